This design comes from an exercise in tuning for small area, a short achievable clock period and few clock cycles on the open sky130 flow, not from production work.
Where RTL was checked, it was by simulation tests only, not by an equivalence proof against the original.
The runs stand in the order in which they began. Some may have run side by side, so a run need not build on the results above it, and the first need not be the original design.
Not every run is shown, and edits may drop behaviour that the tests do not exercise.
Only the layout flow was run in runs 5 to 10 and 13 to 16; the RTL was not checked for function there.
Power figures rest on the tool's default switching activity, not on a simulated workload.

## run.sh

```bash
#!/bin/bash
# synth_recipe.tcl (not shown) runs the flow's synth.tcl, then flattens the netlist and writes it again
# the make line also repeats each setting of config.mk as NAME=value (left out here)
make -C /OpenROAD-flow-scripts/flow DESIGN_CONFIG=/design/flow/config.mk WORK_HOME=/design/flow/orfs CLKGATE_MAP_FILE= SYNTH_SCRIPT=/design/flow/synth_recipe.tcl finish
```

## config.mk

```make
export PLATFORM = sky130hd
export DESIGN_NAME = MIPS_Stack
export DESIGN_NICKNAME = MIPS_Stack
export VERILOG_FILES = /design/flow/design.v
export SDC_FILE = /design/flow/constraint.sdc
export NUM_CORES = 4
export LEC_CHECK = 0
export CAP_MARGIN = 20
export CORE_MARGIN = 2
export CORE_UTILIZATION = 40
export SLEW_MARGIN = 20
```

## constraint.sdc

```tcl
create_clock -name core_clock -period 6.0 [get_ports {clk}]
set_input_delay 1.2000 -clock core_clock [delete_from_list [all_inputs] [get_ports {clk}]]
set_output_delay 1.2000 -clock core_clock [all_outputs]
set_load 0.01 [all_outputs]
```

## design.v

```verilog
`timescale 1ns/1ns
module ALU (lop, rop, op, result);
    input [1:0] op;
    input [7:0] lop, rop;
    output [7:0] result;
    parameter Add = 2'b00, Sub = 2'b01, And = 2'b10, Not = 2'b11;
    assign result = op == Add ? lop + rop :
                    op == Sub ? rop - lop : 
                    op == And ? lop & rop :
		    ~lop;
endmodule
`timescale 1ns/1ns
module DecideMuxPC(tos_Stack, next, jump, decide);
	input next, jump;
	input[7:0] tos_Stack;
	output decide;
	assign decide = next || (~jump && |tos_Stack);
endmodule
module EnRegister (clk, pi, po, en);
parameter size = 8;
input clk, en;
input [size-1:0] pi;
output reg [size-1:0] po;
always @(posedge clk) begin
    if (en)
        po <= pi;
end
endmodule
`timescale 1ns/1ns
module Mux#(parameter n = 8)(s, a, b, c );
	input s;
	input[n-1:0] a,b;
	output[n-1:0] c;	
	assign c = s ? b : a;
endmodule
`timescale 1ns/1ns
module programCounter(clk, rst, nextAddr, currAddr, PCL);
input [4:0] nextAddr;
input clk, rst, PCL;
output reg [4:0] currAddr;
	always@(posedge clk, posedge rst)begin
		if (rst)
			currAddr <= 0;
		else if (PCL)
			currAddr <= nextAddr;
	end
endmodule
`timescale 1ns/1ns
module Stack (clk, rst, din, dout, tos, push, pop);
    input push, pop, tos, clk, rst;
    input [7:0] din;
    output reg [7:0] dout;
    reg [7:0] file[31:0];
    reg [4:0] top;
    always @(posedge clk, posedge rst) begin
        if(rst)
            top <= 0;
        else begin
            if(push)
                top <= top + 1;
            if(pop)
                top <= top - 1;
        end
    end
    always @(posedge clk) begin
        if(push)
            file[top] <= din;
    end
    assign dout = file[top - 1];
endmodule
`timescale 1ns/1ns
module Controller(opcode,clk, rst, next, jump, PCL, LorD, MR, MW, LR, StackSrc,RegDst,
		ToS, Push, Pop, LA, LB, Ain, Bin, ALUop);
	input[2:0] opcode;
	input rst, clk;
	output reg next, jump, PCL, LorD, MR, MW, LR, StackSrc, 
		ToS, Push, Pop, LA, LB, Ain, Bin, RegDst;
	output reg[1:0] ALUop;
	reg[3:0] ps, ns;
parameter [3:0]
	IF = 0, ID = 1, RTYPE = 2, PUSH = 3, POP = 4, JZ = 5, JUMP = 6, SP = 7,
	ALU = 8, Save = 9, NOTP = 10;
	always@(ps,opcode)begin
		case(ps)
			IF    : ns = ID;
			ID    : ns = 	opcode == 3'b011 ? NOTP : 
					opcode == 3'b100 ? PUSH :
					opcode == 3'b101 ? POP  :
					opcode == 3'b110 ? JUMP :
					opcode == 3'b111 ? JZ   : RTYPE;
			RTYPE : ns = SP  ;
			PUSH  : ns = 0   ;
			POP   : ns = 0   ;
			JZ    : ns = 0   ;
			JUMP  : ns = 0   ;
			SP    : ns = ALU ;
			ALU   : ns = Save;
			Save  : ns = 0   ;
			NOTP  : ns = ALU ;
			default: ns = 0;
		endcase
	end
	always@(posedge clk,posedge rst)begin
		if(rst)
			ps <= IF;
		else
			ps <= ns;
	end
	always@(ps)begin
	{next, jump, PCL, LorD, MR, MW, LR, RegDst,
		StackSrc, ToS, Push, Pop, LA, LB, Ain, Bin,
		ALUop} = 0;
		case(ps)
			IF    : begin next = 1; PCL = 1; LorD = 1; MR = 1; LR = 1; Ain = 1; Bin = 0; ALUop=0;	end
			ID    : begin ToS = 1; RegDst=0; LA = 1;  						end
			RTYPE : begin Pop = 1; ALUop = 3; 							end
			PUSH  : begin MR = 1; LorD = 0; Push = 1; StackSrc = 0;  				end
			POP   : begin MW = 1; LorD = 0; Pop = 1;  						end
			JZ    : begin jump = 0; next = 0; PCL = 1;  						end
			JUMP  : begin jump = 1; next = 0; PCL = 1;  						end
			SP    : begin Pop = 1; ToS = 1; RegDst = 1; LB = 1;  					end
			ALU   : begin Ain = 0; Bin = 1; ALUop = opcode[1:0];  					end
			Save  : begin StackSrc = 1; Push = 1;  							end
			NOTP  : begin Pop = 1;  								end
		endcase
	end
endmodule
`timescale 1ns/1ns
module Datapath(clk, rst, mem_addr, mem_wdata, mem_write, mem_rdata, LorD, read, write, StackSrc, tos, push, pop, RegDst,LA , LB, Ain, Bin, ALUop, next, jump, opcode, PCL, LR);
	input clk, LorD, read, write, StackSrc, tos, push, pop, RegDst, LA, LB, Ain, Bin, next, jump, PCL, LR;
	input rst;
	input [7:0] mem_rdata;
	output [4:0] mem_addr;
	output [7:0] mem_wdata;
	output mem_write;
	input [1:0] ALUop;
	output[2:0] opcode;
	wire[7:0] regA;
	wire decide;
	DecideMuxPC instDecide(regA, next, jump, decide);
	wire[7:0] outALU;
	wire[7:0] IR;
	wire[4:0] nextAddr;
	Mux#(5) mux0(decide, IR[4:0], outALU[4:0], nextAddr );
	wire[4:0] currAddr;
	wire PCen = PCL & (next | jump | ~decide);
	programCounter PC(clk, rst, nextAddr, currAddr, PCen);
	wire[4:0] selectLorD;
	Mux#(5) mux1(LorD, IR[4:0], currAddr, selectLorD );
	wire[7:0] readData;
	assign mem_addr = selectLorD;
	assign mem_wdata = regA;
	assign mem_write = write;
	assign readData = mem_rdata;
	EnRegister IRreg(clk, readData, IR, LR);
	assign opcode = IR[7:5];
	wire[7:0] regALU;
	wire[7:0] selectStackSrc;
	Mux#(8) mux2(StackSrc, readData, regALU, selectStackSrc );
	wire[7:0] outStack;
	Stack stack(clk, rst, selectStackSrc, outStack, tos, push, pop);
	wire[7:0] regB;
	EnRegister Areg(clk, outStack, regA, LA);
	EnRegister Breg(clk, outStack, regB, LB);
	wire[7:0] selectAin;
	Mux#(8) mux3(Ain, regA, {{3{currAddr[4]}}, currAddr} , selectAin );
	wire[7:0] selectBin;
	Mux#(8) mux4(Bin, 8'b00000001, regB, selectBin );
	ALU instALU(selectAin, selectBin, ALUop, outALU);
	EnRegister ALUreg(clk, outALU, regALU, 1'b1);
endmodule
module MIPS_Stack(input clk, rst,
	output [4:0] mem_addr,
	output [7:0] mem_wdata,
	output mem_write,
	input [7:0] mem_rdata);
	wire[2:0] opcode;
	wire[1:0] ALUop;
	wire next, jump, PCL, LorD, MR, MW, LR, StackSrc, ToS, Push, Pop, LA, LB, Ain, Bin, RegDst;
	Datapath datapath(clk, rst, mem_addr, mem_wdata, mem_write, mem_rdata, LorD, MR, MW, StackSrc, ToS, Push, Pop, RegDst, LA , LB, Ain, Bin, ALUop, next, jump, opcode, PCL, LR);
	Controller controller(opcode,clk, rst, next, jump, PCL, LorD, MR, MW, LR, StackSrc, RegDst, ToS, Push, Pop, LA, LB, Ain, Bin, ALUop);
endmodule
```

==> summary.txt, run 1 <==
status timing/DRC/antenna clean; die area around 34000 µm²; share of flip-flops with an asynchronous set or reset 0.0464; max-slew violation count 0; Seq/Total Area, Yosys 0.689; gr usage total 0.187; Clock Tree Root clkbuf_16; number of synthesized flops with an enable pin between 200 and 300; top cell type's share of synthesized area 0.650; synth warn 5; Worst setup EP type flip-flop; count of cell types in the netlist 71; vias in the first global route 7005; Rows 65; I/O pins 24; Setup crit start kind flip-flop; # DRC 0; worst-skew pair later-pin latency ~0.52 ns; Critical Path Fanout Max 19; Crit path required time 6.41 ns; final setup vio count 0; Seq pwr share 0.367; area grow syn2layout 12.5%; worst vdd rail ir drop 0.275 mV; clk buf depth 3; Ant. Diodes 0; core area about 32000 µm²; layout cells sized above 1 0.215; die width roughly 180 µm; Power Density 552 nW/µm²; Comb power frac 0.398; leading area contributor after synthesis edfxtp_1; Clock Pin Slew Worst Setup and Hold Paths ~0.060 ns; Num CTS Buffers 34; DRT iter0 DRCs 668; Final min period 4.25 ns; post-CTS resize count 0; H-Tree Depth 2; routed length per instance approximately 26 µm; switching pwr 2820 µW; final total power 8040 µW; Placer Congestion about 0.85; RSZ-0062 raised after global routing false; global-route wire length before repair 46.4 mm; Placed Area 13600 µm²; CTS Hold Bufs 0; top cells by area, synth edfxtp_1, mux4_2, dfrtp_1; Max Freq 235 MHz; Synth Net Count 754; Port Buffers 23; Worst slew margin 0.239; dominant synthesized flop cell edfxtp_1; largest net degree at the start of global routing 43; leakage 0.00480 µW; Synth Area per Inst 17.8 µm²; # clock sinks roughly 300; GR Overflow Total 0; hpwl dp 19.9 mm; Switching Fraction 0.350; internal power 5220 µW; Worst Path Arrival 4.66 ns; design area 14600 µm²; Tcrit/Tclk final 0.709; Setup TNS 0 ns; Max-Cap Viols 0; Clk pwr share 0.235; Least-Margin Pin Slew 1.13 ns; CP Class reg -> reg; initial antenna violation count 0; Gate Count Post-Synth 726; Post-Syn Area ~13000 µm²; TritonCTS clock tree done; First-pass DRT Iterations 5; Hold Vio Cnt, Final 0; Clock Skew 0.0154 ns; nets 783; die height 184 µm; Initial Util 0.408; DR vias/cell 5.79; Post-Route WL 30.7 mm; vias post-DR 6837; Hold Path Class reg -> reg; Detail Route Antenna Nets 0; post-CTS setup buffer count 0; Seq cells post-synth between 300 and 400
layer usage:
layer / GRT usage / part of all wire
met2: 0.281 / 0.45
met3: 0.0351 / 0.072
met5: 0 / 0
met1: 0.271 / 0.44
met4: 0.0736 / 0.039
power by group through the flow:
stage / combinational [µW] / sequential (µW) / clock, µW
global route: 3450 / 2980 / 2010
global placement: 3130 / 2980 / 0
detailed placement: 3210 / 2990 / 0
CTS: 3220 / 2950 / 1930
floorplan: 2430 / 2770 / 0
finish: 3200 / 2950 / 1890
path summary, 6_finish.rpt:
kind / start / end / slack, ns / cells after the start
min in group asynchronous: rst / datapath.stack.top[2] / 1.07 / 2
max in group asynchronous: rst / datapath.stack.top[0] / 4.47 / 2
min: datapath.PC.currAddr[1] / datapath.PC.currAddr[1] / 0.49 / 2
max reg2reg: controller.ps[0] / datapath.ALUreg.po[7] / 1.75 / 13
max: controller.ps[0] / datapath.ALUreg.po[7] / 1.75 / 13
min reg2reg: datapath.PC.currAddr[1] / datapath.PC.currAddr[1] / 0.49 / 2
Yosys cell counts (2+ instances only):
cell type,instances
a21boi_0,2
dfxtp_1,8
a21o_1,8
xor2_1,5
mux2i_1,6
nand3_1,6
ha_1,16
nor4_1,2
buf_1,8
a221oi_1,3
inv_1,15
nor4b_1,2
dfrtp_1,14
edfxtp_1,280
or3_1,3
or4_1,2
o22ai_1,3
nand2_1,40
nand4_1,2
o21ai_0,6
buf_2,2
xnor2_1,8
nand2b_1,8
a211o_1,4
a21oi_2,2
nor2_1,55
or2_2,2
clkbuf_1,20
a21oi_1,20
a22o_1,2
fa_1,2
nor2b_1,4
o31ai_1,3
nor3_1,5
and2_1,9
nand3b_1,4
a221o_1,2
buf_6,4
a211oi_1,7
nor3b_1,3
mux4_2,80
a311oi_1,2
mux2_2,16
and3_1,4
through the flow:
step                      hold WS (ns)  std cells   util  setup slack, ns
after floorplan                  0.450        726      -             2.48
after global placement           0.465       1121  0.427             1.88
after detailed placement         0.477       1121  0.427             1.77
after CTS                        0.489       1180  0.459             1.76
after global routing             0.521       1180  0.459             1.26
final                            0.489       1180  0.459             1.75
critical path: stages (launching register included):
cell      delay (ns)
dfrtp_1         0.72
or4_4           0.37
clkinv_2        0.29
nand2_1         0.19
a21boi_0        0.36
inv_1           0.16
ha_1            0.32
and3_1          0.19
a211oi_1        0.45
a31oi_1         0.23
nand4_1         0.14
nor4b_1         0.34
a211oi_1        0.08
a211o_1         0.29
placed cells by master (no fill, tap or decap), drive strengths merged, types with 4 or more instances in the layout:
| master | synthesis | layout |
|---|---|---|
| clkinv | 1 | 14 |
| xnor2 | 8 | 8 |
| and3 | 4 | 4 |
| a221oi | 4 | 4 |
| nand3 | 6 | 6 |
| and2 | 10 | 10 |
| clkdlybuf4s50 | 0 | 23 |
| nor3 | 5 | 5 |
| o22ai | 4 | 4 |
| a211oi | 8 | 8 |
| ha | 16 | 16 |
| dfxtp | 8 | 8 |
| nand3b | 4 | 4 |
| clkbuf | 21 | 44 |
| buf | 15 | 6 |
| inv | 15 | 16 |
| nor2 | 56 | 56 |
| o21ai | 8 | 8 |
| nand2 | 40 | 40 |
| edfxtp | 280 | 280 |
| mux2 | 17 | 17 |
| a21oi | 22 | 22 |
| xor2 | 5 | 5 |
| mux4 | 80 | 80 |
| nand2b | 8 | 8 |
| a21o | 8 | 8 |
| nor2b | 4 | 4 |
| dfrtp | 14 | 14 |
| a211o | 4 | 4 |
| mux2i | 6 | 6 |
cell families (layout without fill, tap and decap cells):
logic type	Yosys count	count (layout)	share of synthesized area
buf+inv	52	104	0.0188
fa+ha+maj	20	20	0.0202
compound gates	80	80	0.0449
flops	302	302	0.689
simple gates	156	156	0.0593
mux	103	103	0.159
xor+xnor	13	13	0.00880
cell type report:
type	count	area, µm²
fillers	2674	17100
flip-flops and latches	302	8920
multi-input cells	372	3800
clock buffers	44	898
well taps	402	503
repair buffers	29	275
clock inverters	15	111
inverters	16	61.3
registers in the layout, indices dropped and copies added (netlist names):
name	count
datapath.stack.top	5
datapath.PC.currAddr	5
datapath.ALUreg.po	8
datapath.IRreg.po	8
datapath.Breg.po	8
datapath.stack.file	256
controller.ps	4
datapath.Areg.po	8
Testbench counts, summed over its fixed seeds: cycles 90,163.
==> run 2: changes to the inputs <==
==> design.v (replaced) <==
module Stack (clk, hold, up, dn, top_in, top, second);
    input clk;
    input hold, up, dn;           
    input [7:0] top_in;           
    output [7:0] top, second;
    reg [7:0] s [0:31];
    always @(posedge clk)
        s[0] <= top_in;
    genvar i;
    generate
        for (i = 1; i < 32; i = i + 1) begin : g
            always @(posedge clk)
                s[i] <= ~(({8{hold}} & ~s[i]) | ({8{up}} & ~s[i-1]) | ({8{dn}} & ~s[(i+1) % 32]));
        end
    endgenerate
    assign top = s[0];
    assign second = s[1];
endmodule
module MIPS_Stack(input clk, rst,
	output [4:0] mem_addr,
	output [7:0] mem_wdata,
	output mem_write,
	input [7:0] mem_rdata);
	reg [4:0] addr;      
	reg [4:0] ret;       
	reg       pushc;     
	reg       popc;      
	wire fetch = ~pushc & ~popc;
	wire [2:0] op = mem_rdata[7:5];
	wire [4:0] x  = mem_rdata[4:0];
	wire [7:0] T, N;
	wire tz = ~|T;
	wire is_bin  = fetch & ~op[2] & ~(op[1] & op[0]);
	wire is_not  = fetch & (op == 3'b011);
	wire is_mem  = fetch & op[2] & ~op[1];               
	wire to_x    = op[2] & (~op[1] | ~op[0] | tz);       
	wire [4:0] addr_inc = addr + 5'd1;
	wire [4:0] addr_n = ~fetch ? ret : (to_x ? x : addr_inc);
	always @(posedge clk, posedge rst) begin
		if (rst) begin
			addr  <= 5'd0;
			pushc <= 1'b0;
			popc  <= 1'b0;
		end else begin
			addr  <= addr_n;
			pushc <= is_mem & ~op[0];
			popc  <= is_mem & op[0];
		end
	end
	always @(posedge clk)
		if (fetch)
			ret <= addr_inc;
	wire [7:0] sum  = N + T;
	wire [7:0] diff = N - T;
	wire [7:0] alu  = op[1] ? (op[0] ? ~T : (N & T)) : (op[0] ? diff : sum);
	wire up   = pushc;
	wire dn   = popc | is_bin;
	wire hold = ~up & ~dn;
	wire [7:0] top_in = pushc ? mem_rdata :
	                    popc ? N :
	                    (is_bin | is_not) ? alu : T;
	Stack stack(clk, hold, up, dn, top_in, T, N);
	assign mem_addr  = addr;
	assign mem_write = popc;
	assign mem_wdata = T;
endmodule
==> run 2 against run 1 <==
Net effect: non-clock buffer count grew 1; power is 24% lower; fmax rose by 15%; synthesized cell count up 72%; critical path depth fell by 6; sequential share of layout area fell by 14 points; clock power is 8% lower; area after synthesis decreased by 20%; setup slack improved by 0.56 ns; routed wire length fell by 35%; die area fell by 19%.
==> summary.txt, run 2 <==
status timing/DRC/antenna clean; Layout fillers 2507; Seq/Total Area, Yosys 0.532; worst-skew pair later-pin latency 0.53 ns; top cells by area, synth dfxtp_1, nor2_1, o22ai_1; worst vdd rail ir drop around 0.27 mV; Least-Margin Pin Slew 0.948 ns; Crit path required time 6.46 ns; top cell type's share of synthesized area 0.477; Placer Congestion 0.770; die height roughly 170 µm; nets between 1k and 1.5k; leading area contributor after synthesis dfxtp_1; Post-Route WL approximately 20 mm; final total power 6130 µW; dominant synthesized flop cell dfxtp_1; largest registers stack.s (256), addr (5), ret (5); die width around 170 µm; # DRC 0; clk buf depth 3; Num CTS Buffers 28; Clock Pin Slew Worst Setup and Hold Paths 0.06 ns; Max Freq 271 MHz; max-slew violation count 0; Final min period about 3.7 ns; synth warn 3; Post-Syn Area 10400 µm²; Gate Count Post-Synth 1249; Hold Vio Cnt, Final 0; hpwl dp roughly 11 mm; die area 27300 µm²; DRT iter0 DRCs around 680; Critical Path Fanout Max 137; number of synthesized flops with an enable pin 13; Max-Cap Viols 0; Synth Net Count ~1.3k; top-count cell post-synth nor2_1; Top reg by flops stack.s; Worst Path Arrival about 4.2 ns; vias post-DR 8323; Ant. Diodes 0; Worst slew margin 0.368; Commonest cells post-synth nor2_1, o22ai_1, dfxtp_1; Setup TNS 0 ns; Rows 59; RSZ-0062 raised after global routing false; Synth Area per Inst between 8 and 9 µm²; Detail Route Antenna Nets 0; share of flip-flops with an asynchronous set or reset 0.0261; # clock sinks between 200 and 300; area of the multi-input gates 4360 µm²; Setup crit start kind input port; Fin Hold WS 0.466 ns; First-pass DRT Iterations 5; Seq cells post-synth between 200 and 300; layout cells sized above 1 0.0549; Initial Util 0.404; TritonCTS clock tree done; Power Density 528 nW/µm²; post-CTS resize count 0; routed length per instance 12.7 µm; most common cell after layout, fill and taps aside nor2_1; global-route wire length before repair 34.1 mm; Tcrit/Tclk final 0.616; area grow syn2layout 11.6%; commonest non-fill, non-tap cells in the layout nor2_1, o22ai_1, dfxtp_1, clkbuf_16, clkdlybuf4s50_1; GR Overflow Total 0; count of cell types in the netlist 48; sequential cell area about 5500 µm²; post-CTS setup buffer count 0; initial antenna violation count 0; Clock Tree Root clkbuf_16; largest net degree at the start of global routing 143; core area between 20000 and 30000 µm²; gr usage total 0.145; H-Tree Depth 1; max FFs per register approximately 260; final setup vio count 0; CP Class in -> reg; leakage 0.00429 µW; Hold Path Class reg -> reg; DR vias/cell 5.29; Port Buffers 23; CTS Hold Bufs 0; Worst setup EP type flip-flop; Clock Skew roughly 0.0088 ns; I/O pins 24; vias in the first global route between 7k and 8k
==> run 2: logic make-up after synthesis <==
group | after synthesis | synth area share
fa+ha+maj | 11 | 0.0140
buf+inv | 105 | 0.0518
simple gates | 545 | 0.203
xor+xnor | 15 | 0.0126
flops | 268 | 0.532
compound gates | 298 | 0.180
mux | 7 | 0.00698
==> run 2: where the power goes <==
part,switching [µW],internal [µW]
clock,680,1060
sequential,577,2500
combinational,647,664
total,1900,4230
==> run 2: worst paths after layout <==
check                                     end  slack, ns          from  cells after the start
worst max-delay path            stack.s[1][6]       2.31  mem_rdata[5]                      7
worst min-delay path                  addr[2]       0.47        ret[2]                      2
worst max register to register  stack.s[1][6]       2.82         pushc                      7
worst min register to register        addr[2]       0.47        ret[2]                      2
max in group asynchronous             addr[4]       4.86           rst                      2
min in group asynchronous                popc       0.91           rst                      2
==> run 2: worst max-delay path, stage by stage <==
cell             delay [ns]
clkdlybuf4s50_1        0.78
nand2_1                0.27
nand2b_1               0.19
nand2_8                0.63
buf_4                  0.74
o22ai_1                0.18
nor2_1                 0.11
==> run 2: layout make-up <==
class / count / share of cell area
multi-input cells: 876 / 0.375
clock inverters: 11 / 0.00937
repair buffers: 30 / 0.0254
flip-flops and latches: 268 / 0.476
inverters: 13 / 0.00463
clock buffers: 41 / 0.0733
well taps: 335 / 0.0361
==> run 2: stage by stage <==
step	std cells	area, µm²	utilization	setup slack [ns]
detailed placement	1522	10700	0.414	1.80
CTS	1574	11600	0.451	2.36
global placement	1522	10700	0.414	1.80
finish	1574	11600	0.451	2.31
floorplan	1249	10400	-	2.89
global route	1574	11600	0.451	1.99
==> run 2: metal layers <==
layer	vias to the layer above	wire, µm	global-route usage
met4	0	447	0.0431
met3	29	807	0.0212
met5	-	0	0
met2	139	8770	0.236
li1	4277	-	-
met1	3878	9950	0.199
Testbench counts for the RTL of run 2, summed over its fixed seeds: cycles 41,413.
==> run 3: changes to the inputs <==
--- a/config.mk
+++ b/config.mk
@@ -6,6 +6,8 @@
 export NUM_CORES = 4
 export LEC_CHECK = 0
+export ABC_CLOCK_PERIOD_IN_PS = 2500
 export CAP_MARGIN = 20
 export CORE_MARGIN = 2
 export CORE_UTILIZATION = 40
+export SETUP_SLACK_MARGIN = 3.5
 export SLEW_MARGIN = 20
==> run 3 against run 2 <==
Net effect: still clean; sequential power down 2%; power grew 2.5%; global-route usage rose by 1.5 points; routed wire length up 13%; hold slack worse by 0.0086 ns; register-to-register slack better by 0.60 ns; first-iteration DRC count fell by 2.4%; setup slack better by 1.1 ns; combinational power rose by 14%; synthesized cell count unchanged; clock power is 2% higher; sequential cell count did not move; largest cell class unchanged.
==> summary.txt, run 3 <==
Tcrit/Tclk final 0.429; Num CTS Buffers 28; Port Buffers 23; final setup vio count 0; Crit path required time 6.25 ns; First-pass DRT Iterations 5; Seq/Total Area, Yosys 0.532; vias in the first global route 7495; Reg2Reg Setup Slack 3.42 ns; largest registers stack.s (256), addr (5), ret (5); leakage 0.00449 µW; Power Density between 500 and 600 nW/µm²; slowest CP cell edfxtp_1; gr usage total 0.160; Worst slew margin 0.567; sequential cell area 5530 µm²; vias post-DR 8534; Max Freq roughly 390 MHz; Detail Route Antenna Nets 0; Crit path max-delay family compound AO/OA/AOI/OAI gates; core area 25800 µm²; hpwl dp 11.0 mm; TritonCTS clock tree done; Post-Syn Area 10400 µm²; initial antenna violation count 0; DR vias/cell 5.34; top-count cell post-synth nor2_1; Gate Count Post-Synth 1249; number of synthesized flops with an enable pin 13; count of cell types in the netlist between 40 and 50; leading area contributor after synthesis dfxtp_1; commonest non-fill, non-tap cells in the layout nor2_1, o22ai_1, dfxtp_1, clkbuf_16, nand2_1; DRT iter0 DRCs 659; status timing/DRC/antenna clean; # DRC 0; Clock Tree Root clkbuf_16; synth warn 3; Setup TNS 0 ns; GR Overflow Total 0; area of the multi-input gates 4490 µm²; Worst setup EP type flip-flop; Setup WS post-layout roughly 3.4 ns; Hold Vio Cnt, Final 0; Buf+Inv Stages, Crit Path 1; Layout fillers 2506; routed length per instance roughly 14 µm; die width between 150 and 200 µm; Ant. Diodes 0; critical-path cell list inv_1 -> ha_2 -> nor2b_4 -> a21oi_2 -> xnor2_1 -> ha_1 -> a21o_1 -> a31o_2 -> a21oi_2 -> xnor2_1 -> o221ai_1; share of flip-flops with an asynchronous set or reset 0.0261; Setup crit start kind flip-flop; CP Class reg -> reg; CP peak stage delay between 0.4 and 0.5 ns; Rows 59; I/O pins 24; area grow syn2layout 15.0%; die height ~170 µm; Worst Path Arrival 2.83 ns; Clock Pin Slew Worst Setup and Hold Paths 0.06 ns; largest net degree at the start of global routing 113; max-slew violation count 0; # clock sinks 268; nets ~1.3k; Commonest cells post-synth nor2_1, o22ai_1, dfxtp_1; die area roughly 27000 µm²; Placer Congestion 0.825; Least-Margin Pin Slew 0.649 ns; layout cells sized above 1 0.0902; Final min period roughly 2.6 ns; pre-CTS WS 1.86 ns; worst-skew pair later-pin latency 0.53 ns; top cell type's share of synthesized area 0.477; dominant synthesized flop cell dfxtp_1; Max-Cap Viols 0; Fin Hold WS about 0.46 ns; top cells by area, synth dfxtp_1, nor2_1, o22ai_1; RSZ-0062 raised after global routing true; Seq cells post-synth 268; Synth Net Count 1270; global-route wire length before repair around 37 mm; worst vdd rail ir drop approximately 0.25 mV; Critical Path Fanout Max 4; max FFs per register between 200 and 300; Post-Route WL 22.6 mm; Hold Path Class reg -> reg; most common cell after layout, fill and taps aside nor2_1; Synth Area per Inst 8.33 µm²; Top reg by flops stack.s; H-Tree Depth 1; clk buf depth 3; Initial Util 0.404; Clock Skew 0.0145 ns
## run 3: changes by cell type in the layout (fill, tap and decap cells not counted), moves of 2 or more
cell	before	now
clkdlybuf4s50_1	23	7
buf_4	6	18
dlygate4sd2_1	0	11
buf_6	0	5
a21oi_1	12	8
a21oi_2	0	4
clkbuf_1	4	0
nand2_4	0	3
dfrtp_1	7	5
dfrtp_2	0	2
inv_6	1	3
o21a_2	0	2
## run 3: what timing repair did
action,in CTS,in global routing
pin swaps,3,1
gates cloned,7,1
buffers inserted,17,2
resized for setup,46,11
hold buffers,0,0
endpoints found under the setup margin,282,65
## run 3: path summary, 6_finish.rpt
kind	from	endpoint	depth (start not counted)
worst max-delay path	stack.s[0][1]	stack.s[0][7]	11
worst min-delay path	ret[2]	addr[2]	2
worst max register to register	stack.s[0][1]	stack.s[0][7]	11
worst min register to register	ret[2]	addr[2]	2
max in group asynchronous	rst	popc	2
min in group asynchronous	rst	addr[2]	2
## run 3: cell type report
| class | instances | share of cell area |
|---|---|---|
| clock buffers | 37 | 0.0708 |
| clock inverters | 14 | 0.0107 |
| inverters | 13 | 0.00669 |
| multi-input cells | 883 | 0.375 |
| flip-flops and latches | 268 | 0.462 |
| well taps | 335 | 0.0350 |
| repair buffers | 48 | 0.0390 |
| repair inverters | 1 | 0.000732 |
## run 3: power by group
part | total (µW) | internal (µW) | switching (µW)
Combinational | 1490 | 722 | 770
Sequential | 3010 | 2500 | 513
Clock | 1780 | 1080 | 704
## run 3: logic make-up (layout without fill, tap and decap cells)
kind of cell    Yosys count  in the layout  synth area share
buf+inv                 105            113            0.0518
flops                   268            268             0.532
xor+xnor                 15             15            0.0126
mux                       7              7           0.00698
compound gates          298            301             0.180
fa+ha+maj                11             11            0.0140
simple gates            545            549             0.203
## run 3: worst min-delay path: cells and delay by family, from the launching register on
| family | cells | cell delay (ns) |
|---|---|---|
| DFF | 1 | 0.32 |
| AOI/OAI and AO/OA | 1 | 0.06 |
| and+or+nand+nor | 1 | 0.04 |
## run 3: metrics by stage
stage | instances | utilization | cell area, µm² | total power [µW]
after global placement | 1521 | 0.415 | 10700 | 4390
after detailed placement | 1521 | 0.415 | 10700 | 4430
final | 1599 | 0.465 | 12000 | 6290
after CTS | 1596 | 0.463 | 11900 | 6310
after floorplan | 1249 | - | 10400 | 4060
after global routing | 1599 | 0.465 | 12000 | 6690
## run 3: routing by layer
layer,part of all wire,track usage,wire length [µm]
met5,0,0,0
met4,0.018,0.0407,397
met3,0.041,0.0225,935
met2,0.44,0.262,9970
met1,0.50,0.222,11300
==> run 4: changes to the inputs <==
--- a/config.mk
+++ b/config.mk
@@ -6,8 +6,8 @@
 export NUM_CORES = 4
 export LEC_CHECK = 0
-export ABC_CLOCK_PERIOD_IN_PS = 2500
+export ABC_CLOCK_PERIOD_IN_PS = 1800
 export CAP_MARGIN = 20
 export CORE_MARGIN = 2
 export CORE_UTILIZATION = 40
-export SETUP_SLACK_MARGIN = 3.5
+export SETUP_SLACK_MARGIN = 4.2
 export SLEW_MARGIN = 20
==> run 4 against run 3 <==
Net effect: still clean; area after synthesis did not move; clock power barely moved; hold slack improved by 0.019 ns; critical path type unchanged; critical endpoint unchanged.
==> summary.txt, run 4 <==
Detail Route Antenna Nets 0; Worst setup EP type flip-flop; worst-skew pair later-pin latency 0.54 ns; DRT iter0 DRCs 1068; Top reg by flops stack.s; Placed Area 10700 µm²; H-Tree Depth 1; # DRC 0; Setup crit start kind flip-flop; Commonest cells post-synth nor2_1, o22ai_1, dfxtp_1; Crit path required time around 6.3 ns; met1 WL 15.6 mm; status timing/DRC/antenna clean; Worst Path Arrival 2.81 ns; xor-xnor portion of the synthesized cell area 0.0126; Setup TNS 0 ns; Seq/Total Area, Yosys 0.532; Rows 59; design area 16700 µm²; synth warn 3; Clock Skew 0.0110 ns; Synth Area in Adders 0.0140; Max Freq around 390 MHz; largest net degree at the start of global routing 52; die width roughly 170 µm; complex-gate fraction of the synthesized area 0.180; top cells by area, synth dfxtp_1, nor2_1, o22ai_1; critical-path cell list inv_1 -> ha_2 -> nor2b_4 -> a21oi_2 -> xnor2_1 -> ha_1 -> a21o_1 -> a31o_2 -> a21oi_2 -> xnor2_1 -> o221ai_1; vias in the first global route a little under 10k; Clock Pin Slew Worst Setup and Hold Paths 0.06 ns; share of flip-flops with an asynchronous set or reset 0.0261; core area 25800 µm²; layout cells sized above 1 0.391; Hold Path Class reg -> reg; final setup vio count 0; DR vias/cell between 6 and 7; top layer in use met4; leading area contributor after synthesis dfxtp_1; routed length per instance 23.0 µm; hpwl dp approximately 11 mm; Synth Area per Inst 8.33 µm²; Synth Net Count 1270; most common cell after layout, fill and taps aside nor2_1; Hold Vio Cnt, Final 0; combinational family with the most area after synthesis simple AND/OR/NAND/NOR gates; die area 27300 µm²; Post-Route WL 39.8 mm; Tcrit/Tclk final 0.424; gr usage total 0.244; First-pass DRT Iterations 5; dominant synthesized flop cell dfxtp_1; CTS Hold Bufs 0; I/O pins 24; Clock Tree Root clkbuf_16; Max-Cap Viols 0; global-route wire length before repair 52.7 mm; clk buf depth 3; simple-gate portion of the synthesized area 0.203; max FFs per register between 200 and 300; Port Buffers 23; Placer Congestion between 0.8 and 0.9; Layout fillers around 1.7k; initial antenna violation count 0; Initial Util 0.404; number of synthesized flops with an enable pin 13; top-count cell post-synth nor2_1; count of cell types in the netlist 48; DR WL met2 ~19 mm; Ant. Diodes 0; Fin Hold WS 0.477 ns; post-synthesis mux area share 0.00698; CP peak stage delay 0.44 ns; commonest non-fill, non-tap cells in the layout nor2_1, dfxtp_1, o22ai_1, nor2_4, buf_16; worst vdd rail ir drop 0.273 mV; nets 1400; Seq cells post-synth between 200 and 300; TritonCTS clock tree done; max-slew violation count 0; die height 165 µm; Least-Margin Pin Slew approximately 0.37 ns; CP Class reg -> reg; Num CTS Buffers 27; Gate Count Post-Synth roughly 1.2k; RSZ-0062 raised after global routing true; Post-Syn Area 10400 µm²; top cell type's share of synthesized area 0.477; leakage 0.00586 µW; GR Overflow Total 0; vias post-DR 10.7k; met3 WL ~3.1 mm; slowest CP cell edfxtp_1; Worst slew margin 0.753; # clock sinks between 200 and 300; largest registers stack.s (256), addr (5), ret (5); area grow syn2layout 60.7%; Final min period between 2 and 3 ns; Critical Path Fanout Max 5; Power Density around 450 nW/µm²
-- run 4: critical path, delay by kind of cell (launching register included) --
| kind | cells | cell delay (ns) |
|---|---|---|
| AOI/OAI and AO/OA | 5 | 0.74 |
| adders and majority gates | 2 | 0.52 |
| DFF | 1 | 0.44 |
| xor gates and xnor gates | 2 | 0.28 |
| and+or+nand+nor | 1 | 0.20 |
| buffers and inverters | 1 | 0.10 |
-- run 4: kinds of logic (layout without fill, tap and decap cells) --
| family | after synthesis | count (layout) |
|---|---|---|
| AO/OA/AOI/OAI | 298 | 304 |
| buffers and inverters | 105 | 221 |
| adder cells (fa/ha/maj) | 11 | 11 |
| AND/OR/NAND/NOR | 545 | 573 |
| XOR/XNOR | 15 | 15 |
| flip-flops | 268 | 268 |
| multiplexers | 7 | 7 |
-- run 4: cell type report --
cell class / count / area [µm²] / share of cell area
clock buffers: 41 / 840 / 0.0502
clock inverters: 8 / 93.8 / 0.00561
inverters: 13 / 93.8 / 0.00561
multi-input cells: 910 / 7020 / 0.420
flip-flops and latches: 268 / 5540 / 0.331
well taps: 335 / 419 / 0.0251
repair buffers: 158 / 2710 / 0.162
repair inverters: 1 / 8.76 / 0.000524
-- run 4: power breakdown --
part / switching (µW) / internal (µW)
sequential: 896 / 2500
clock: 737 / 1050
combinational: 1150 / 1230
total: 2790 / 4780
-- run 4: routing by layer --
metal,up-vias,global-route usage
li1,4686,-
met1,5253,0.323
met2,576,0.406
met3,142,0.0327
met4,0,0.0945
met5,-,0
-- run 4: final timing paths --
kind                               startpoint            end  slack, ns  cells after the start
worst max-delay path            stack.s[0][1]  stack.s[0][7]       3.45                     11
worst min-delay path                   ret[1]        addr[1]       0.48                      2
worst max register to register  stack.s[0][1]  stack.s[0][7]       3.45                     11
worst min register to register         ret[1]        addr[1]       0.48                      2
max in group asynchronous                 rst          pushc       4.82                      2
min in group asynchronous                 rst        addr[1]       0.91                      2
-- run 4: timing repair --
item,4_1_cts,5_1_grt
setup endpoints to repair,290,283
setup buffers,62,20
cloned,58,24
gates resized for setup,572,167
pin swaps,93,45
-- run 4: per-stage QoR --
stage / std cells / util / setup WS (ns) / power [µW]
CTS: 1690 / 0.596 / 3.56 / 7020
global placement: 1521 / 0.415 / 1.91 / 4380
finish: 1734 / 0.649 / 3.45 / 7560
floorplan: 1249 / - / 3.04 / 4080
global route: 1734 / 0.649 / 3.35 / 7880
detailed placement: 1521 / 0.415 / 1.89 / 4420
==> run 5: changes to the inputs <==
--- a/design.v
+++ b/design.v
@@ -26,4 +26,5 @@
 	reg       pushc;     
 	reg       popc;      
+	reg [7:0] wdata;     
 	wire fetch = ~pushc & ~popc;
 	wire [2:0] op = mem_rdata[7:5];
@@ -31,8 +32,12 @@
 	wire [7:0] T, N;
 	wire tz = ~|T;
-	wire is_bin  = fetch & ~op[2] & ~(op[1] & op[0]);
-	wire is_not  = fetch & (op == 3'b011);
-	wire is_mem  = fetch & op[2] & ~op[1];               
-	wire to_x    = op[2] & (~op[1] | ~op[0] | tz);       
+	wire s_add  = fetch & (op == 3'b000);
+	wire s_sub  = fetch & (op == 3'b001);
+	wire s_and  = fetch & (op == 3'b010);
+	wire s_not  = fetch & (op == 3'b011);
+	wire s_hold = fetch & op[2];
+	wire is_bin = fetch & ~op[2] & ~(op[1] & op[0]);
+	wire is_mem = fetch & op[2] & ~op[1];               
+	wire to_x   = op[2] & (~op[1] | ~op[0] | tz);       
 	wire [4:0] addr_inc = addr + 5'd1;
 	wire [4:0] addr_n = ~fetch ? ret : (to_x ? x : addr_inc);
@@ -48,19 +53,24 @@
 		end
 	end
-	always @(posedge clk)
+	always @(posedge clk) begin
 		if (fetch)
 			ret <= addr_inc;
+		wdata <= T;
+	end
 	wire [7:0] sum  = N + T;
 	wire [7:0] diff = N - T;
-	wire [7:0] alu  = op[1] ? (op[0] ? ~T : (N & T)) : (op[0] ? diff : sum);
 	wire up   = pushc;
 	wire dn   = popc | is_bin;
 	wire hold = ~up & ~dn;
-	wire [7:0] top_in = pushc ? mem_rdata :
-	                    popc ? N :
-	                    (is_bin | is_not) ? alu : T;
+	wire [7:0] top_in = ({8{pushc}}  & mem_rdata) |
+	                    ({8{popc}}   & N) |
+	                    ({8{s_add}}  & sum) |
+	                    ({8{s_sub}}  & diff) |
+	                    ({8{s_and}}  & (N & T)) |
+	                    ({8{s_not}}  & ~T) |
+	                    ({8{s_hold}} & T);
 	Stack stack(clk, hold, up, dn, top_in, T, N);
 	assign mem_addr  = addr;
 	assign mem_write = popc;
-	assign mem_wdata = T;
+	assign mem_wdata = wdata;
 endmodule
--- a/config.mk
+++ b/config.mk
@@ -6,8 +6,8 @@
 export NUM_CORES = 4
 export LEC_CHECK = 0
-export ABC_CLOCK_PERIOD_IN_PS = 1800
+export ABC_CLOCK_PERIOD_IN_PS = 2000
 export CAP_MARGIN = 20
 export CORE_MARGIN = 2
 export CORE_UTILIZATION = 40
-export SETUP_SLACK_MARGIN = 4.2
+export SETUP_SLACK_MARGIN = 4.0
 export SLEW_MARGIN = 20
==> run 5 against run 4 <==
Net effect: still clean; global-route usage fell by 6.4 points; area after synthesis up 5.5%; via count shrank 12%; clock-buffer cell count up 5; sequential power fell by 6%; critical path depth down 10; clock skew fell by 0.0015 ns; critical path type is now reg -> out.
==> summary.txt, run 5 <==
count of cell types in the netlist 53; slowest CP cell dfrtp_4; Worst Hold End wdata[3]; GR Overflow Total 0; worst reg2reg path depth 8; worst-skew pair later-pin latency 0.54 ns; Clock Skew 0.00947 ns; clk buf depth 3; DR vias/cell 5.68; Clock Tree Root clkbuf_16; Gate Count Post-Synth about 1.3k; Clock Pin Slew Worst Setup and Hold Paths ~0.060 ns; # DRC 0; largest registers stack.s (256), wdata (8); Rows 60; Hold Path Class reg -> reg; top-count cell post-synth dfxtp_1; dominant synthesized flop cell dfxtp_1; Crit path required time 4.80 ns; Reg2Reg Setup Slack 3.98 ns; Initial Util 0.407; final setup vio count 0; Layout fillers 2463; Detail Route Antenna Nets 0; top cells by area, synth dfxtp_1, o22ai_1, a21oi_1; Placer Congestion 0.830; Placed Cells 1558; Setup TNS 0 ns; area of the multi-input gates approximately 4400 µm²; largest net degree at the start of global routing 111; Commonest cells post-synth dfxtp_1, a21oi_1, inv_1; Placed Area 11500 µm²; vias post-DR 9390; Ant. Diodes 0; core area 27000 µm²; Power Density 511 nW/µm²; Crit Reg-Reg Startpoint popc; Worst setup EP type output port; gr usage total 0.181; Seq pwr share 0.470; synth warn 3; Max-Cap Viols 0; TritonCTS clock tree done; Tcrit/Tclk final 0.390; status timing/DRC/antenna clean; commonest non-fill, non-tap cells in the layout inv_1, a21oi_1, dfxtp_1, o22ai_1, o22ai_2; RSZ-0062 raised after global routing true; Top reg by flops stack.s; CP Class reg -> out; Setup crit start kind flip-flop; area grow syn2layout 21.8%; CP peak stage delay between 0.4 and 0.5 ns; Critical Path Fanout Max 2; Seq cells post-synth 276; First-pass DRT Iterations 5; Synth Net Count 1314; leakage 0.00660 µW; Buf+Inv Stages, Crit Path 1; Synth Area per Inst 8.53 µm²; critical-path cell list buf_6; design area ~13000 µm²; Port Buffers 23; max-slew violation count 0; vias in the first global route 8705; top cell type's share of synthesized area 0.482; Comb power frac 0.285; Hold Vio Cnt, Final 0; Post-Route WL 31.3 mm; Final Non-Filler Cells 1654; final total power between 6000 and 7000 µW; initial antenna violation count 0; Clk pwr share 0.246; Final min period 2.34 ns; Worst slew margin 0.379; DRT iter0 DRCs 792; Worst Path Arrival 1.14 ns; share of flip-flops with an asynchronous set or reset 0.0254; die width 170 µm; CTS Hold Bufs 0; leading area contributor after synthesis dfxtp_1; # clock sinks around 280; die height 170 µm; switching pwr 2330 µW; worst vdd rail ir drop 0.211 mV; internal power between 4000 and 5000 µW; layout cells sized above 1 0.140; number of synthesized flops with an enable pin 5; nets about 1.3k; max FFs per register 256; hold path startpoint stack.s[0][3]; Max Freq 428 MHz; H-Tree Depth 1; Switching Fraction 0.341; Crit path max-delay family flip-flops; die area 28800 µm²; Fin Hold WS roughly 0.43 ns; hold path depth 0; hpwl dp 11.8 mm; routed length per instance 18.9 µm; Least-Margin Pin Slew 0.932 ns; sequential cell area between 5000 and 6000 µm²; Num CTS Buffers 28; reg-to-reg endpoint stack.s[25][1]; I/O pins 24; Seq/Total Area, Yosys 0.511; global-route wire length before repair 43.3 mm; Post-Syn Area between 10000 and 15000 µm²
run 5: timing repair:
action | CTS | global route
endpoints found under the setup margin | 277 | 223
gates cloned | 9 | 19
pin swaps | 3 | 3
gates resized for setup | 108 | 46
hold endpoints to repair | 0 | 0
setup buffers | 17 | 4
run 5: per-stage QoR:
stage	worst slack, ns	util
floorplan	3.77	-
global placement	2.09	0.425
detailed placement	2.07	0.425
CTS	3.64	0.473
global route	3.63	0.496
finish	3.66	0.496
run 5: final cells by class:
cell class / instances / area share
clock inverters: 1 / 0.00225
repair buffers: 76 / 0.0814
well taps: 341 / 0.0319
inverters: 260 / 0.0736
clock buffers: 46 / 0.0628
multi-input cells: 654 / 0.326
flip-flops and latches: 276 / 0.422
run 5: how the worst max path moves through the flow:
stage	endpoint	depth (start not counted)	startpoint	slack, ns
floorplan	stack.s[0][6]	6	mem_rdata[7]	3.77
global placement	stack.s[25][4]	7	mem_rdata[5]	2.09
detailed placement	stack.s[7][6]	6	mem_rdata[5]	2.07
CTS	mem_write	1	popc	3.64
global route	mem_write	1	popc	3.63
finish	mem_write	1	popc	3.66
run 5: cell families (layout without fill, tap and decap cells):
group / Yosys count / count (layout) / share of synthesized area
AND/OR/NAND/NOR: 60 / 60 / 0.0273
buffers and inverters: 356 / 383 / 0.130
AO/OA/AOI/OAI: 563 / 563 / 0.298
XOR/XNOR: 6 / 6 / 0.00479
flip-flops: 276 / 276 / 0.511
multiplexers: 7 / 7 / 0.00639
adder cells (fa/ha/maj): 18 / 18 / 0.0219
run 5: metal layers:
metal / track usage / share of wire / vias up
met2: 0.313 / 0.46 / 266
met1: 0.234 / 0.46 / 4521
met5: 0 / 0 / -
met3: 0.0294 / 0.054 / 62
met4: 0.0476 / 0.026 / 0
li1: - / - / 4541
run 5: power groups by stage:
stage / sequential (µW) / clock [µW] / combinational (µW)
2_1_floorplan: 3050 / 0 / 1370
3_3_place_gp: 3190 / 0 / 1620
3_5_place_dp: 3200 / 0 / 1660
4_1_cts: 3160 / 1710 / 1760
5_1_grt: 3300 / 1790 / 2180
6_report: 3210 / 1680 / 1940
run 5: worst reg2reg max path: stages (launching register included):
cell	delay, ns
dfrtp_4	0.49
buf_4	0.21
or2_4	0.29
inv_6	0.11
o21ai_4	0.07
buf_12	0.18
buf_16	0.21
o22ai_1	0.23
a21oi_1	0.08
==> run 6: changes to the inputs <==
--- a/config.mk
+++ b/config.mk
@@ -6,8 +6,8 @@
 export NUM_CORES = 4
 export LEC_CHECK = 0
-export ABC_CLOCK_PERIOD_IN_PS = 2000
+export ABC_CLOCK_PERIOD_IN_PS = 2400
 export CAP_MARGIN = 20
 export CORE_MARGIN = 2
 export CORE_UTILIZATION = 40
-export SETUP_SLACK_MARGIN = 4.0
+export SETUP_SLACK_MARGIN = 3.6
 export SLEW_MARGIN = 20
==> run 6 against run 5 <==
Net effect: hold slack improved by 0.022 ns; die area is the same; setup slack worse by 0.031 ns; still clean on timing, DRC and antenna; sequential power is 2% lower; register-to-register slack got worse by 0.21 ns; area after synthesis unchanged; power decreased by 3.2%; combinational power shrank 13%.
==> summary.txt, run 6 <==
TritonCTS clock tree done; nets about 1.3k; Crit path max-delay family flip-flops; synth warn 3; worst vdd rail ir drop around 0.22 mV; number of synthesized flops with an enable pin 5; pre-CTS WS 1.85 ns; Port Buffers 23; Hold Path Class reg -> reg; Post-Route WL roughly 24 mm; Rows 60; top cells by area, synth dfxtp_1, o22ai_1, a21oi_1; clk buf depth 3; Placer Congestion 0.849; Setup TNS 0 ns; Comb power frac 0.257; Max-Cap Viols 0; CP peak stage delay around 0.4 ns; Core Util, Final 0.467; Seq/Total Area, Yosys 0.511; Gate Count Post-Synth 1286; global-route wire length before repair 39.9 mm; slowest CP cell dfrtp_1; Worst Path Arrival 1.17 ns; Setup crit start kind flip-flop; largest registers stack.s (256), wdata (8); Clock Tree Root clkbuf_16; layout cells sized above 1 0.0746; CP Class reg -> out; routed length per instance 14.6 µm; Ant. Diodes 0; Placed Cells 1560; die width 170 µm; die area between 20000 and 30000 µm²; top cell type's share of synthesized area 0.482; top-count cell post-synth dfxtp_1; Reg2Reg Setup Slack 3.77 ns; Top reg by flops stack.s; Crit path required time 4.80 ns; DRT iter0 DRCs 605; worst-skew pair later-pin latency 0.53 ns; Hold Vio Cnt, Final 0; Setup WS post-layout around 3.6 ns; Clock Skew 0.0115 ns; Tcrit/Tclk final 0.395; dominant synthesized flop cell dfxtp_1; area grow syn2layout 14.6%; CTS Hold Bufs 0; Least-Margin Pin Slew 0.771 ns; switching pwr approximately 2200 µW; internal power 4460 µW; GR Overflow Total 0; die height about 170 µm; Commonest cells post-synth dfxtp_1, a21oi_1, inv_1; vias in the first global route 8261; Buf+Inv Stages, Crit Path 1; H-Tree Depth 1; Placed Area 11300 µm²; Final min period 2.37 ns; Worst setup EP type output port; Layout fillers 2526; core area approximately 27000 µm²; I/O pins 24; Power Density 525 nW/µm²; gr usage total 0.163; # clock sinks 276; Num CTS Buffers 29; Switching Fraction 0.325; most common cell after layout, fill and taps aside dfxtp_1; largest net degree at the start of global routing roughly 110; status timing/DRC/antenna clean; leakage roughly 0.0063 µW; design area around 13000 µm²; RSZ-0062 raised after global routing true; commonest non-fill, non-tap cells in the layout dfxtp_1, a21oi_1, inv_1, o22ai_1, clkbuf_16; Clock Pin Slew Worst Setup and Hold Paths 0.06 ns; vias post-DR 8728; Max Freq 422 MHz; Seq cells post-synth approximately 280; count of cell types in the netlist 53; leading area contributor after synthesis dfxtp_1; DR vias/cell 5.36; Final Non-Filler Cells 1628; Synth Net Count 1314; max FFs per register 256; Initial Util 0.407; Seq pwr share 0.475; final setup vio count 0; Post-Syn Area between 10000 and 15000 µm²; Critical Path Fanout Max 2; hpwl dp about 12 mm; critical-path cell list clkdlybuf4s15_2; First-pass DRT Iterations 5; Worst slew margin 0.481; Synth Area per Inst 8.53 µm²; initial antenna violation count 0; max-slew violation count 0; Clk pwr share 0.268; Detail Route Antenna Nets 0; # DRC 0; share of flip-flops with an asynchronous set or reset 0.0254
==> run 6: layer usage <==
layer,wire [µm],vias to the layer above,global-route usage
met3,992,35,0.0268
met2,10600,169,0.269
met4,551,0,0.0461
li1,-,4474,-
met1,11600,4050,0.220
met5,0,-,0
==> run 6: what timing repair did <==
item | in CTS | in global routing
buffers inserted | 12 | 2
resized for setup | 51 | 6
gates cloned | 5 | 0
endpoints found under the setup margin | 275 | 10
pin swaps | 2 | 0
==> run 6: logic make-up after synthesis <==
logic type	share of synthesized area
DFF	0.511
buffers and inverters	0.130
xor gates and xnor gates	0.00479
AOI/OAI and AO/OA	0.298
adders and majority gates	0.0219
muxes	0.00639
and+or+nand+nor	0.0273
==> run 6: cell type report <==
type,count,area (µm²),share of cell area
Sequential cell,276,5620,0.447
Multi-Input combinational cell,655,3990,0.317
Inverter,260,976,0.0776
Clock buffer,38,821,0.0653
Timing Repair Buffer,48,622,0.0494
Tap cell,341,427,0.0339
Clock inverter,10,125,0.00995
==> run 6: power by group through the flow <==
stage	logic, µW	clock network [µW]	registers [µW]
4_1_cts	1680	1820	3140
3_3_place_gp	1580	0	3170
3_5_place_dp	1610	0	3180
5_1_grt	1950	1900	3230
6_report	1690	1770	3140
2_1_floorplan	1300	0	3030
==> run 6: through the flow <==
stage / total power (µW) / hold slack [ns]
after global placement: 4750 / 0.429
final: 6610 / 0.457
after CTS: 6640 / 0.454
after global routing: 7080 / 0.464
after floorplan: 4330 / 0.393
after detailed placement: 4790 / 0.447
==> run 6: worst paths after layout <==
kind | cells after the start | startpoint | to
min in group asynchronous | 2 | rst | addr[1]
setup reg to reg | 8 | popc | stack.s[29][6]
max in group asynchronous | 2 | rst | pushc
hold / removal | 0 | stack.s[0][1] | wdata[1]
setup / recovery | 1 | addr[0] | mem_addr[0]
hold reg to reg | 0 | stack.s[0][1] | wdata[1]
==> run 7: changes to the inputs <==
--- a/design.v
+++ b/design.v
@@ -27,4 +27,6 @@
 	reg       popc;      
 	reg [7:0] wdata;     
+	reg [4:0] waddr;     
+	reg       wvalid;    
 	wire fetch = ~pushc & ~popc;
 	wire [2:0] op = mem_rdata[7:5];
@@ -32,23 +34,29 @@
 	wire [7:0] T, N;
 	wire tz = ~|T;
+	wire hit = wvalid & (x == waddr);
 	wire s_add  = fetch & (op == 3'b000);
 	wire s_sub  = fetch & (op == 3'b001);
 	wire s_and  = fetch & (op == 3'b010);
 	wire s_not  = fetch & (op == 3'b011);
-	wire s_hold = fetch & op[2];
+	wire s_fwd  = fetch & (op == 3'b100) & hit;         
+	wire s_hold = fetch & op[2] & ~(~op[1] & ~op[0] & hit);
 	wire is_bin = fetch & ~op[2] & ~(op[1] & op[0]);
-	wire is_mem = fetch & op[2] & ~op[1];               
-	wire to_x   = op[2] & (~op[1] | ~op[0] | tz);       
+	wire is_pop = fetch & (op == 3'b101);
+	wire is_push = fetch & (op == 3'b100) & ~hit;
+	wire to_x   = op[2] & (op[1] | op[0] | ~hit) & (~op[1] | ~op[0] | tz);
 	wire [4:0] addr_inc = addr + 5'd1;
 	wire [4:0] addr_n = ~fetch ? ret : (to_x ? x : addr_inc);
 	always @(posedge clk, posedge rst) begin
 		if (rst) begin
-			addr  <= 5'd0;
-			pushc <= 1'b0;
-			popc  <= 1'b0;
+			addr   <= 5'd0;
+			pushc  <= 1'b0;
+			popc   <= 1'b0;
+			wvalid <= 1'b0;
 		end else begin
-			addr  <= addr_n;
-			pushc <= is_mem & ~op[0];
-			popc  <= is_mem & op[0];
+			addr   <= addr_n;
+			pushc  <= is_push;
+			popc   <= is_pop;
+			if (is_pop)
+				wvalid <= 1'b1;
 		end
 	end
@@ -56,12 +64,16 @@
 		if (fetch)
 			ret <= addr_inc;
-		wdata <= T;
+		if (is_pop) begin
+			wdata <= T;
+			waddr <= x;
+		end
 	end
 	wire [7:0] sum  = N + T;
 	wire [7:0] diff = N - T;
-	wire up   = pushc;
+	wire up   = pushc | s_fwd;
 	wire dn   = popc | is_bin;
 	wire hold = ~up & ~dn;
 	wire [7:0] top_in = ({8{pushc}}  & mem_rdata) |
+	                    ({8{s_fwd}}  & wdata) |
 	                    ({8{popc}}   & N) |
 	                    ({8{s_add}}  & sum) |
--- a/config.mk
+++ b/config.mk
@@ -10,4 +10,6 @@
 export CORE_MARGIN = 2
 export CORE_UTILIZATION = 40
+export CTS_CLUSTER_DIAMETER = 100
+export CTS_CLUSTER_SIZE = 30
 export SETUP_SLACK_MARGIN = 3.6
 export SLEW_MARGIN = 20
==> run 7 against run 6 <==
Net effect: clock skew increased by 0.0050 ns; synthesized cell count is 1.6% higher; sequential power up 12%; setup slack worse by 0.11 ns; cell area rose by 2.9%.
==> summary.txt, run 7 <==
CP peak stage delay 0.33 ns; routed length per instance 17.9 µm; Num CTS Buffers 13; switching pwr 2290 µW; H-Tree Depth 1; hpwl dp between 10 and 15 mm; Worst Path Arrival 2.86 ns; Worst slew margin 0.386; Crit path required time between 6 and 7 ns; commonest non-fill, non-tap cells in the layout nor2_1, dfxtp_1, o22ai_1, buf_4, nand2_1; Max-Cap Viols 0; reg-to-reg endpoint stack.s[25][1]; Synth Area per Inst 8.51 µm²; worst reg2reg path depth 10; final setup vio count 0; largest net degree at the start of global routing 64; Least-Margin Pin Slew 0.920 ns; GR Overflow Total 0; top-count cell post-synth nor2_1; count of cell types in the netlist 52; max FFs per register 256; TritonCTS clock tree done; CP Class in -> reg; hold path depth 2; Hold Path Class reg -> reg; internal power just over 4000 µW; Setup crit start kind input port; top cells by area, synth dfxtp_1, nor2_1, o22ai_1; First-pass DRT Iterations 6; Max Freq 404 MHz; nets between 1k and 1.5k; Seq cells post-synth 282; Commonest cells post-synth nor2_1, dfxtp_1, o22ai_1; die height ~170 µm; top cell type's share of synthesized area 0.461; Power Density 496 nW/µm²; Clk pwr share 0.155; dominant synthesized flop cell dfxtp_1; Reg2Reg Setup Slack about 3.6 ns; Clock Skew 0.0165 ns; Layout fillers 2595; Setup TNS 0 ns; critical-path cell list buf_6 -> xnor2_4 -> nand4_1 -> buf_4 -> nor4_4 -> nor2_4 -> a221o_1 -> a211o_1; clk buf depth 3; slowest CP cell a221o_1; Worst setup EP type flip-flop; most common cell after layout, fill and taps aside nor2_1; core area 27600 µm²; vias post-DR around 9.5k; Rows 61; Comb power frac 0.297; # clock sinks 282; Port Buffers 23; Hold Vio Cnt, Final 0; Clock Pin Slew Worst Setup and Hold Paths 0.11 ns; DRT iter0 DRCs 966; worst-skew pair later-pin latency 0.49 ns; area of the multi-input gates 5100 µm²; Post-Syn Area 11100 µm²; share of flip-flops with an asynchronous set or reset 0.0284; hold path startpoint ret[0]; gr usage total 0.197; Seq/Total Area, Yosys 0.528; Setup WS post-layout 3.52 ns; leading area contributor after synthesis dfxtp_1; initial antenna violation count 0; synth warn 3; sequential cell area 5870 µm²; die width 171 µm; RSZ-0062 raised after global routing true; Top reg by flops stack.s; die area 29100 µm²; # DRC 0; number of synthesized flops with an enable pin 18; vias in the first global route about 8.6k; area grow syn2layout 16.4%; Tcrit/Tclk final 0.413; Post-Route WL between 30 and 40 mm; Switching Fraction 0.356; Synth Net Count 1334; I/O pins 24; Detail Route Antenna Nets 0; global-route wire length before repair 46.3 mm; worst vdd rail ir drop 0.263 mV; Crit Reg-Reg Startpoint popc; largest registers stack.s (256), wdata (8); status timing/DRC/antenna clean; DR vias/cell 5.59; Final min period roughly 2.5 ns; Initial Util 0.403; Gate Count Post-Synth 1306; Clock Tree Root clkbuf_16; layout cells sized above 1 0.103; Critical Path Fanout Max 4; final total power around 6400 µW; Seq pwr share 0.549; Ant. Diodes 0; CTS Hold Bufs 0; leakage 0.00486 µW; max-slew violation count 0; Placer Congestion 0.832; Worst Hold End addr[0]; pre-CTS WS between 1.5 and 2 ns
==> run 7: timing repair <==
item / in CTS / in global routing
gates cloned: 19 / 9
gates resized for setup: 97 / 41
setup buffers: 25 / 11
endpoints found under the setup margin: 290 / 276
pin swaps: 10 / 16
==> run 7: cells by family (layout without fill, tap and decap cells) <==
| group | count (synthesis) | in the layout | synth area share |
|---|---|---|---|
| compound gates | 306 | 306 | 0.176 |
| xor+xnor | 15 | 15 | 0.0118 |
| fa+ha+maj | 18 | 18 | 0.0216 |
| buf+inv | 108 | 113 | 0.0540 |
| flops | 282 | 282 | 0.528 |
| mux | 10 | 10 | 0.0104 |
| simple gates | 567 | 577 | 0.199 |
==> run 7: power by group through the flow <==
stage | combinational [µW] | sequential (µW) | clock, µW
global placement | 1640 | 3530 | 0
CTS | 1850 | 3490 | 1030
global route | 2150 | 3640 | 1100
floorplan | 1480 | 3330 | 0
detailed placement | 1700 | 3530 | 0
finish | 1910 | 3520 | 993
==> run 7: cell type report <==
class	count	area share
Sequential cell	282	0.453
Multi-Input combinational cell	926	0.394
Clock inverter	2	0.00155
Inverter	16	0.00503
Timing Repair Buffer	80	0.0840
Tap cell	378	0.0365
Clock buffer	15	0.0257
==> run 7: per-layer routing <==
layer | GRT usage | share of wire
met1 | 0.275 | 0.47
met2 | 0.330 | 0.47
met3 | 0.0250 | 0.048
met4 | 0.0386 | 0.015
met5 | 0 | 0
==> run 7: worst max-delay path: cells and delay by family <==
kind | cells | cell delay [ns]
AND/OR/NAND/NOR | 3 | 0.57
buffers and inverters | 2 | 0.33
AO/OA/AOI/OAI | 2 | 0.59
XOR/XNOR | 1 | 0.16
==> run 7: worst max path at each step <==
| stage | startpoint | endpoint | depth (start not counted) |
|---|---|---|---|
| 2_1_floorplan | mem_rdata[0] | stack.s[0][7] | 6 |
| 3_3_place_gp | mem_rdata[5] | stack.s[23][6] | 8 |
| 3_5_place_dp | mem_rdata[5] | stack.s[5][6] | 8 |
| 4_1_cts | wdata[5] | mem_wdata[5] | 1 |
| 5_1_grt | mem_rdata[1] | stack.s[0][7] | 8 |
| 6_report | mem_rdata[1] | stack.s[0][7] | 8 |
==> run 7: metrics by stage <==
stage / cell area [µm²] / hold WS (ns) / util / std cells
finish: 12900 / 0.471 / 0.470 / 1699
global route: 12900 / 0.483 / 0.470 / 1699
CTS: 12600 / 0.474 / 0.457 / 1679
detailed placement: 11500 / 0.455 / 0.416 / 1618
global placement: 11500 / 0.437 / 0.416 / 1618
floorplan: 11500 / 0.432 / - / 1306
==> run 8: changes to the inputs <==
--- a/config.mk
+++ b/config.mk
@@ -10,6 +10,4 @@
 export CORE_MARGIN = 2
 export CORE_UTILIZATION = 40
-export CTS_CLUSTER_DIAMETER = 100
-export CTS_CLUSTER_SIZE = 30
 export SETUP_SLACK_MARGIN = 3.6
 export SLEW_MARGIN = 20
==> run 8 against run 7 <==
Net effect: critical path type unchanged; hold slack worse by 0.0079 ns; area after synthesis stayed put; sequential power is 3% higher; first-iteration DRC count is 2.3% lower; clock skew is 0.018 ns higher; sequential share of layout area is 4.3 points lower; setup slack worse by 0.027 ns; critical path depth is 1 higher.
==> summary.txt, run 8 <==
# clock sinks about 280; Final min period 2.50 ns; dominant synthesized flop cell dfxtp_1; GR Overflow Total 0; hold path startpoint ret[0]; Buf+Inv Stages, Crit Path 4; vias in the first global route 8586; Ant. Diodes 0; top cell type's share of synthesized area 0.461; # DRC 0; Rows 61; max FFs per register 256; Placer Congestion 0.832; Port Buffers 23; final setup vio count 0; top cells by area, synth dfxtp_1, nor2_1, o22ai_1; Gate Count Post-Synth between 1k and 1.5k; I/O pins 24; gr usage total 0.193; CP Class in -> reg; largest registers stack.s (256), wdata (8); Placed Cells about 1.6k; Hold Vio Cnt, Final 0; Tcrit/Tclk final 0.417; die area 29100 µm²; CP peak stage delay 0.46 ns; core area 27600 µm²; vias post-DR 9919; slowest CP cell o31a_4; max-slew violation count 0; Max Freq 399 MHz; largest net degree at the start of global routing 126; reg-to-reg endpoint stack.s[6][3]; top-count cell post-synth nor2_1; Least-Margin Pin Slew ~0.57 ns; Post-Route WL 33.4 mm; Crit path max-delay family buffers and inverters; Power Density 530 nW/µm²; number of synthesized flops with an enable pin 18; Crit path required time 6.42 ns; pre-CTS WS 1.84 ns; Clock Skew 0.0349 ns; Worst setup EP type flip-flop; CTS Hold Bufs 0; worst vdd rail ir drop 0.336 mV; initial antenna violation count 0; Max-Cap Viols 0; count of cell types in the netlist 52; Clock Pin Slew Worst Setup and Hold Paths 0.06 ns; critical-path cell list buf_12 -> xnor2_4 -> nand4_1 -> buf_4 -> o31a_4 -> buf_6 -> clkbuf_16 -> o22ai_1 -> nor2_1; Worst Path Arrival 2.93 ns; design area 14300 µm²; Seq cells post-synth approximately 280; hold path depth 2; die width 171 µm; nets 1375; Crit Reg-Reg Startpoint popc; leakage 0.00538 µW; Detail Route Antenna Nets 0; synth warn 3; Setup WS post-layout 3.50 ns; die height 171 µm; RSZ-0062 raised after global routing true; status timing/DRC/antenna clean; H-Tree Depth 1; Reg2Reg Setup Slack 3.63 ns; Synth Net Count roughly 1.3k; layout cells sized above 1 0.176; clk buf depth 3; global-route wire length before repair around 46 mm; leading area contributor after synthesis dfxtp_1; Setup TNS 0 ns; cell depth of the worst setup path 9; Placed Area 11500 µm²; worst-skew pair later-pin latency 0.56 ns; TritonCTS clock tree done; area grow syn2layout 28.5%; routed length per instance 19.1 µm; Setup crit start kind input port; First-pass DRT Iterations 6; Commonest cells post-synth nor2_1, dfxtp_1, o22ai_1; Initial Util 0.403; Final Non-Filler Cells 1746; Top reg by flops stack.s; DR vias/cell 5.68; commonest non-fill, non-tap cells in the layout nor2_1, dfxtp_1, o22ai_1, o22ai_2, clkbuf_16; Worst slew margin 0.621; most common cell after layout, fill and taps aside nor2_1; Critical Path Fanout Max 8; hpwl dp around 12 mm; worst reg2reg path depth 9; DRT iter0 DRCs 944; Post-Syn Area around 11000 µm²; share of flip-flops with an asynchronous set or reset 0.0284; Clock Tree Root clkbuf_16; Hold Path Class reg -> reg; Seq/Total Area, Yosys 0.528; Num CTS Buffers 30; Worst Hold End addr[0]; Synth Area per Inst roughly 8.5 µm²
[run 8: cell types whose count changed in the layout (fill, tap and decap cells not counted), moves of 4 or more]
cell / delta
buf_2: +11
buf_4: -5
buf_6: +4
clkbuf_16: +28
clkdlybuf4s15_1: -7
clkinv_2: +6
o22ai_1: -53
o22ai_2: +40
o22ai_4: +13
[run 8: metrics by stage]
step	utilization	hold slack, ns	total power [µW]
detailed placement	0.416	0.455	5230
floorplan	-	0.432	4810
finish	0.519	0.463	7580
global route	0.519	0.488	8050
CTS	0.475	0.469	7230
global placement	0.416	0.437	5180
[run 8: final cells by class]
cell class / instances / area (µm²)
tap: 378 / 473
multi-input combinational: 926 / 5550
timing repair buffer: 91 / 1330
clock buffer: 40 / 861
sequential: 282 / 5870
inverter: 16 / 62.6
clock inverter: 13 / 151
fill: 2441 / 13300
[run 8: layer usage]
metal  part of all wire  track usage  vias up
li1                   -            -     4678
met1               0.45        0.266     4852
met2               0.46        0.315      318
met3              0.067       0.0289       71
met4              0.030       0.0520        0
met5                  0            0        -
[run 8: power by group]
group	internal (µW)	switching (µW)	total, µW
clock network	1130	763	1900
registers	2780	847	3630
logic	1050	1000	2050
total	4960	2610	7580
[run 8: logic make-up after synthesis]
| logic type | count (synthesis) | share of synthesized area |
|---|---|---|
| AO/OA/AOI/OAI | 306 | 0.176 |
| XOR/XNOR | 15 | 0.0118 |
| adder cells (fa/ha/maj) | 18 | 0.0216 |
| buffers and inverters | 108 | 0.0540 |
| flip-flops | 282 | 0.528 |
| multiplexers | 10 | 0.0104 |
| AND/OR/NAND/NOR | 567 | 0.199 |
[run 8: how the worst max path moves through the flow]
| stage | from | endpoint | slack [ns] |
|---|---|---|---|
| 3_5_place_dp | mem_rdata[5] | stack.s[5][6] | 1.84 |
| 2_1_floorplan | mem_rdata[0] | stack.s[0][7] | 3.49 |
| 4_1_cts | mem_rdata[3] | stack.s[2][1] | 3.54 |
| 5_1_grt | mem_rdata[0] | stack.s[6][2] | 3.49 |
| 6_report | mem_rdata[0] | stack.s[6][2] | 3.50 |
| 3_3_place_gp | mem_rdata[5] | stack.s[23][6] | 1.83 |
[run 8: timing repair]
item	CTS	global route
gates cloned	18	23
buffers inserted	23	11
endpoints found under the setup margin	290	257
pin swaps	7	46
gates resized for setup	118	115
[run 8: tightest hold or removal path, stage by stage (launching register included)]
cell and delay [ns]:
edfxtp_1 0.32, nand2_1 0.04, o21ai_1 0.06
==> run 9: changes to the inputs <==
==> design.v (replaced) <==
module Stack (clk, hold, up, dn, top_in, top, second);
    input clk;
    input hold, up, dn;           
    input [7:0] top_in;           
    output [7:0] top, second;
    reg [7:0] s [0:31];
    always @(posedge clk)
        s[0] <= top_in;
    genvar i;
    generate
        for (i = 1; i < 32; i = i + 1) begin : g
            always @(posedge clk)
                s[i] <= ~(({8{hold}} & ~s[i]) | ({8{up}} & ~s[i-1]) | ({8{dn}} & ~s[(i+1) % 32]));
        end
    endgenerate
    assign top = s[0];
    assign second = s[1];
endmodule
module MIPS_Stack(input clk, rst,
	output [4:0] mem_addr,
	output [7:0] mem_wdata,
	output mem_write,
	input [7:0] mem_rdata);
	reg [4:0] addr;      
	reg [4:0] ret;       
	reg r_add, r_sub, r_and, r_not;
	reg r_pushm;         
	reg r_pushf;         
	reg r_pop;           
	reg z;               
	reg [7:0] wdata;     
	reg [4:0] waddr;     
	reg       wvalid;    
	wire [7:0] T, N;
	wire fa = ~r_pushm & ~r_pop;
	wire [2:0] op = mem_rdata[7:5];
	wire [4:0] x  = mem_rdata[4:0];
	wire hit = wvalid & (x == waddr);
	wire hold = ~(r_add | r_sub | r_and | r_not | r_pushm | r_pushf | r_pop);
	wire [7:0] sum  = N + T;
	wire [7:0] diff = N - T;
	wire [7:0] top_in = ({8{r_pushm}} & mem_rdata) |
	                    ({8{r_pushf}} & wdata) |
	                    ({8{r_pop}}   & N) |
	                    ({8{r_add}}   & sum) |
	                    ({8{r_sub}}   & diff) |
	                    ({8{r_and}}   & (N & T)) |
	                    ({8{r_not}}   & ~T) |
	                    ({8{hold}}    & T);
	wire [7:0] nt_or = N | T;
	wire z_sum = ~|(N ^ T ^ {nt_or[6:0], 1'b0});
	wire z_next = (r_pushm & ~|mem_rdata) |
	              (r_pushf & ~|wdata) |
	              (r_pop   & ~|N) |
	              (r_add   & z_sum) |
	              (r_sub   & (N == T)) |
	              (r_and   & ~|(N & T)) |
	              (r_not   & (&T)) |
	              (hold    & z);
	wire j_add   = fa & (op == 3'b000);
	wire j_sub   = fa & (op == 3'b001);
	wire j_and   = fa & (op == 3'b010);
	wire j_not   = fa & (op == 3'b011);
	wire j_pushf = fa & (op == 3'b100) & hit;
	wire j_pushm = fa & (op == 3'b100) & ~hit;
	wire j_pop   = fa & (op == 3'b101);
	wire to_x    = (op == 3'b101) | ((op == 3'b100) & ~hit) | (op == 3'b110) |
	               ((op == 3'b111) & z_next);
	wire [4:0] addr_inc = addr + 5'd1;
	wire [4:0] addr_n = ~fa ? ret : (to_x ? x : addr_inc);
	always @(posedge clk, posedge rst) begin
		if (rst) begin
			addr    <= 5'd0;
			r_add   <= 1'b0;
			r_sub   <= 1'b0;
			r_and   <= 1'b0;
			r_not   <= 1'b0;
			r_pushm <= 1'b0;
			r_pushf <= 1'b0;
			r_pop   <= 1'b0;
			wvalid  <= 1'b0;
		end else begin
			addr    <= addr_n;
			r_add   <= j_add;
			r_sub   <= j_sub;
			r_and   <= j_and;
			r_not   <= j_not;
			r_pushm <= j_pushm;
			r_pushf <= j_pushf;
			r_pop   <= j_pop;
			if (j_pop)
				wvalid <= 1'b1;
		end
	end
	always @(posedge clk) begin
		z <= z_next;
		if (fa)
			ret <= addr_inc;
		if (j_pop) begin
			wdata <= top_in;
			waddr <= x;
		end
	end
	wire up = r_pushm | r_pushf;
	wire dn = r_pop | r_add | r_sub | r_and;
	Stack stack(clk, ~up & ~dn, up, dn, top_in, T, N);
	assign mem_addr  = addr;
	assign mem_write = r_pop;
	assign mem_wdata = wdata;
endmodule
--- a/config.mk
+++ b/config.mk
@@ -6,8 +6,10 @@
 export NUM_CORES = 4
 export LEC_CHECK = 0
-export ABC_CLOCK_PERIOD_IN_PS = 2400
+export ABC_CLOCK_PERIOD_IN_PS = 2100
 export CAP_MARGIN = 20
 export CORE_MARGIN = 2
 export CORE_UTILIZATION = 40
-export SETUP_SLACK_MARGIN = 3.6
+export CTS_CLUSTER_DIAMETER = 100
+export CTS_CLUSTER_SIZE = 30
+export SETUP_SLACK_MARGIN = 3.9
 export SLEW_MARGIN = 20
==> run 9 against run 8 <==
Net effect: clock power down 46%; clock skew down 0.021 ns; setup slack better by 0.18 ns; final cell count up 1.2%; register-to-register slack better by 0.06 ns; global-route usage down 3.0 points; critical endpoint is now mem_wdata[1]; largest power group unchanged.
==> summary.txt, run 9 <==
status timing/DRC/antenna clean; design area 13500 µm²; worst vdd rail ir drop 0.229 mV; global-route wire length before repair around 42 mm; Max-Cap Viols 0; core area 28000 µm²; most common cell after layout, fill and taps aside nor2_1; Top reg by flops stack.s; Setup TNS 0 ns; Hold Vio Cnt, Final 0; hold path depth 2; Placed Area approximately 12000 µm²; switching pwr 2610 µW; Power Density 534 nW/µm²; top cells by area, synth dfxtp_1, nor2_1, o22ai_1; # clock sinks 288; largest net degree at the start of global routing 129; clk buf depth 3; CTS Hold Bufs 0; Gate Count Post-Synth 1358; vias in the first global route 8333; vias post-DR about 9.7k; First-pass DRT Iterations 5; Clock Skew 0.0136 ns; Commonest cells post-synth nor2_1, dfxtp_1, o22ai_1; Setup crit start kind flip-flop; dominant synthesized flop cell dfxtp_1; top cell type's share of synthesized area 0.449; Seq cells post-synth between 200 and 300; Port Buffers 23; TritonCTS clock tree done; Crit Reg-Reg Startpoint r_pop; GR Overflow Total 0; Worst Path Arrival 1.12 ns; Reg2Reg Setup Slack 3.69 ns; initial antenna violation count 0; Clock Pin Slew Worst Setup and Hold Paths 0.12 ns; slowest CP cell edfxtp_1; CP Class reg -> out; Tcrit/Tclk final 0.387; leakage between 0.005 and 0.006 µW; Detail Route Antenna Nets 0; Switching Fraction 0.363; Rows 61; Clk pwr share 0.144; hpwl dp 13.5 mm; Least-Margin Pin Slew 0.980 ns; Clock Tree Root clkbuf_16; Num CTS Buffers 13; internal power 4580 µW; RSZ-0062 raised after global routing true; nets 1421; share of flip-flops with an asynchronous set or reset 0.0451; Synth Area per Inst 8.44 µm²; Fin Hold WS 0.483 ns; Max Freq 430 MHz; worst reg2reg path depth 8; Comb power frac 0.356; critical-path cell list buf_2; Seq/Total Area, Yosys 0.525; Buf+Inv Stages, Crit Path 1; DR vias/cell about 5.5; final setup vio count 0; Worst setup EP type output port; max FFs per register between 200 and 300; Layout fillers 2595; Worst slew margin 0.346; synth warn 3; Hold Path Class reg -> reg; Post-Route WL 27.7 mm; die area 30000 µm²; Critical Path Fanout Max 2; routed length per instance between 15 and 20 µm; Synth Net Count 1393; I/O pins 24; leading area contributor after synthesis dfxtp_1; area grow syn2layout 17.5%; gr usage total 0.163; H-Tree Depth 1; number of synthesized flops with an enable pin 18; top-count cell post-synth nor2_1; count of cell types in the netlist between 50 and 60; # DRC 0; Post-Syn Area about 11000 µm²; layout cells sized above 1 0.150; largest registers stack.s (256), wdata (8); die width 173 µm; CP peak stage delay 0.46 ns; reg-to-reg endpoint addr[4]; Worst Hold End stack.s[31][6]; Crit path required time between 4 and 5 ns; Seq pwr share 0.500; Initial Util 0.409; worst-skew pair later-pin latency 0.49 ns; hold path startpoint stack.s[31][6]; Final min period 2.32 ns; Placer Congestion ~0.84; max-slew violation count 0; Ant. Diodes 0; Crit path max-delay family flip-flops; die height 173 µm; commonest non-fill, non-tap cells in the layout nor2_1, o22ai_1, dfxtp_1, buf_4, edfxtp_1; DRT iter0 DRCs 831
## run 9: repair_timing
action,CTS,global route
endpoints found under the hold margin,0,0
gates resized for setup,165,67
setup endpoints to repair,300,210
buffers inserted,30,44
gates cloned,6,3
pin swaps,23,42
## run 9: area by class of cell
class | count | area, µm² | share of cell area
flip-flops and latches | 288 | 6070 | 0.451
multi-input cells | 949 | 5400 | 0.401
repair buffers | 107 | 1020 | 0.0756
well taps | 378 | 473 | 0.0351
clock buffers | 15 | 333 | 0.0247
inverters | 27 | 126 | 0.00939
clock inverters | 3 | 41.3 | 0.00307
## run 9: worst max path at each step
stage	start	end	slack (ns)	cells past startpoint
4_1_cts	wdata[3]	mem_wdata[3]	3.66	1
5_1_grt	stack.s[0][3]	addr[3]	3.59	9
3_5_place_dp	mem_rdata[1]	addr[1]	2.61	7
3_3_place_gp	mem_rdata[1]	addr[1]	2.66	7
2_1_floorplan	mem_rdata[1]	addr[1]	3.38	6
6_report	wdata[1]	mem_wdata[1]	3.68	1
## run 9: metal layers
metal / vias to the layer above / global-route usage / part of all wire
li1: 4818 / - / -
met1: 4578 / 0.233 / 0.47
met2: 247 / 0.262 / 0.46
met3: 36 / 0.0226 / 0.053
met4: 0 / 0.0357 / 0.020
met5: - / 0 / 0
## run 9: logic make-up (layout without fill, tap and decap cells)
| group | Yosys count | after routing | share of synthesized area |
|---|---|---|---|
| AOI/OAI and AO/OA | 318 | 318 | 0.180 |
| and+or+nand+nor | 578 | 581 | 0.206 |
| xor gates and xnor gates | 23 | 23 | 0.0176 |
| buffers and inverters | 124 | 152 | 0.0418 |
| DFF | 288 | 288 | 0.525 |
| adders and majority gates | 25 | 25 | 0.0286 |
| muxes | 2 | 2 | 0.00175 |
## run 9: through the flow
stage | setup WS (ns) | power, µW | std cells | util
after floorplan | 3.38 | 4980 | 1358 | -
after global placement | 2.66 | 5480 | 1666 | 0.425
after detailed placement | 2.61 | 5520 | 1666 | 0.425
after CTS | 3.66 | 6810 | 1720 | 0.457
after global routing | 3.59 | 7670 | 1767 | 0.481
final | 3.68 | 7180 | 1767 | 0.481
## run 9: power groups by stage
stage               logic [µW]  registers (µW)  clock network, µW
finish                    2560            3590               1030
global route              2830            3710               1130
CTS                       2160            3570               1070
detailed placement        1920            3610                  0
global placement          1880            3600                  0
floorplan                 1580            3390                  0
==> run 10: changes to the inputs <==
--- a/config.mk
+++ b/config.mk
@@ -6,5 +6,5 @@
 export NUM_CORES = 4
 export LEC_CHECK = 0
-export ABC_CLOCK_PERIOD_IN_PS = 2100
+export ABC_CLOCK_PERIOD_IN_PS = 2300
 export CAP_MARGIN = 20
 export CORE_MARGIN = 2
@@ -12,4 +12,4 @@
 export CTS_CLUSTER_DIAMETER = 100
 export CTS_CLUSTER_SIZE = 30
-export SETUP_SLACK_MARGIN = 3.9
+export SETUP_SLACK_MARGIN = 3.7
 export SLEW_MARGIN = 20
==> run 10 against run 9 <==
Net effect: still clean on timing, DRC and antenna; combinational power down about 10%; utilization down 2.0 points; power down 4.2%; routed wire length down 9.2%; hold slack better by 0.0080 ns; clock-buffer cell count up 1; critical path depth unchanged; first-iteration DRC count up 4.6%; global-route usage down 0.35 points; critical path type unchanged; critical endpoint is now mem_wdata[3].
==> summary.txt, run 10 <==
# clock sinks roughly 290; Top reg by flops stack.s; clk buf depth 3; internal power around 4400 µW; Setup TNS 0 ns; Final Non-Filler Cells 1736; Comb power frac 0.335; Fin Hold WS around 0.5 ns; Seq cells post-synth 288; Placed Cells 1667; core area 28000 µm²; Worst Path Arrival 1.10 ns; Max Freq 434 MHz; worst-skew pair later-pin latency slightly below 0.5 ns; critical-path cell list buf_2; GR Overflow Total 0; Clk pwr share 0.146; hold path startpoint stack.s[31][4]; switching pwr ~2500 µW; DR vias/cell 5.41; Clock Tree Root clkbuf_16; CP Class reg -> out; nets 1390; Final min period 2.30 ns; top-count cell post-synth nor2_1; status timing/DRC/antenna clean; layout cells sized above 1 0.113; Hold Path Class reg -> reg; Tcrit/Tclk final 0.384; Least-Margin Pin Slew 0.740 ns; Initial Util 0.409; Placer Congestion around 0.86; area grow syn2layout 12.7%; worst vdd rail ir drop roughly 0.19 mV; Placed Area 11900 µm²; count of cell types in the netlist between 50 and 60; I/O pins 24; First-pass DRT Iterations 5; Port Buffers 23; Switching Fraction 0.362; Max-Cap Viols 0; Post-Syn Area 11500 µm²; Rows 61; Worst slew margin 0.507; RSZ-0062 raised after global routing true; die area 30000 µm²; final total power 6880 µW; Gate Count Post-Synth 1358; top cells by area, synth dfxtp_1, nor2_1, o22ai_1; vias in the first global route 8576; CTS Hold Bufs 0; most common cell after layout, fill and taps aside nor2_1; Synth Net Count about 1.4k; vias post-DR 9391; Post-Route WL 25.1 mm; Power Density 533 nW/µm²; CP startpoint wdata[3]; Seq pwr share 0.519; dominant synthesized flop cell dfxtp_1; Hold Vio Cnt, Final 0; leakage 0.00479 µW; largest registers stack.s (256), wdata (8); routed length per instance between 10 and 15 µm; slowest CP cell edfxtp_1; number of synthesized flops with an enable pin 18; initial antenna violation count 0; commonest non-fill, non-tap cells in the layout nor2_1, o22ai_1, dfxtp_1, buf_4, inv_1; Crit path max-delay family flip-flops; Seq/Total Area, Yosys 0.525; Synth Area per Inst 8.44 µm²; DRT iter0 DRCs 869; Crit path required time 4.80 ns; TritonCTS clock tree done; Buf+Inv Stages, Crit Path 1; max-slew violation count 0; max FFs per register 256; Ant. Diodes 0; Crit Reg-Reg Startpoint stack.s[0][1]; leading area contributor after synthesis dfxtp_1; Critical Path Fanout Max 2; Detail Route Antenna Nets 0; die height 173 µm; share of flip-flops with an asynchronous set or reset 0.0451; Clock Skew 0.0129 ns; design area 12900 µm²; largest net degree at the start of global routing 256; Commonest cells post-synth nor2_1, dfxtp_1, o22ai_1; CP peak stage delay 0.45 ns; Setup crit start kind flip-flop; gr usage total 0.159; Worst setup EP type output port; top cell type's share of synthesized area 0.449; H-Tree Depth 1; Clock Pin Slew Worst Setup and Hold Paths approximately 0.12 ns; synth warn 3; hpwl dp between 10 and 15 mm; # DRC 0; global-route wire length before repair 42.0 mm; die width 173 µm; final setup vio count 0; Num CTS Buffers 13
run 10: cell counts after synthesis:
Identical to the previous run, type by type.
run 10: area by class of cell:
type / count / area [µm²]
fill: 2662 / 15100
inverter: 27 / 110
clock buffer: 16 / 347
tap: 378 / 473
clock inverter: 2 / 13.8
sequential: 288 / 6070
multi-input combinational: 949 / 5270
timing repair buffer: 76 / 631
run 10: worst register-to-register path: stages (launching register included):
cell and delay, ns:
dfxtp_4 0.40, clkinvlp_4 0.14, ha_4 0.32, xor2_1 0.18
nand4_1 0.18, nor4_4 0.31, nor4_4 0.09, or3_1 0.36
a31o_1 0.22
run 10: worst paths after layout:
| kind | end | slack [ns] | depth (start not counted) |
|---|---|---|---|
| max | mem_wdata[3] | 3.70 | 1 |
| min | stack.s[31][4] | 0.49 | 2 |
| max reg2reg | addr[3] | 3.70 | 8 |
| min reg2reg | stack.s[31][4] | 0.49 | 2 |
| max in group asynchronous | r_sub | 4.55 | 2 |
| min in group asynchronous | addr[2] | 1.04 | 2 |
run 10: cells by family after synthesis:
logic type               count (synthesis)  share of synthesized area
adder cells (fa/ha/maj)                 25                     0.0286
XOR/XNOR                                23                     0.0176
AO/OA/AOI/OAI                          318                      0.180
AND/OR/NAND/NOR                        578                      0.206
flip-flops                             288                      0.525
multiplexers                             2                    0.00175
buffers and inverters                  124                     0.0418
run 10: layer usage:
| layer | part of all wire | vias up | GRT usage | routed length [µm] |
|---|---|---|---|---|
| met5 | 0 | - | 0 | 0 |
| li1 | - | 4778 | - | - |
| met2 | 0.44 | 193 | 0.250 | 11000 |
| met3 | 0.049 | 25 | 0.0270 | 1240 |
| met4 | 0.013 | 0 | 0.0353 | 333 |
| met1 | 0.50 | 4395 | 0.230 | 12500 |
run 10: metrics by stage:
step	util	worst slack (ns)
after global routing	0.461	3.59
after floorplan	-	3.38
after CTS	0.453	3.64
final	0.461	3.70
after global placement	0.424	2.61
after detailed placement	0.424	2.58
run 10: power by group through the flow:
stage / clock network [µW] / logic [µW] / registers, µW
after global placement: 0 / 1870 / 3600
after detailed placement: 0 / 1920 / 3600
after CTS: 1040 / 2100 / 3570
after floorplan: 0 / 1580 / 3390
after global routing: 1120 / 2580 / 3700
final: 1000 / 2300 / 3570
run 10: repair_timing:
action                                  CTS  global route
resized for setup                       148            34
setup buffers                            34            13
gates cloned                              3             1
endpoints found under the setup margin  296           262
pin swaps                                20            18
==> run 11: changes to the inputs <==
--- a/design.v
+++ b/design.v
@@ -28,4 +28,6 @@
 	reg r_pushf;         
 	reg r_pop;           
+	reg r_up, r_dn, r_hold;  
+	reg [7:0] wout;      
 	reg z;               
 	reg [7:0] wdata;     
@@ -37,5 +39,5 @@
 	wire [4:0] x  = mem_rdata[4:0];
 	wire hit = wvalid & (x == waddr);
-	wire hold = ~(r_add | r_sub | r_and | r_not | r_pushm | r_pushf | r_pop);
+	wire hold = r_hold & ~r_not;
 	wire [7:0] sum  = N + T;
 	wire [7:0] diff = N - T;
@@ -65,8 +67,9 @@
 	wire j_pushm = fa & (op == 3'b100) & ~hit;
 	wire j_pop   = fa & (op == 3'b101);
-	wire to_x    = (op == 3'b101) | ((op == 3'b100) & ~hit) | (op == 3'b110) |
-	               ((op == 3'b111) & z_next);
+	wire to_x    = (op == 3'b101) | ((op == 3'b100) & ~hit) | (op == 3'b110);
+	wire j_jz    = fa & (op == 3'b111);
 	wire [4:0] addr_inc = addr + 5'd1;
-	wire [4:0] addr_n = ~fa ? ret : (to_x ? x : addr_inc);
+	wire [4:0] addr_b = ~fa ? ret : (to_x ? x : addr_inc);
+	wire [4:0] addr_n = (j_jz & z_next) ? x : addr_b;
 	always @(posedge clk, posedge rst) begin
 		if (rst) begin
@@ -79,4 +82,7 @@
 			r_pushf <= 1'b0;
 			r_pop   <= 1'b0;
+			r_up    <= 1'b0;
+			r_dn    <= 1'b0;
+			r_hold  <= 1'b1;
 			wvalid  <= 1'b0;
 		end else begin
@@ -89,4 +95,7 @@
 			r_pushf <= j_pushf;
 			r_pop   <= j_pop;
+			r_up    <= j_pushm | j_pushf;
+			r_dn    <= j_pop | j_add | j_sub | j_and;
+			r_hold  <= ~(j_pushm | j_pushf | j_pop | j_add | j_sub | j_and);
 			if (j_pop)
 				wvalid <= 1'b1;
@@ -95,4 +104,5 @@
 	always @(posedge clk) begin
 		z <= z_next;
+		wout <= j_pop ? top_in : 8'h00;
 		if (fa)
 			ret <= addr_inc;
@@ -102,9 +112,7 @@
 		end
 	end
-	wire up = r_pushm | r_pushf;
-	wire dn = r_pop | r_add | r_sub | r_and;
-	Stack stack(clk, ~up & ~dn, up, dn, top_in, T, N);
+	Stack stack(clk, r_hold, r_up, r_dn, top_in, T, N);
 	assign mem_addr  = addr;
 	assign mem_write = r_pop;
-	assign mem_wdata = wdata;
+	assign mem_wdata = wout;
 endmodule
--- a/config.mk
+++ b/config.mk
@@ -6,5 +6,5 @@
 export NUM_CORES = 4
 export LEC_CHECK = 0
-export ABC_CLOCK_PERIOD_IN_PS = 2300
+export ABC_CLOCK_PERIOD_IN_PS = 2100
 export CAP_MARGIN = 20
 export CORE_MARGIN = 2
@@ -12,4 +12,4 @@
 export CTS_CLUSTER_DIAMETER = 100
 export CTS_CLUSTER_SIZE = 30
-export SETUP_SLACK_MARGIN = 3.7
+export SETUP_SLACK_MARGIN = 3.85
 export SLEW_MARGIN = 20
==> run 11 against run 10 <==
Net effect: still clean; non-clock buffer count decreased by 20; die area increased by 2.4%; first-iteration DRC count increased by 84%; setup slack improved by 0.030 ns; cell area increased by 1.2%; fmax increased by 1.3%; final cell count decreased by 14%; sequential share of layout area increased by 1.3 points; clock-buffer cell count increased by 2; combinational power decreased by about 10%; synthesized cell count decreased by 17%; register-to-register slack improved by 0.15 ns; critical path type unchanged.
==> summary.txt, run 11 <==
status timing/DRC/antenna clean; TritonCTS clock tree done; most common cell after layout, fill and taps aside inv_1; Initial Util 0.408; First-pass DRT Iterations 15; Clock Tree Root clkbuf_16; Seq pwr share 0.483; Worst Path Arrival 1.07 ns; share of flip-flops with an asynchronous set or reset 0.0535; worst reg2reg path depth 7; Seq cells post-synth 299; Num CTS Buffers 14; CP peak stage delay 0.45 ns; Power Density 470 nW/µm²; count of cell types in the netlist 55; Worst slew margin 0.265; worst-skew pair later-pin latency 0.50 ns; GR Overflow Total 0; Fin Hold WS ~0.48 ns; Reg2Reg Setup Slack 3.85 ns; H-Tree Depth 1; worst vdd rail ir drop 0.193 mV; Critical Path Fanout Max 2; Max Freq 440 MHz; Rows 62; nets 1139; Max-Cap Viols 0; largest registers stack.s (256), wdata (8), wout (8); final total power 6140 µW; DR vias/cell 5.99; max-slew violation count 0; Post-Syn Area 11700 µm²; Setup crit start kind flip-flop; Ant. Diodes 0; Crit Reg-Reg Startpoint stack.s[0][5]; Hold Vio Cnt, Final 0; RSZ-0062 raised after global routing true; hold path depth 2; Switching Fraction 0.335; vias post-DR 8938; Crit path max-delay family flip-flops; # DRC 0; core area 28800 µm²; commonest non-fill, non-tap cells in the layout inv_1, a222oi_1, dfxtp_1, buf_4, edfxtp_1; Synth Net Count 1167; Seq/Total Area, Yosys 0.532; vias in the first global route ~7.9k; global-route wire length before repair 39.7 mm; top cells by area, synth dfxtp_1, a222oi_1, inv_1; Top reg by flops stack.s; Setup WS post-layout 3.73 ns; clk buf depth 3; Clk pwr share 0.181; Comb power frac 0.336; area grow syn2layout 11.2%; hold path startpoint stack.s[31][1]; critical-path cell list buf_6; reg-to-reg endpoint addr[2]; Clock Pin Slew Worst Setup and Hold Paths 0.11 ns; slowest CP cell dfrtp_2; Port Buffers 23; Commonest cells post-synth inv_1, dfxtp_1, a222oi_1; switching pwr 2060 µW; # clock sinks 299; dominant synthesized flop cell dfxtp_1; Tcrit/Tclk final 0.379; top cell type's share of synthesized area 0.452; Least-Margin Pin Slew 1.10 ns; die area 30700 µm²; Hold Path Class reg -> reg; leading area contributor after synthesis dfxtp_1; pre-CTS WS roughly 2.8 ns; top-count cell post-synth inv_1; initial antenna violation count 0; Post-Route WL 24.2 mm; Synth Area per Inst 10.4 µm²; number of synthesized flops with an enable pin 18; layout cells sized above 1 0.128; Crit path required time 4.80 ns; max FFs per register around 260; synth warn 3; Worst setup EP type output port; I/O pins 24; internal power 4080 µW; routed length per instance 16.2 µm; die height 175 µm; Placer Congestion 0.862; final setup vio count 0; Final min period 2.27 ns; die width 175 µm; CP Class reg -> out; Setup TNS 0 ns; Gate Count Post-Synth ~1.1k; hpwl dp 13.7 mm; largest net degree at the start of global routing 235; Detail Route Antenna Nets 0; leakage 0.00637 µW; Worst Hold End stack.s[31][1]; Clock Skew about 0.023 ns; Buf+Inv Stages, Crit Path 1; gr usage total 0.151; DRT iter0 DRCs 1602
-- run 11: cell types whose count changed after synthesis, sizes merged, moves of 6 or more --
cell,before,now
a222oi,4,257
a22oi,14,2
clkbuf,80,87
dfxtp,257,265
inv,27,268
nor2,496,11
nor3,4,12
o22ai,248,1
xor2,12,6
-- run 11: what timing repair did --
action / CTS / global route
pin swaps: 12 / 22
setup buffers: 21 / 8
resized for setup: 139 / 47
hold buffers: 0 / 0
cloned: 1 / 0
endpoints found under the setup margin: 223 / 45
-- run 11: area by class of cell --
type	instances	area [µm²]
fill	2690	15700
clock inverter	3	41.3
timing repair buffer	56	520
inverter	268	1010
multi-input combinational	463	4300
sequential	299	6300
tap	384	480
clock buffer	18	397
-- run 11: stage by stage --
stage               utilization  area, µm²  cells
floorplan                     -      11800   1130
detailed placement        0.422      12200   1440
finish                    0.454      13100   1491
global placement          0.422      12200   1440
CTS                       0.448      12900   1483
global route              0.454      13100   1491
-- run 11: cells by family (layout without fill, tap and decap cells) --
logic type      Yosys count  after routing  synth area share
mux                       4              4           0.00352
buf+inv                 369            345             0.119
xor+xnor                 19             19            0.0142
simple gates             98             98            0.0476
fa+ha+maj                27             27            0.0301
flops                   299            299             0.532
compound gates          314            315             0.253
-- run 11: worst max-delay path by stage --
stage                       startpoint   endpoint  slack, ns  cells after the start
after floorplan           mem_rdata[2]    addr[2]       3.57                      6
after global placement    mem_rdata[2]    addr[3]       2.85                      6
after detailed placement  mem_rdata[4]    addr[0]       2.82                      7
after CTS                        r_pop  mem_write       3.70                      1
after global routing             r_pop  mem_write       3.69                      1
final                            r_pop  mem_write       3.73                      1
-- run 11: layer usage --
metal	vias up	global-route usage	wire length, µm
met5	-	0	0
met4	0	0.0469	581
met3	41	0.0199	1370
met2	277	0.237	11100
met1	4389	0.216	11200
li1	4231	-	-
-- run 11: power groups by stage --
stage,clock (µW),sequential [µW],combinational [µW]
after floorplan,0,2950,1490
after global placement,0,3020,1810
after detailed placement,0,3030,1840
after CTS,1160,2960,1980
after global routing,1230,3040,2320
final,1110,2970,2060
Testbench counts for the RTL of run 11, summed over its fixed seeds: cycles 38,429.
==> run 12: changes to the inputs <==
--- a/config.mk
+++ b/config.mk
@@ -6,5 +6,5 @@
 export NUM_CORES = 4
 export LEC_CHECK = 0
-export ABC_CLOCK_PERIOD_IN_PS = 2100
+export ABC_CLOCK_PERIOD_IN_PS = 2300
 export CAP_MARGIN = 20
 export CORE_MARGIN = 2
@@ -12,4 +12,4 @@
 export CTS_CLUSTER_DIAMETER = 100
 export CTS_CLUSTER_SIZE = 30
-export SETUP_SLACK_MARGIN = 3.85
+export SETUP_SLACK_MARGIN = 3.7
 export SLEW_MARGIN = 20
==> run 12 against run 11 <==
Net effect: still clean on timing, DRC and antenna; utilization shrank 0.86 points; via count shrank 1.3%; sequential power is essentially flat; fmax is essentially flat; cell area shrank 1.9%; clock skew shrank 0.0038 ns; global-route usage grew 0.067 points; sequential share of layout area grew 0.80 points; sequential cell count is the same; combinational power shrank 3%; non-clock buffer count shrank 17; area after synthesis is the same.
==> summary.txt, run 12 <==
status timing/DRC/antenna clean; gr usage total 0.152; Critical Path Fanout Max 3; Fin Hold WS 0.472 ns; First-pass DRT Iterations 12; Post-Syn Area between 10000 and 15000 µm²; Initial Util 0.408; die height between 150 and 200 µm; Post-Route WL approximately 24 mm; Layout fillers 2696; Synth Area per Inst 10.4 µm²; Clock Skew about 0.02 ns; Clock Pin Slew Worst Setup and Hold Paths 0.11 ns; Setup crit start kind flip-flop; design area about 13000 µm²; Detail Route Antenna Nets 0; Worst slew margin 0.260; Setup WS post-layout 3.72 ns; most common cell after layout, fill and taps aside inv_1; Placed Area 12200 µm²; Core Util, Final 0.445; max FFs per register 256; Final min period 2.28 ns; Hold Path Class reg -> reg; I/O pins 24; Worst Path Arrival 1.08 ns; layout cells sized above 1 0.0946; H-Tree Depth 1; CP peak stage delay 0.43 ns; count of cell types in the netlist 55; slowest CP cell dfrtp_1; Seq cells post-synth around 300; Setup TNS 0 ns; hpwl dp between 10 and 15 mm; top cells by area, synth dfxtp_1, a222oi_1, inv_1; area grow syn2layout 9.11%; DR vias/cell 5.99; GR Overflow Total 0; Power Density about 470 nW/µm²; # clock sinks roughly 300; largest net degree at the start of global routing 249; commonest non-fill, non-tap cells in the layout inv_1, a222oi_1, dfxtp_1, ha_1, edfxtp_1; Rows 62; # DRC 0; Top reg by flops stack.s; Tcrit/Tclk final 0.379; vias post-DR 8825; share of flip-flops with an asynchronous set or reset 0.0535; Gate Count Post-Synth 1130; dominant synthesized flop cell dfxtp_1; CTS Hold Bufs 0; largest registers stack.s (256), wdata (8), wout (8); Crit path required time between 4 and 5 ns; leading area contributor after synthesis dfxtp_1; global-route wire length before repair 39.9 mm; Ant. Diodes 0; die area 30700 µm²; core area approximately 29000 µm²; synth warn 3; DRT iter0 DRCs between 1.5k and 2k; critical-path cell list buf_2; clk buf depth 3; Least-Margin Pin Slew 1.11 ns; number of synthesized flops with an enable pin 18; worst vdd rail ir drop 0.189 mV; top cell type's share of synthesized area 0.452; Crit path max-delay family flip-flops; vias in the first global route 7878; Num CTS Buffers 14; initial antenna violation count 0; Worst setup EP type output port; Port Buffers 23; top-count cell post-synth inv_1; leakage ~0.0063 µW; RSZ-0062 raised after global routing true; nets 1122; die width 175 µm; Buf+Inv Stages, Crit Path 1; Max Freq roughly 440 MHz; routed length per instance approximately 17 µm; pre-CTS WS 2.77 ns; CP Class reg -> out; Synth Net Count between 1k and 1.5k; Hold Vio Cnt, Final 0; Clock Tree Root clkbuf_16; final setup vio count 0; max-slew violation count 0; Max-Cap Viols 0; TritonCTS clock tree done; Commonest cells post-synth inv_1, dfxtp_1, a222oi_1; Placer Congestion 0.860; Seq/Total Area, Yosys 0.532; worst-skew pair later-pin latency slightly below 0.5 ns
-- run 12: cell counts after synthesis --
No cell type changed its count.
-- run 12: what timing repair did --
| item | 4_1_cts | 5_1_grt |
|---|---|---|
| gates resized for setup | 85 | 46 |
| setup buffers | 10 | 2 |
| cloned | 1 | 0 |
| pin swaps | 7 | 12 |
| setup endpoints to repair | 148 | 37 |
-- run 12: worst paths after layout --
path | slack, ns | cells after the start | endpoint | from
worst min-delay path | 0.47 | 2 | stack.s[31][3] | stack.s[31][3]
max in group asynchronous | 4.40 | 2 | r_up | rst
worst min register to register | 0.47 | 2 | stack.s[31][3] | stack.s[31][3]
worst max register to register | 3.79 | 10 | wdata[6] | stack.s[1][0]
worst max-delay path | 3.72 | 1 | mem_addr[1] | addr[1]
min in group asynchronous | 1.09 | 2 | r_dn | rst
-- run 12: power breakdown --
part           internal [µW]  leakage (µW)  total [µW]  switching, µW
sequential              2740       0.00255        2960            224
clock                    488      0.000212        1110            623
combinational            798       0.00350        1990           1190
-- run 12: cell families after synthesis --
family / count (synthesis) / synth area share
AO/OA/AOI/OAI: 314 / 0.253
XOR/XNOR: 19 / 0.0142
adder cells (fa/ha/maj): 27 / 0.0301
buffers and inverters: 369 / 0.119
flip-flops: 299 / 0.532
multiplexers: 4 / 0.00352
AND/OR/NAND/NOR: 98 / 0.0476
-- run 12: through the flow --
stage | cells | power (µW)
finish | 1473 | 6060
CTS | 1471 | 6040
global route | 1473 | 6510
floorplan | 1130 | 4430
detailed placement | 1440 | 4870
global placement | 1440 | 4820
-- run 12: layer usage --
layer  GRT usage  up-vias  wire length, µm
li1            -     4194                -
met1       0.218     4325            11400
met2       0.237      268            11100
met3      0.0214       38             1360
met4      0.0458        0              626
met5           0        -                0
-- run 12: area by class of cell --
cell class | instances | area, µm² | share of cell area
timing repair buffer | 39 | 344 | 0.0269
sequential | 299 | 6280 | 0.491
tap | 384 | 480 | 0.0375
multi-input combinational | 463 | 4250 | 0.332
inverter | 268 | 1010 | 0.0790
clock buffer | 18 | 400 | 0.0313
clock inverter | 2 | 32.5 | 0.00254
==> run 13: changes to the inputs <==
--- a/design.v
+++ b/design.v
@@ -105,6 +105,5 @@
 		z <= z_next;
 		wout <= j_pop ? top_in : 8'h00;
-		if (fa)
-			ret <= addr_inc;
+		ret <= addr_inc;     
 		if (j_pop) begin
 			wdata <= top_in;
--- a/config.mk
+++ b/config.mk
@@ -8,4 +8,5 @@
 export ABC_CLOCK_PERIOD_IN_PS = 2300
 export CAP_MARGIN = 20
+export CELL_PAD_IN_SITES_DETAIL_PLACEMENT = 1
 export CORE_MARGIN = 2
 export CORE_UTILIZATION = 40
==> run 13 against run 12 <==
Net effect: still clean on timing, DRC and antenna; utilization grew 0.51 points; hold slack better by 0.0027 ns; clock-buffer cell count is 1 higher; combinational power increased by 9%.
==> summary.txt, run 13 <==
# DRC 0; routed length per instance 18.3 µm; GR Overflow Total 0; Fin Hold WS approximately 0.47 ns; Post-Syn Area roughly 12000 µm²; Buf+Inv Stages, Crit Path 2; Post-Route WL roughly 27 mm; Ant. Diodes 0; top cell type's share of synthesized area 0.460; Max-Cap Viols 0; Worst Hold End addr[2]; Critical Path Fanout Max 6; Seq/Total Area, Yosys 0.528; nets 1137; reg-to-reg endpoint addr[3]; critical-path cell list clkinvlp_4 -> ha_4 -> or4_4 -> or3_4 -> o41ai_4 -> buf_4 -> nor4b_4 -> or3_1 -> a31o_1; clk buf depth 3; Least-Margin Pin Slew 1.02 ns; design area about 13000 µm²; Switching Fraction 0.349; max-slew violation count 0; top cells by area, synth dfxtp_1, a222oi_1, inv_1; Num CTS Buffers 14; Reg2Reg Setup Slack 3.29 ns; Max Freq about 370 MHz; Setup TNS 0 ns; Clk pwr share 0.178; Comb power frac 0.346; synth warn 3; Crit path required time about 6.4 ns; hpwl dp 15.7 mm; leakage 0.00641 µW; core area 28800 µm²; status timing/DRC/antenna clean; Tcrit/Tclk final 0.451; commonest non-fill, non-tap cells in the layout a222oi_1, dfxtp_1, inv_1, buf_4, ha_1; vias in the first global route 8570; Worst setup EP type flip-flop; slowest CP cell dfxtp_4; dominant synthesized flop cell dfxtp_1; DR vias/cell slightly above 6; TritonCTS clock tree done; top-count cell post-synth dfxtp_1; number of synthesized flops with an enable pin 13; largest registers stack.s (256), wdata (8), wout (8); Hold Path Class reg -> reg; Clock Tree Root clkbuf_16; Port Buffers 23; Clock Pin Slew Worst Setup and Hold Paths 0.11 ns; Layout fillers 3163; Final min period 2.71 ns; switching pwr 2190 µW; internal power 4080 µW; largest net degree at the start of global routing 229; die height 175 µm; First-pass DRT Iterations 14; initial antenna violation count 0; H-Tree Depth 1; I/O pins 24; share of flip-flops with an asynchronous set or reset 0.0535; Worst Path Arrival 3.10 ns; Worst slew margin 0.323; vias post-DR 9271; Crit path max-delay family simple AND/OR/NAND/NOR gates; count of cell types in the netlist 60; worst reg2reg path depth 9; RSZ-0062 raised after global routing true; Power Density 484 nW/µm²; # clock sinks 299; most common cell after layout, fill and taps aside a222oi_1; die area just over 30000 µm²; gr usage total 0.166; Placed Area 12200 µm²; area grow syn2layout 10.3%; Setup crit start kind flip-flop; CP peak stage delay 0.41 ns; Seq pwr share 0.476; Hold Vio Cnt, Final 0; CP Class reg -> reg; leading area contributor after synthesis dfxtp_1; Rows 62; Synth Net Count 1166; hold path depth 2; Detail Route Antenna Nets 0; worst vdd rail ir drop roughly 0.19 mV; DRT iter0 DRCs 1691; Commonest cells post-synth dfxtp_1, inv_1, a222oi_1; Placer Congestion roughly 0.86; Initial Util 0.408; Crit Reg-Reg Startpoint stack.s[0][1]; hold path startpoint ret[2]; die width 175 µm; global-route wire length before repair 43.5 mm; Core Util, Final 0.450; Seq cells post-synth 299; final setup vio count 0; max FFs per register 256; Top reg by flops stack.s; Clock Skew 0.0345 ns; worst-skew pair later-pin latency 0.53 ns; Gate Count Post-Synth 1129; Synth Area per Inst 10.4 µm²; layout cells sized above 1 0.119
run 13: how the worst max path moves through the flow:
stage	slack (ns)	from	end	depth (start not counted)
2_1_floorplan	3.31	stack.s[0][4]	addr[3]	9
3_3_place_gp	2.59	mem_rdata[6]	addr[1]	7
3_5_place_dp	2.48	mem_rdata[6]	addr[1]	7
4_1_cts	3.34	stack.s[0][5]	addr[4]	9
5_1_grt	3.23	stack.s[0][5]	addr[4]	9
6_report	3.29	stack.s[0][1]	addr[3]	9
run 13: layer usage:
metal  track usage  vias to the layer above  wire (µm)
met5             0                        -          0
met4        0.0378                        0        511
met3        0.0219                       38       1450
met2         0.272                      287      12900
met1         0.233                     4723      12400
li1              -                     4223          -
run 13: tightest hold or removal path: stages (launching register included):
cell	delay, ns
dfxtp_1	0.32
nand2_1	0.06
o31ai_1	0.06
run 13: what timing repair did:
item | CTS | global route
hold buffers | 0 | 0
pin swaps | 10 | 7
setup buffers | 21 | 7
gates resized for setup | 107 | 37
gates cloned | 0 | 0
setup endpoints to repair | 153 | 191
run 13: final cells by class:
class                   instances  area, µm²  area share
clock buffers                  19        389      0.0300
clock inverters                 2       46.3     0.00357
inverters                     268       1030      0.0793
multi-input cells             461       4330       0.334
flip-flops and latches        299       6240       0.482
well taps                     384        480      0.0371
repair buffers                 56        439      0.0339
run 13: power groups by stage:
stage | clock network [µW] | logic (µW) | registers, µW
global route | 1230 | 2420 | 3060
floorplan | 0 | 1550 | 2950
detailed placement | 0 | 1950 | 3060
CTS | 1160 | 2080 | 2990
global placement | 0 | 1880 | 3030
finish | 1110 | 2170 | 2980
run 13: logic make-up (layout without fill, tap and decap cells):
group | Yosys count | after routing | synth area share
and+or+nand+nor | 92 | 92 | 0.0446
buffers and inverters | 369 | 345 | 0.120
xor gates and xnor gates | 18 | 18 | 0.0134
AOI/OAI and AO/OA | 316 | 316 | 0.258
DFF | 299 | 299 | 0.528
muxes | 8 | 8 | 0.00714
adders and majority gates | 27 | 27 | 0.0300
run 13: stage by stage:
step / power, µW / worst slack, ns / cells
after floorplan: 4510 / 3.31 / 1129
after global placement: 4910 / 2.59 / 1440
after detailed placement: 5010 / 2.48 / 1440
after CTS: 6230 / 3.34 / 1482
after global routing: 6710 / 3.23 / 1489
final: 6270 / 3.29 / 1489
==> run 14: changes to the inputs <==
--- a/design.v
+++ b/design.v
@@ -29,5 +29,4 @@
 	reg r_pop;           
 	reg r_up, r_dn, r_hold;  
-	reg [7:0] wout;      
 	reg z;               
 	reg [7:0] wdata;     
@@ -104,5 +103,4 @@
 	always @(posedge clk) begin
 		z <= z_next;
-		wout <= j_pop ? top_in : 8'h00;
 		ret <= addr_inc;     
 		if (j_pop) begin
@@ -114,4 +112,4 @@
 	assign mem_addr  = addr;
 	assign mem_write = r_pop;
-	assign mem_wdata = wout;
+	assign mem_wdata = wdata;
 endmodule
==> run 14 against run 13 <==
Net effect: critical endpoint is now mem_wdata[6]; via count fell by 2.1%; final cell count fell by 0.40%; critical path type is now reg -> out; still clean; critical path depth fell by 8; fmax rose by 14%; first-iteration DRC count rose by 5.6%.
==> summary.txt, run 14 <==
Critical Path Fanout Max 2; Placed Cells 1423; number of synthesized flops with an enable pin 13; Worst slew margin 0.170; Clock Tree Root clkbuf_16; reg-to-reg endpoint addr[1]; worst reg2reg path depth 9; Commonest cells post-synth inv_1, dfxtp_1, a222oi_1; Num CTS Buffers 14; hpwl dp 15.3 mm; Buf+Inv Stages, Crit Path 1; share of flip-flops with an asynchronous set or reset 0.0550; TritonCTS clock tree done; die area 30100 µm²; global-route wire length before repair 43.3 mm; status timing/DRC/antenna clean; Synth Area per Inst 10.3 µm²; Worst Hold End stack.s[31][0]; Crit Reg-Reg Startpoint stack.s[1][2]; leading area contributor after synthesis dfxtp_1; # DRC 0; Crit path required time approximately 4.8 ns; Placer Congestion 0.874; Final Non-Filler Cells 1483; commonest non-fill, non-tap cells in the layout inv_1, a222oi_1, dfxtp_1, buf_4, nand2_1; Port Buffers 23; Clock Skew 0.0246 ns; Seq cells post-synth 291; Final min period about 2.4 ns; Hold Path Class reg -> reg; routed length per instance 18.6 µm; DR vias/cell slightly above 6; area grow syn2layout 12.4%; Max-Cap Viols 0; I/O pins 24; top cell type's share of synthesized area 0.456; dominant synthesized flop cell dfxtp_1; die height approximately 170 µm; max-slew violation count 0; Setup TNS 0 ns; gr usage total 0.167; Gate Count Post-Synth 1113; final setup vio count 0; clk buf depth 3; synth warn 3; worst vdd rail ir drop between 0.15 and 0.2 mV; Worst Path Arrival 1.17 ns; Tcrit/Tclk final 0.395; top cells by area, synth dfxtp_1, a222oi_1, inv_1; Post-Route WL 27.6 mm; vias post-DR 9078; Worst setup EP type output port; worst-skew pair later-pin latency 0.49 ns; Top reg by flops stack.s; Ant. Diodes 0; hold path startpoint stack.s[31][0]; Clock Pin Slew Worst Setup and Hold Paths 0.11 ns; count of cell types in the netlist 59; layout cells sized above 1 0.146; top-count cell post-synth inv_1; GR Overflow Total 0; CP Class reg -> out; slowest CP cell edfxtp_1; largest net degree at the start of global routing approximately 250; Detail Route Antenna Nets 0; CP peak stage delay roughly 0.49 ns; Hold Vio Cnt, Final 0; Power Density 478 nW/µm²; Layout fillers a little over 3k; nets 1131; Setup crit start kind flip-flop; hold path depth 2; max FFs per register roughly 260; Synth Net Count 1150; initial antenna violation count 0; Post-Syn Area 11500 µm²; Crit path max-delay family flip-flops; Rows 62; Initial Util 0.404; Least-Margin Pin Slew roughly 1.2 ns; First-pass DRT Iterations 13; leakage 0.00632 µW; H-Tree Depth 1; critical-path cell list buf_2; Max Freq 422 MHz; core area 28500 µm²; RSZ-0062 raised after global routing true; Reg2Reg Setup Slack about 3.7 ns; # clock sinks 291; DRT iter0 DRCs about 1.8k; vias in the first global route 8692; CTS Hold Bufs 0; largest registers stack.s (256), wdata (8); Seq/Total Area, Yosys 0.525; die width 173 µm
run 14: power by group:
group / internal [µW] / switching, µW
registers: 2680 / 246
logic: 866 / 1280
clock network: 486 / 616
total: 4030 / 2150
run 14: cells by family (layout without fill, tap and decap cells):
family,after synthesis,in the layout,share of synthesized area
xor gates and xnor gates,22,22,0.0168
muxes,3,3,0.00261
and+or+nand+nor,88,88,0.0454
adders and majority gates,27,27,0.0307
DFF,291,291,0.525
AOI/OAI and AO/OA,312,312,0.257
buffers and inverters,370,356,0.122
run 14: layout make-up:
class	count	area, µm²	area share
clock buffers	18	397	0.0307
well taps	384	480	0.0372
clock inverters	3	46.3	0.00358
inverters	269	1030	0.0794
repair buffers	66	563	0.0436
multi-input cells	452	4310	0.334
flip-flops and latches	291	6090	0.472
run 14: worst max path at each step:
stage | start | endpoint | slack (ns) | cells after the start
floorplan | mem_rdata[4] | addr[2] | 3.55 | 6
global placement | mem_rdata[7] | addr[4] | 2.75 | 7
detailed placement | mem_rdata[7] | addr[2] | 2.65 | 7
CTS | r_pop | mem_write | 3.58 | 1
global route | stack.s[1][6] | addr[1] | 3.62 | 9
finish | wdata[6] | mem_wdata[6] | 3.63 | 1
run 14: through the flow:
| step | power (µW) | utilization | hold slack [ns] | setup WS, ns | cell area [µm²] |
|---|---|---|---|---|---|
| after floorplan | 4360 | - | 0.408 | 3.55 | 11500 |
| after CTS | 6040 | 0.440 | 0.479 | 3.58 | 12500 |
| final | 6180 | 0.454 | 0.482 | 3.63 | 12900 |
| after detailed placement | 4860 | 0.418 | 0.452 | 2.65 | 11900 |
| after global routing | 6610 | 0.454 | 0.495 | 3.62 | 12900 |
| after global placement | 4740 | 0.418 | 0.450 | 2.75 | 11900 |
run 14: layer usage:
layer	wire length, µm	up-vias	track usage
met1	12300	4609	0.228
met5	0	-	0
li1	-	4172	-
met4	590	0	0.0526
met3	1210	46	0.0200
met2	13500	251	0.276
run 14: repair_timing:
item | CTS | global route
setup endpoints to repair | 149 | 39
pin swaps | 11 | 23
setup buffers | 16 | 23
gates resized for setup | 135 | 66
==> run 15: changes to the inputs <==
--- a/design.v
+++ b/design.v
@@ -29,5 +29,8 @@
 	reg r_pop;           
 	reg r_up, r_dn, r_hold;  
+	reg [7:0] wout;      
 	reg z;               
+	reg r_jz;            
+	reg [4:0] jzx;       
 	reg [7:0] wdata;     
 	reg [4:0] waddr;     
@@ -35,4 +38,6 @@
 	wire [7:0] T, N;
 	wire fa = ~r_pushm & ~r_pop;
+	wire taken = r_jz & z;
+	wire fd = fa & ~taken;
 	wire [2:0] op = mem_rdata[7:5];
 	wire [4:0] x  = mem_rdata[4:0];
@@ -59,16 +64,16 @@
 	              (r_not   & (&T)) |
 	              (hold    & z);
-	wire j_add   = fa & (op == 3'b000);
-	wire j_sub   = fa & (op == 3'b001);
-	wire j_and   = fa & (op == 3'b010);
-	wire j_not   = fa & (op == 3'b011);
-	wire j_pushf = fa & (op == 3'b100) & hit;
-	wire j_pushm = fa & (op == 3'b100) & ~hit;
-	wire j_pop   = fa & (op == 3'b101);
+	wire j_add   = fd & (op == 3'b000);
+	wire j_sub   = fd & (op == 3'b001);
+	wire j_and   = fd & (op == 3'b010);
+	wire j_not   = fd & (op == 3'b011);
+	wire j_pushf = fd & (op == 3'b100) & hit;
+	wire j_pushm = fd & (op == 3'b100) & ~hit;
+	wire j_pop   = fd & (op == 3'b101);
 	wire to_x    = (op == 3'b101) | ((op == 3'b100) & ~hit) | (op == 3'b110);
-	wire j_jz    = fa & (op == 3'b111);
+	wire j_jz    = fd & (op == 3'b111);
 	wire [4:0] addr_inc = addr + 5'd1;
 	wire [4:0] addr_b = ~fa ? ret : (to_x ? x : addr_inc);
-	wire [4:0] addr_n = (j_jz & z_next) ? x : addr_b;
+	wire [4:0] addr_n = taken ? jzx : addr_b;
 	always @(posedge clk, posedge rst) begin
 		if (rst) begin
@@ -81,4 +86,5 @@
 			r_pushf <= 1'b0;
 			r_pop   <= 1'b0;
+			r_jz    <= 1'b0;
 			r_up    <= 1'b0;
 			r_dn    <= 1'b0;
@@ -94,4 +100,5 @@
 			r_pushf <= j_pushf;
 			r_pop   <= j_pop;
+			r_jz    <= j_jz;
 			r_up    <= j_pushm | j_pushf;
 			r_dn    <= j_pop | j_add | j_sub | j_and;
@@ -103,5 +110,7 @@
 	always @(posedge clk) begin
 		z <= z_next;
-		ret <= addr_inc;     
+		wout <= j_pop ? top_in : 8'h00;
+		ret <= addr_inc;
+		jzx <= x;     
 		if (j_pop) begin
 			wdata <= top_in;
@@ -112,4 +121,4 @@
 	assign mem_addr  = addr;
 	assign mem_write = r_pop;
-	assign mem_wdata = wdata;
+	assign mem_wdata = wout;
 endmodule
--- a/config.mk
+++ b/config.mk
@@ -8,5 +8,4 @@
 export ABC_CLOCK_PERIOD_IN_PS = 2300
 export CAP_MARGIN = 20
-export CELL_PAD_IN_SITES_DETAIL_PLACEMENT = 1
 export CORE_MARGIN = 2
 export CORE_UTILIZATION = 40
==> run 15 against run 14 <==
Net effect: sequential cell count rose by 14; first-iteration DRC count fell by 9.5%; sequential power up 3%; final cell count grew 1.0%; utilization shrank 1.6 points.
==> summary.txt, run 15 <==
layout cells sized above 1 0.0894; Max-Cap Viols 0; # clock sinks approximately 310; commonest non-fill, non-tap cells in the layout inv_1, dfxtp_1, a222oi_1; leakage 0.00633 µW; final setup vio count 0; Post-Route WL 24.0 mm; global-route wire length before repair 39.4 mm; nets 1138; Top reg by flops stack.s; Num CTS Buffers 14; TritonCTS clock tree done; routed length per instance 16.0 µm; Worst setup EP type output port; synth warn 3; worst reg2reg path depth 7; leading area contributor after synthesis dfxtp_1; Commonest cells post-synth dfxtp_1, inv_1, a222oi_1; share of flip-flops with an asynchronous set or reset 0.0557; simple-gate portion of the synthesized area 0.0450; Hold Vio Cnt, Final 0; top-count cell post-synth dfxtp_1; Setup TNS 0 ns; worst-skew pair later-pin latency ~0.50 ns; Gate Count Post-Synth 1150; DRT iter0 DRCs 1616; worst vdd rail ir drop between 0.15 and 0.2 mV; Clock Tree Root clkbuf_16; number of synthesized flops with an enable pin 13; Synth Net Count 1185; top cell type's share of synthesized area 0.461; Clock Skew about 0.027 ns; Power Density around 470 nW/µm²; vias post-DR 8926; Crit path required time 4.80 ns; Placed Area between 10000 and 15000 µm²; complex-gate fraction of the synthesized area 0.260; Crit Reg-Reg Startpoint stack.s[0][0]; Placed Cells 1465; H-Tree Depth 1; reg-to-reg endpoint wdata[6]; Seq cells post-synth 305; hold path depth 2; Post-Syn Area 11900 µm²; Rows 63; top cells by area, synth dfxtp_1, a222oi_1, inv_1; die width 177 µm; Ant. Diodes 0; max FFs per register 256; slowest CP cell dfrtp_1; clk buf depth 3; Tcrit/Tclk final 0.381; Seq/Total Area, Yosys 0.530; # DRC 0; Worst Hold End stack.s[31][6]; RSZ-0062 raised after global routing true; Synth Area per Inst 10.4 µm²; combinational family with the most area after synthesis compound AO/OA/AOI/OAI gates; dominant synthesized flop cell dfxtp_1; status timing/DRC/antenna clean; xor-xnor portion of the synthesized cell area 0.0117; vias in the first global route 7807; gr usage total 0.147; DR vias/cell 5.96; largest net degree at the start of global routing 249; Core Util, Final 0.438; count of cell types in the netlist 66; critical-path cell list buf_2; Worst slew margin 0.193; Initial Util 0.405; Placer Congestion 0.861; Worst Path Arrival between 1 and 1.5 ns; die height 177 µm; core area 29500 µm²; Layout fillers 2815; Final Non-Filler Cells 1498; max-slew violation count 0; largest registers stack.s (256), wdata (8), wout (8); Buf+Inv Stages, Crit Path 1; most common cell after layout, fill and taps aside inv_1; GR Overflow Total 0; Reg2Reg Setup Slack 3.76 ns; Detail Route Antenna Nets 0; area grow syn2layout 8.23%; I/O pins 24; die area 31200 µm²; CP peak stage delay about 0.43 ns; hold path startpoint stack.s[31][6]; hpwl dp 13.7 mm; Hold Path Class reg -> reg; Synth Area in Adders 0.0275; Port Buffers 23; design area 12900 µm²; First-pass DRT Iterations 15; CP Class reg -> out; Critical Path Fanout Max 3; Crit path max-delay family flip-flops; Least-Margin Pin Slew 1.21 ns; Max Freq 437 MHz; initial antenna violation count 0; Setup crit start kind flip-flop; post-synthesis mux area share 0.00545; Final min period 2.29 ns; Clock Pin Slew Worst Setup and Hold Paths 0.11 ns
-- run 15: cell count changes after synthesis, moves of 5 or more --
| cell | previous run | this run |
|---|---|---|
| o31ai_1 | 5 | 0 |
| dfxtp_1 | 262 | 275 |
| nand4_1 | 2 | 7 |
| a22oi_1 | 1 | 8 |
-- run 15: layout make-up --
cell class	count	area, µm²	area share
sequential	305	6350	0.492
inverter	271	1020	0.0791
multi-input combinational	472	4290	0.332
tap	390	488	0.0378
clock buffer	20	394	0.0305
clock inverter	1	30.0	0.00232
timing repair buffer	39	335	0.0260
-- run 15: repair_timing --
| action | in CTS | in global routing |
|---|---|---|
| hold buffers | 0 | 0 |
| setup endpoints to repair | 152 | 127 |
| setup buffers | 6 | 6 |
| gates resized for setup | 73 | 38 |
| pin swaps | 3 | 7 |
-- run 15: per-stage QoR --
| stage | setup slack [ns] | hold slack, ns | total power, µW |
|---|---|---|---|
| 4_1_cts | 3.55 | 0.475 | 6060 |
| 6_report | 3.71 | 0.471 | 6080 |
| 3_5_place_dp | 2.82 | 0.456 | 4920 |
| 2_1_floorplan | 3.69 | 0.433 | 4490 |
| 3_3_place_gp | 2.85 | 0.455 | 4870 |
| 5_1_grt | 3.67 | 0.497 | 6520 |
-- run 15: how the worst max path moves through the flow --
stage,start,end,slack (ns),cells after the start
after floorplan,mem_rdata[5],wdata[5],3.69,5
after global placement,mem_rdata[1],addr[4],2.85,6
after detailed placement,mem_rdata[1],addr[4],2.82,6
after CTS,r_pop,mem_write,3.55,1
after global routing,addr[3],mem_addr[3],3.67,1
final,addr[3],mem_addr[3],3.71,1
-- run 15: routing by layer --
metal	part of all wire	vias up	track usage
met4	0.019	0	0.0351
met3	0.054	22	0.0183
met2	0.46	266	0.231
li1	-	4259	-
met5	0	-	0
met1	0.47	4379	0.215
-- run 15: worst reg2reg max path, stage by stage (launching register included) --
cell,delay (ns)
dfxtp_2,0.38
ha_4,0.19
fa_2,0.38
a211oi_2,0.28
o21bai_1,0.12
a21oi_1,0.16
mux2i_1,0.14
or3_1,0.35
-- run 15: cells by family (layout without fill, tap and decap cells) --
group,count (synthesis),count (layout)
AO/OA/AOI/OAI,328,328
XOR/XNOR,16,16
adder cells (fa/ha/maj),25,25
buffers and inverters,373,331
flip-flops,305,305
multiplexers,6,6
AND/OR/NAND/NOR,97,97
-- run 15: report_power, final --
part           leakage (µW)  switching, µW  total, µW  internal [µW]
registers           0.00260            240       3010           2770
clock network      0.000202            626       1100            474
logic               0.00352           1170       1970            800
==> run 16: changes to the inputs <==
--- a/design.v
+++ b/design.v
@@ -29,5 +29,4 @@
 	reg r_pop;           
 	reg r_up, r_dn, r_hold;  
-	reg [7:0] wout;      
 	reg z;               
 	reg r_jz;            
@@ -110,5 +109,4 @@
 	always @(posedge clk) begin
 		z <= z_next;
-		wout <= j_pop ? top_in : 8'h00;
 		ret <= addr_inc;
 		jzx <= x;     
@@ -121,4 +119,4 @@
 	assign mem_addr  = addr;
 	assign mem_write = r_pop;
-	assign mem_wdata = wout;
+	assign mem_wdata = wdata;
 endmodule
==> run 16 against run 15 <==
Net effect: still clean; global-route usage hardly changed; critical path depth stayed put; combinational power is 4% lower; clock-buffer cell count is 4 lower; sequential power is 3% lower; sequential cell count is 8 lower; fmax is 1.5% lower; non-clock buffer count is 7 higher; setup slack worse by 0.034 ns; cell area is 3.1% lower; clock power is about 10% lower.
==> summary.txt, run 16 <==
Max-Cap Viols 0; Setup crit start kind flip-flop; Layout fillers 2689; leakage 0.00622 µW; gr usage total 0.147; # clock sinks 297; status timing/DRC/antenna clean; clk buf depth 3; Commonest cells post-synth inv_1, dfxtp_1, a222oi_1; H-Tree Depth 1; Synth Net Count 1158; area grow syn2layout 7.87%; synth warn 3; vias post-DR just under 9k; final total power 5800 µW; CP peak stage delay 0.46 ns; critical-path cell list buf_2; Clock Skew roughly 0.019 ns; Synth Area in Adders 0.0283; final setup vio count 0; complex-gate fraction of the synthesized area 0.260; Crit path required time 4.80 ns; post-synthesis mux area share 0.00539; nets ~1.1k; area of the multi-input gates 4140 µm²; Seq cells post-synth 297; Tcrit/Tclk final 0.387; Reg2Reg Setup Slack between 3 and 4 ns; commonest non-fill, non-tap cells in the layout inv_1, dfxtp_1, a222oi_1, ha_1, buf_4; TritonCTS clock tree done; Core Util, Final 0.437; simple-gate portion of the synthesized area 0.0428; initial antenna violation count 0; Post-Syn Area 11600 µm²; RSZ-0062 raised after global routing true; I/O pins 24; Worst slew margin 0.224; DR vias/cell 5.95; Gate Count Post-Synth 1123; CTS Hold Bufs 0; Worst setup EP type output port; combinational family with the most area after synthesis compound AO/OA/AOI/OAI gates; Placer Congestion 0.836; die area 30400 µm²; largest registers stack.s (256), wdata (8); Rows 62; Worst Path Arrival 1.12 ns; Port Buffers 23; DRT iter0 DRCs 1862; max-slew violation count 0; worst vdd rail ir drop 0.171 mV; CP Class reg -> out; Power Density 464 nW/µm²; Worst Hold End stack.s[31][3]; CP startpoint wdata[4]; leading area contributor after synthesis dfxtp_1; top cells by area, synth dfxtp_1, a222oi_1, inv_1; number of synthesized flops with an enable pin 13; Hold Vio Cnt, Final 0; Max Freq 431 MHz; GR Overflow Total 0; Setup TNS 0 ns; hold path startpoint stack.s[31][3]; share of flip-flops with an asynchronous set or reset 0.0572; Critical Path Fanout Max 2; core area 28600 µm²; count of cell types in the netlist 54; die width 174 µm; hold path depth 2; hpwl dp between 10 and 15 mm; reg-to-reg endpoint wdata[6]; top-count cell post-synth inv_1; slowest CP cell edfxtp_1; Clock Pin Slew Worst Setup and Hold Paths about 0.11 ns; Ant. Diodes 0; Buf+Inv Stages, Crit Path 1; Initial Util 0.405; routed length per instance 16.0 µm; sequential cell area 6180 µm²; dominant synthesized flop cell dfxtp_1; Detail Route Antenna Nets 0; First-pass DRT Iterations 17; vias in the first global route 7612; Synth Area per Inst just over 10 µm²; xor-xnor portion of the synthesized cell area 0.0136; Crit path max-delay family flip-flops; largest net degree at the start of global routing 249; # DRC 0; global-route wire length before repair 38.6 mm; Crit Reg-Reg Startpoint stack.s[0][3]; Seq/Total Area, Yosys 0.531; Post-Route WL 23.6 mm; Hold Path Class reg -> reg; Num CTS Buffers 13; Fin Hold WS 0.474 ns; Least-Margin Pin Slew 1.16 ns; top cell type's share of synthesized area 0.461; worst-skew pair later-pin latency ~0.5 ns; worst reg2reg path depth 7; Top reg by flops stack.s; max FFs per register 256; die height between 150 and 200 µm; layout cells sized above 1 0.0856; Clock Tree Root clkbuf_16; most common cell after layout, fill and taps aside inv_1; Final min period 2.32 ns
## run 16: changes by cell type in the layout (fill, tap and decap cells not counted), sizes merged, moves of 4 or more
cell	previous run	this run
a22oi	8	12
a31oi	5	1
clkbuf	25	21
buf	25	36
a221oi	2	6
dfxtp	275	267
clkdlybuf4s15	5	1
nand2	16	11
## run 16: through the flow
stage / cell area [µm²] / std cells / worst slack (ns)
final: 12500 / 1471 / 3.68
after global routing: 12500 / 1471 / 3.64
after CTS: 12400 / 1466 / 3.56
after detailed placement: 12000 / 1435 / 2.88
after global placement: 12000 / 1435 / 2.92
after floorplan: 11600 / 1123 / 3.71
## run 16: area by class of cell
class	instances	share of cell area
Sequential cell	297	0.494
Multi-Input combinational cell	459	0.331
Inverter	268	0.0804
Tap cell	384	0.0384
Timing Repair Buffer	46	0.0293
Clock buffer	16	0.0269
Clock inverter	1	0.000400
## run 16: repair_timing
item / CTS / global route
pin swaps: 1 / 3
setup buffers: 14 / 5
setup endpoints to repair: 136 / 29
cloned: 0 / 0
resized for setup: 70 / 30
## run 16: layer usage
metal / track usage / wire length, µm
met1: 0.215 / 11200
met2: 0.228 / 10700
met3: 0.0214 / 1390
met4: 0.0389 / 385
met5: 0 / 0
## run 16: cell families (layout without fill, tap and decap cells)
| logic type | after synthesis | count (layout) |
|---|---|---|
| AOI/OAI and AO/OA | 318 | 318 |
| xor gates and xnor gates | 18 | 18 |
| and+or+nand+nor | 92 | 92 |
| DFF | 297 | 297 |
| muxes | 6 | 6 |
| adders and majority gates | 25 | 25 |
| buffers and inverters | 367 | 331 |
## run 16: where the power goes
part / switching (µW) / internal, µW / leakage, µW / total, µW
clock network: 582 / 403 / 0.000168 / 986
logic: 1140 / 761 / 0.00352 / 1900
registers: 226 / 2690 / 0.00253 / 2920
total: 1940 / 3860 / 0.00622 / 5800
## run 16: worst max path at each step
stage | slack [ns] | cells after the start | to
floorplan | 3.71 | 5 | addr[3]
global placement | 2.92 | 6 | addr[3]
detailed placement | 2.88 | 6 | addr[3]
CTS | 3.56 | 1 | mem_write
global route | 3.64 | 1 | mem_wdata[3]
finish | 3.68 | 1 | mem_wdata[4]
## run 16: worst min-delay path: stages (launching register included)
cell,delay [ns]
dfxtp_1,0.31
inv_1,0.06
a222oi_1,0.06

==> afterwards: timing with drivers on the ports <==
In the flow no input, the clock included, has a driving cell. The finished layouts below were timed again as built, in two steps. Step 1 sets driving cells, clkbuf_16 on the clock port and buf_2 on the other inputs (assumed; they add their load-dependent delay and slew). Step 2, shift: input delay + t, output delay - t, t = (earliest + latest rising clock arrival at the registers) / 2. This alone moves slack from input paths to output paths. Slacks: ideal ports / drivers / drivers and shift; pairs: ideal ports / drivers.
run | t, ns | setup WS [ns] | worst data-port slew with drivers (ns) | cell pins on the clock port's net
run 1 | 0.562 | 1.746 / 1.746 / 1.746 | 0.04 | 1
run 2 | 0.573 | 2.305 / 2.328 / 1.755 | 0.04 | 1
run 3 | 0.570 | 3.423 / 3.423 / 2.923 | 0.05 | 1
run 4 | 0.579 | 3.454 / 3.433 / 2.853 | 0.20 | 1
run 5 | 0.579 | 3.662 / 3.613 / 3.408 | 0.06 | 1
run 6 | 0.575 | 3.631 / 3.584 / 3.114 | 0.04 | 1
run 7 | 0.525 | 3.523 / 3.539 / 3.014 | 0.04 | 1
run 8 | 0.591 | 3.496 / 3.492 / 2.901 | 0.06 | 1
run 9 | 0.528 | 3.675 / 3.628 / 3.175 | 0.06 | 1
run 10 | 0.524 | 3.695 / 3.649 / 3.203 | 0.06 | 1
run 11 | 0.538 | 3.725 / 3.677 / 3.284 | 0.06 | 1
run 12 | 0.532 | 3.725 / 3.677 / 3.258 | 0.04 | 1
run 13 | 0.556 | 3.295 / 3.295 / 2.959 | 0.04 | 1
run 14 | 0.532 | 3.632 / 3.583 / 3.198 | 0.05 | 1
run 15 | 0.530 | 3.712 / 3.666 / 3.284 | 0.04 | 1
run 16 | 0.534 | 3.678 / 3.627 / 3.287 | 0.03 | 1
After both steps every run listed still meets setup and hold. For run 4, which loses most, drivers alone change the setup slack by -0.021 ns; drivers and shift together by -0.601 ns.
